This design comes from an exercise in tuning for small area and a short achievable clock period on the open sky130 flow, not from production work. In this exercise RTL edits were held to simulation tests only and were not proved equivalent to the original. Runs are listed by start time; runs that overlapped did not see each other's results, and the first one shown may already differ from the original design. Not every run is shown, and edits may drop behaviour that the tests do not exercise. Power figures rest on the tool's default switching activity, not on a simulated workload.

**design.v**
```verilog
module processelement #(
parameter data_size = 8
)
(
  input  wire clk,
  input  wire reset,
  input  wire cal_ele_cho_in,
  input  wire mem_ele_cho,
  input  wire mem_change,
  input  wire [data_size - 1:0] MUL_A_in,
  input  wire [data_size - 1:0] MUL_B_in,
  output reg  [data_size - 1:0] MUL_A_out,
  output reg  [data_size - 1:0] MUL_B_out,  
  output reg  [data_size - 1:0] MEM_out,
  output reg  [data_size - 1:0] MUL_C_out,
  output reg cal_ele_cho_out,
  input  wire [data_size - 1:0] MEM_in
);
  wire [data_size - 1:0] RESULT;
  wire [data_size - 1:0] NEXT_RESULT;
  wire [data_size - 1:0] Meminput;
  assign RESULT 		= MUL_A_in * MUL_B_in;
  assign NEXT_RESULT = cal_ele_cho_in ? RESULT : RESULT + MUL_C_out;
  assign Meminput 	= mem_ele_cho ? MEM_in : NEXT_RESULT;
  always @( posedge clk ) begin
    if ( reset ) begin
      MUL_C_out <= 'b0;
		MEM_out <= 'b0;
		MUL_A_out <= 'b0;
		MUL_B_out <= 'b0;
		cal_ele_cho_out <= 0;
	 end
    else begin
      MUL_C_out <= NEXT_RESULT;
		MUL_A_out <= MUL_A_in;
		MUL_B_out <= MUL_B_in;
		cal_ele_cho_out <= cal_ele_cho_in;
		if (mem_change) begin
			MEM_out <= Meminput;
		end
	 end
   end
endmodule
module systolicDPcol
#(
	parameter data_size = 8, systolic_size = 2, memory_data_size = 16
)
(
 input wire  clk,reset,
 input wire  [systolic_size * data_size - 1:0] in_a,
 output wire [systolic_size * data_size - 1:0] out_a,
 input wire  [data_size - 1:0] memory_in_b,
 output wire [systolic_size * data_size - 1:0] result_out,
 input wire  [systolic_size * data_size - 1:0] result_in,
 input wire  					mem_ele_cho,
 input wire  					mem_change,
 input wire  [systolic_size - 1:0]		cal_ele_cho_array_in,
 output wire [systolic_size - 1:0]		cal_ele_cho_array_out
);
wire	 [(systolic_size + 1) * data_size - 1:0] in_b;
assign in_b[data_size - 1:0] = memory_in_b;
	genvar i;
	generate
	for(i = 0; i < systolic_size; i = i + 1) begin: generate_pe
		processelement #(
			.data_size(data_size)
		)pe(
			.clk(clk), 
			.reset(reset), 
			.cal_ele_cho_in(cal_ele_cho_array_in[i]), 
			.cal_ele_cho_out(cal_ele_cho_array_out[i]), 
			.mem_ele_cho(mem_ele_cho), 
			.mem_change(mem_change),
			.MEM_in(result_in[i * data_size +: data_size]), 
			.MEM_out(result_out[i * data_size +: data_size]), 
			.MUL_A_in(in_a[i * data_size +: data_size]),  
			.MUL_B_in(in_b[i * data_size +: data_size]),  
			.MUL_A_out(out_a[i * data_size +: data_size]), 
			.MUL_B_out(in_b[(i + 1) * data_size +: data_size]), 
			.MUL_C_out()
		);
	end
	endgenerate
endmodule
module systolicDP
#(
	parameter data_size = 8, systolic_size = 2, memory_data_size = 16
)
(
 input wire  clk,reset,
 input wire  [systolic_size * data_size - 1:0] memory_in_a,
 input wire  [systolic_size * data_size - 1:0] memory_in_b,
 output wire [systolic_size * data_size - 1:0] memory_out,
 input wire  [systolic_size - 1:0] cal_ele_cho_array,
 input wire  mem_ele_cho,
 input wire  mem_change
);
 localparam VW = systolic_size * data_size;
 wire [(systolic_size + 1) * VW - 1:0]            in_a;
 wire [(systolic_size + 1) * VW - 1:0]            result;
 wire [(systolic_size + 1) * systolic_size - 1:0] cal_ele_cho_array_block;
 assign in_a [VW - 1:0] = memory_in_a;
 assign cal_ele_cho_array_block [systolic_size - 1:0] = cal_ele_cho_array;
 assign memory_out = result [VW - 1:0];
 assign result [(systolic_size + 1) * VW - 1 : systolic_size * VW] = 'b0;
genvar i;
generate
for(i = 0; i < systolic_size; i = i + 1) begin: generate_DP_col
	systolicDPcol #(
		.data_size(data_size), .systolic_size(systolic_size), .memory_data_size(memory_data_size)
	)col(
		.clk(clk),
		.reset(reset),
		.in_a( in_a [i * VW +: VW]),
		.out_a( in_a [(i + 1) * VW +: VW]),
		.memory_in_b(memory_in_b [i * data_size +: data_size]),
		.result_out(result[i * VW +: VW]),
		.result_in(result[(i + 1) * VW +: VW]),
		.mem_ele_cho(mem_ele_cho),
		.mem_change(mem_change),
		.cal_ele_cho_array_in(cal_ele_cho_array_block[i * systolic_size +: systolic_size]),
		.cal_ele_cho_array_out(cal_ele_cho_array_block[(i + 1) * systolic_size +: systolic_size])
	);
end
endgenerate
endmodule
module systolicFIFO
#(
	parameter data_size = 8, systolic_size = 2, memory_data_size = 16, ADDR_W = 1
)
(
			output   reg 		[data_size   	:	0]						data_out,
			input		wire		[data_size  	:	0]	    				data_in,
			input		wire														RD_EN,
			input		wire														WR_EN,
			input		wire 														reset,
			input		wire														clk
);
			reg					[ADDR_W			: 0]						count;
			reg 				   [data_size     : 0] 						mem_array [0 : (2**(ADDR_W + 1) - 1)];
			reg					[ADDR_W  		: 0]		  				rd_ptr, wr_ptr;
			wire																	empty,full;
assign full = (count == (2**(ADDR_W + 1) - 1));
assign empty = (count == 0);
always @ (posedge clk)
begin
	if (reset) begin
		rd_ptr <= 0;
		wr_ptr <= 0;
		count <= 0;
	end
	else if (WR_EN == 1'b1 && (!full) && (RD_EN == 1'b0)) begin
		mem_array[wr_ptr]  <= data_in;
		wr_ptr <= wr_ptr + 1;
		count <= count + 1;
	end
	else if (WR_EN == 1'b0 && (!empty) && (RD_EN == 1'b1)) begin
		data_out  <= mem_array[rd_ptr];
		rd_ptr <= rd_ptr + 1;
		count <= count - 1;
	end
	else if (WR_EN == 1'b1 && (empty) && (RD_EN == 1'b1)) begin
		mem_array[wr_ptr]  <= data_in;
		wr_ptr <= wr_ptr + 1;
		count <= count + 1;
	end
	else if (WR_EN == 1'b1 && (full) && (RD_EN == 1'b1)) begin
		data_out  <= mem_array[rd_ptr];
		rd_ptr <= rd_ptr + 1;
		count <= count - 1;
	end
	else if ((WR_EN == 1'b1) && (!full) && (!empty) && (RD_EN == 1'b1)) begin
		mem_array[wr_ptr]  <= data_in;
		data_out  <= mem_array[rd_ptr];
		rd_ptr <= rd_ptr + 1;
		wr_ptr <= wr_ptr + 1;
	end
	else if (WR_EN == 1'b0 && (empty) && (RD_EN == 1'b1)) begin
		data_out  <= 0;
	end
end
endmodule
module systolicCU
#(
	parameter data_size = 8, systolic_size = 4, memory_data_size = 32, ADDR_W = 2, 
	baseaddr_A = 32'h00000000, baseaddr_B = 32'h40000000, baseaddr_C = 32'h80000000
)
(
 input  wire  clk,
 input  wire  reset,
 input  wire  [31:0] matrix_size,
 input  wire  go,
 output reg  done,
 output reg  mem_ele_cho,
 output reg  mem_change,
 output reg  [31:0] memory_address_A,
 output reg  [31:0] memory_address_B,
 output reg  [31:0] memory_address_OUT,
 output reg  in_out,
 output reg  out_in,
 output reg  [systolic_size - 1 :0] FIFO_rd,
 output reg  [systolic_size - 1 :0] FIFO_wr,
 output reg  [systolic_size - 1 :0] clear_cal_ele_cho
);
	reg [28 : 0] A_round;       
	reg [28 : 0] B_round;	    
	reg [28 : 0] in_round;		 
	reg [28 : 0] A_count;
	reg [28 : 0] B_count;
	reg [28 : 0] in_count;
	reg [28 : 0] flush_count;	 
	reg [28 : 0] load_count;	 
reg [systolic_size - 1 : 0] FIFO_rd_O;
reg [4:0] state_reg,state_next;
localparam IDLE  = 0;
localparam WAIT  = 1;
localparam LOAD  = 2;
localparam CALC  = 3;
localparam CHANGE= 4;
localparam FLUSH = 5;
localparam UPDATE= 6;
localparam DONE  = 7;
always @(posedge clk) begin
    if (reset) begin
        state_reg <= IDLE;
    end
    else begin
        state_reg <= state_next;
    end
end 
always @(*) begin 
    case (state_reg)
	   IDLE: begin
			if(go)
				state_next <= WAIT;
			else
				state_next <= IDLE;
		end
		WAIT:
			state_next <= LOAD;
		LOAD:
			state_next <= CALC;
		CALC:
			if(in_count == in_round - 1 + matrix_size)
				state_next <= CHANGE;
			else
				state_next <= CALC;
		CHANGE:
			state_next <= FLUSH;
		FLUSH:
			if(flush_count == systolic_size - 1)
				state_next <= UPDATE;
			else
				state_next <= FLUSH;
		UPDATE:
			if((A_count == A_round - 1)&& (B_count == B_round - 1))
				state_next <= DONE;
			else
				state_next <= WAIT;
		DONE:
			state_next <= DONE;
		default:
			state_next <= IDLE;
    endcase
end 
always @(posedge clk) begin
    case (state_reg)  
        IDLE: begin
				load_count <= 0;
				FIFO_rd_O  <= 0;
				memory_address_A <= baseaddr_A;
				memory_address_B <= baseaddr_B;
				memory_address_OUT <= baseaddr_C;
				A_round  <= matrix_size >> ADDR_W;
				B_round  <= matrix_size >> ADDR_W;
				in_round <= 2 * systolic_size - 1;
				A_count <= 0;
				B_count <= 0;
				in_count <= 0;
				flush_count <= 0;
				load_count <= 0;
				mem_ele_cho <= 0;
				mem_change <= 0;
				FIFO_wr <= 'b0;
				done <= 0;
				clear_cal_ele_cho <= 0;
				in_out <= 0;
				out_in <= 0;
				FIFO_rd <= 0;
        end
		  WAIT: begin
				memory_address_A <= baseaddr_A + A_count;
				memory_address_B <= baseaddr_B + B_count;
				out_in <= 1;
				in_count <= 0;
				mem_ele_cho <= 0;
				mem_change <= 0;
				flush_count <= 0;
				clear_cal_ele_cho <= 0;
				in_out <= 0;
				FIFO_rd <= FIFO_rd_O;
		  end
		  LOAD: begin
		      FIFO_wr <= ~0;
				load_count <= load_count + 1;				
				memory_address_OUT <= memory_address_A + baseaddr_C - baseaddr_A + B_count * matrix_size;
				memory_address_A <= memory_address_A + (matrix_size >> (ADDR_W));
				memory_address_B <= memory_address_B + (matrix_size >> (ADDR_W));
		  end
		  CALC: begin
		  		FIFO_rd <= (FIFO_rd << 1) + 1;
				in_count <= in_count + 1;
				if(in_count == 1)
					clear_cal_ele_cho <= 1;
				else
					clear_cal_ele_cho <= clear_cal_ele_cho << 1;
				if(load_count < matrix_size  ) begin    
					load_count <= load_count + 1;
					FIFO_wr <= ~0;
					memory_address_A <= memory_address_A + (matrix_size >> (ADDR_W));
					memory_address_B <= memory_address_B + (matrix_size >> (ADDR_W));
				end
				else if (load_count == matrix_size  ) begin
					FIFO_wr <= 0;
					out_in <= 0;
				end
		  end
		  CHANGE:begin
				mem_ele_cho <= 0;
				mem_change <= 1;
				load_count <= 0;
				in_out <= 1;
			end
		  FLUSH: begin
				mem_ele_cho <= 1;
				mem_change <= 1;
				if( flush_count == 0)
					memory_address_OUT <= memory_address_OUT;
				else
					memory_address_OUT <= memory_address_OUT + (matrix_size >> (ADDR_W));
				flush_count <= flush_count + 1;
		  end
		  UPDATE:begin
				if(A_count < A_round - 1) begin
					A_count <= A_count + 1;
				end
				else if(A_count == A_round - 1) begin
					A_count <= 0;
					B_count <= B_count + 1;
				end				
				in_out <= 0;
		  end
		  DONE:begin
		      done <= 1;
				load_count <= 0;
				FIFO_rd_O  <= 0;
				A_count <= 0;
				B_count <= 0;
				in_count <= 0;
				flush_count <= 0;
				load_count <= 0;
				mem_ele_cho <= 0;
				mem_change <= 0;
				FIFO_wr <= 'b0;
				clear_cal_ele_cho <= 0;
				in_out <= 0;
		  end
		  default: begin
		  end
    endcase
end
endmodule
module systolictop
#(
	parameter data_size = 8, systolic_size = 8, memory_data_size = 64, ADDR_W = 3, 
	baseaddr_A = 32'h00000000, baseaddr_B = 32'h40000000, baseaddr_C = 32'h80000000
)
(
 input  wire  clk,reset,
 input  wire  [memory_data_size - 1:0] memory_in_a,
 input  wire  [memory_data_size - 1:0] memory_in_b,
 output wire  [memory_data_size - 1:0] memory_out,
 output wire  [31:0] memory_address_A,
 output wire  [31:0] memory_address_B,
 output wire  in_out,
 output wire  [31:0] memory_address_OUT,
 output wire  out_in,
 input  wire  [31:0] matrix_size,
 input  wire  go,
 output wire  done 
);
 wire					    			mem_ele_cho;
 wire					    			mem_change;
 wire [ data_size - 1:0 ] 		memory_input_a [0 : systolic_size - 1];
 wire [ data_size - 1:0 ] 		memory_input_b [0 : systolic_size - 1];
 wire [ systolic_size * data_size - 1:0 ]	FIFO_input_a;
 wire [ systolic_size * data_size - 1:0 ] 	FIFO_input_b;
 wire [ systolic_size * data_size - 1:0 ]	memory_output;
 wire [ systolic_size - 1:0] 	FIFO_rd;
 wire [ systolic_size - 1:0] 	FIFO_wr;
 wire [ systolic_size - 1:0]    	clear_cal_ele_cho;
 wire [ systolic_size - 1:0]		cal_ele_cho_array;
 genvar i;
 generate
 for(i = 0; i < systolic_size; i = i + 1) begin: generate_seperate_wire
	assign memory_input_a[i] = memory_in_a[ data_size * i + data_size - 1: data_size * i ];
	assign memory_input_b[i] = memory_in_b[ data_size * i + data_size - 1: data_size * i ];
	assign memory_out[ data_size * i + data_size - 1 : data_size * i ] = memory_output [ data_size * i + data_size - 1 : data_size * i ];
	assign cal_ele_cho_array[i] = clear_cal_ele_cho[i];
 end
 endgenerate
 systolicDP #(
		.data_size(data_size),
		.systolic_size(systolic_size),
		.memory_data_size(memory_data_size)
	)DP(
		.clk(clk),
		.reset(reset),
		.memory_in_a(FIFO_input_a),
		.memory_in_b(FIFO_input_b),
		.memory_out(memory_output),
		.mem_ele_cho(mem_ele_cho),
		.mem_change(mem_change),
		.cal_ele_cho_array(cal_ele_cho_array)
	);
 genvar j;
 generate
 for(j = 0; j < systolic_size; j = j + 1) begin: generate_FIFO_a
 systolicFIFO #(
 		.data_size(data_size),
		.systolic_size(systolic_size),
		.memory_data_size(memory_data_size),
		.ADDR_W(ADDR_W)
	) FIFO_a(
		.data_out(FIFO_input_a[data_size * j +: data_size]),
		.data_in (memory_input_a[j]),
		.RD_EN	(FIFO_rd[j]),
		.WR_EN	(FIFO_wr[j]),
		.clk(clk),
		.reset(reset)
	);
 end
endgenerate
 genvar k;
 generate
 for(k = 0; k < systolic_size; k = k + 1) begin: generate_FIFO_b
 systolicFIFO #(
 		.data_size(data_size),
		.systolic_size(systolic_size),
		.memory_data_size(memory_data_size),
		.ADDR_W(ADDR_W)
	) FIFO_b(
		.data_out(FIFO_input_b[data_size * k +: data_size]),
		.data_in (memory_input_b[k]),
		.RD_EN	(FIFO_rd[k]),
		.WR_EN	(FIFO_wr[k]),
		.clk(clk),
		.reset(reset)
	);
 end
endgenerate
 systolicCU #(
		.data_size(data_size),
		.systolic_size(systolic_size),
		.memory_data_size(memory_data_size),
		.ADDR_W(ADDR_W),
		.baseaddr_A(baseaddr_A), 
		.baseaddr_B(baseaddr_B),  
		.baseaddr_C(baseaddr_C)
	) CTRL(
		.clk(clk), 
		.reset(reset),
		.go(go),
		.done(done),
		.mem_ele_cho(mem_ele_cho),
		.mem_change(mem_change),
		.memory_address_A(memory_address_A),
		.memory_address_B(memory_address_B),
		.memory_address_OUT(memory_address_OUT),
		.matrix_size(matrix_size),
		.in_out(in_out),
		.FIFO_rd(FIFO_rd),
		.FIFO_wr(FIFO_wr),
		.clear_cal_ele_cho(clear_cal_ele_cho),
		.out_in(out_in)
	);
endmodule
```
**run.sh**
```bash
#!/bin/bash
# synth_recipe.tcl (not shown) runs the flow's synth.tcl, then flattens the netlist and writes it again
# the make line also repeats each setting of config.mk as NAME=value (left out here)
make -C /OpenROAD-flow-scripts/flow DESIGN_CONFIG=/design/flow/config.mk WORK_HOME=/design/flow/orfs CLKGATE_MAP_FILE= SYNTH_SCRIPT=/design/flow/synth_recipe.tcl finish
```
**config.mk**
```make
export PLATFORM = sky130hd
export DESIGN_NAME = systolictop
export DESIGN_NICKNAME = systolictop
export VERILOG_FILES = /design/flow/design.v
export SDC_FILE = /design/flow/constraint.sdc
export NUM_CORES = 4
export LEC_CHECK = 0
export CAP_MARGIN = 20
export CORE_MARGIN = 2
export CORE_UTILIZATION = 45
export PLACE_DENSITY = 0.6
export SLEW_MARGIN = 20
```
**constraint.sdc**
```tcl
create_clock -name core_clock -period 10.0 [get_ports {clk}]
set_input_delay 2.0000 -clock core_clock [delete_from_list [all_inputs] [get_ports {clk}]]
set_output_delay 2.0000 -clock core_clock [all_outputs]
set_load 0.01 [all_outputs]
```
==> results of run 1 <==
## metal layers
layer	vias up	wire (um)	global-route usage, %
li1	80544	-	-
met1	84198	297000	30.0
met2	3577	320000	36.8
met3	960	33800	2.97
met4	30	19700	6.08
met5	-	187	0
## worst register-to-register path: cells and delay by family, from the launching register on
kind | cells | cell delay (ns)
AND/OR/NAND/NOR | 1 | 0.26
flip-flops | 1 | 0.76
buffers and inverters | 6 | 0.83
AO/OA/AOI/OAI | 8 | 1.71
XOR/XNOR | 1 | 0.14
adder cells (fa/ha/maj) | 9 | 4.16
## synth_stat cells, drive strengths merged (28+ instances only)
library cell  count  area (um^2)
o211ai           70          526
a22o             79          692
nand2          2025         7600
ha             1884        23600
nor3            116          586
nand4            76          488
and2           1843        11500
and3            103          644
buf             138          526
o21bai          140         1050
o21a             36          270
dfxtp          2235        44700
mux2i           534         5350
nand2b           55          344
a21o            321         2410
fa             1272        25500
inv            1863         6990
mux4            640        14400
xnor2          1236        10800
clkbuf          729         2740
nor2b          1080         6760
xor2            668         5850
a21oi           942         4710
o21ai           765         3830
nand3           121          606
nor4             28          190
edfxtp         2468        74100
o22ai            28          175
nor2           1887         7080
o31ai            65          493
a31oi            29          188
or3              59          369
## where the power goes
part           switching, mW  internal, mW  total (mW)  leakage (nW)
logic                   13.3          10.0        23.3          73.5
registers              0.817          21.1        21.9          41.0
clock network           8.32          11.6        19.9          8.74
total                   22.4          42.7        65.2           123
## worst paths after layout
kind         cells past startpoint  slack (ns)                          end
max                             27        1.13  CTRL.memory_address_OUT[31]
min                              2        0.46                    flip-flop
max reg2reg                     25        1.84  CTRL.memory_address_OUT[31]
min reg2reg                      2        0.46                    flip-flop
## cell families (layout without fill, tap and decap cells)
| logic type | after synthesis | count (layout) | share of synthesized area (%) |
|---|---|---|---|
| AOI/OAI and AO/OA | 2591 | 2591 | 5.76 |
| xor gates and xnor gates | 1904 | 1904 | 6.24 |
| adders and majority gates | 3156 | 3156 | 18.4 |
| buffers and inverters | 2730 | 3369 | 3.84 |
| DFF | 4703 | 4703 | 44.5 |
| muxes | 1184 | 1184 | 7.44 |
| other | 0 | 24 | 0 |
| and+or+nand+nor | 7485 | 7485 | 13.8 |
## area by class of cell
| class | count | area [um^2] |
|---|---|---|
| clock inverters | 238 | 2850 |
| flip-flops and latches | 4703 | 119000 |
| multi-input cells | 16320 | 138000 |
| repair buffers | 528 | 4950 |
| diodes | 24 | 60.1 |
| clock buffers | 740 | 15100 |
| inverters | 1863 | 6990 |
| well taps | 7810 | 9770 |
| fillers | 52519 | 294000 |
## stage by stage
| stage | hold slack, ns | instances | worst slack, ns |
|---|---|---|---|
| after global placement | 0.439 | 31222 | 0.183 |
| after floorplan | 0.425 | 23753 | 0.987 |
| after CTS | 0.464 | 32201 | 1.31 |
| final | 0.462 | 32226 | 1.13 |
| after detailed placement | 0.451 | 31223 | 0.119 |
| after global routing | 0.478 | 32210 | 0.784 |
==> results.tsv, run 1 <==
stage	metric	value	unit
outcome	status	finished clean	
critical_path	Top Family by Delay on Critical Path	adder cells	
critical_path	Max stage delay on crit path	0.70	ns
clock_tree	CTS sink cnt	4703	
detailed_routing	Via-to-Cell Ratio	5.25	
floorplanning	die width	774	um
synthesis	mapped cell area	267000	um^2
global_routing	Overflow after GRT	0	
detailed_routing	# DRC	0	
critical_path	Crit-path slowest cell	clkdlybuf4s50_1	
floorplanning	initial core utilization	45.2	%
critical_path	Critical Path Sink Type	flip-flop	
finish	Util after Layout	50.3	%
clock_tree	CTS root buf	clkbuf_16	
global_routing	first-pass GRT wire length	1040000	um
sta	crit share post-route	88.7	%
finish	Final nets	27273	
sta	min Tclk post-route	8.87	ns
clock_tree	total CTS buffers	538	
clock_tree	postcts setup bufs	0	
sta	RSZ-0062 raised after global routing	no	
floorplanning	die area	600000	um^2
sta	Max transition margin	15.2	%
critical_path	CP required	10.81	ns
floorplanning	height of the die	774	um
sta	Final Hold Vio Count	0	
synthesis	Post-synth ARST share	0	%
pwr	final total power	65.2	mW
floorplanning	Rows	282	
critical_path	CP dominant cell by count	fa_1	
placed_design	routability cong.	0.884	
critical_path	arrival time worst endpoint	9.68	ns
sta	Clock Skew	0.0661	ns
sta	count of final setup violators	0	
detailed_routing	first drt pass iteration count	6	
detailed_routing	via count	169309	
finish	top flop regs	generate_FIFO_a.FIFO_a.mem_array (1024), generate_FIFO_b.FIFO_b.mem_array (1024)	
pwr	leak pwr	123	nW
clock_tree	Worst-path clk slew	0.06	ns
critical_path	crit path kind	in2reg	
synthesis	synthesized area per cell	11.2	um^2
critical_path	crit start category	primary input	
synthesis	Mapped Cells	23753	
synthesis	sequential area share after synthesis	44.5	%
detailed_routing	drt total wl	670000	um
synthesis	Synth Warn #	4	
critical_path	Worst setup startpoint	matrix_size[10]	
detailed_routing	drt first-iter violations	11159	
global_routing	initial antenna violation count	58	
finish	fin area	297000	um^2
clock_tree	clock buffer depth	4	
floorplanning	core box area	590000	um^2
finish	layout cells sized above 1	7.19	%
global_routing	vias in the first global route	172531	
pwr	P per Cell Area	220	nW/um^2
placed_design	Detailed Place HPWL	499000	um
synthesis	#FFs+latches synth	4703	
floorplanning	Top Ports	326	
sta	maximum clock frequency	0.113	GHz
pwr	maximum VDD drop	1.17	mV
synthesis	Post-synth EDFFs	2468	
clock_tree	Post-CTS Hold Fix Bufs	0	
detailed_routing	Final ANT Viol Nets	0	
clock_tree	Worst-Skew Late Latency	1.08	ns
finish	most common cell after layout, fill and taps aside	edfxtp_1	
global_routing	all-layer global routing usage	22.0	%
critical_path	FF-to-FF Start	CTRL.B_count[2]	
placed_design	cell area after placement	279000	um^2
sta	Pins Over Slew Limit	0	
sta	Slew @ Worst Pin	1.26	ns
global_routing	largest net degree at the start of global routing	197	
finish	synth-to-layout area growth	11.1	%
detailed_routing	wire per inst	20.8	um
min_path	HP Class	reg2reg	
clock_tree	post-CTS sizing	0	
finish	most frequent cells in the layout	2468 x edfxtp_1, 2203 x dfxtp_1, 2024 x nand2_1	
critical_path	Buf/Inv on CP	8	
sta	total negative slack	0	ns
critical_path	CP max FO	23	
flow_run	Max Cap Viol	0	
synthesis	Yosys cell types	89	
clock_tree	H-tree depth	6	
synthesis	Synth Flop Type	edfxtp_1	
placed_design	Buffers on Ports	325	
clock_tree	CTS tree	done	
==> run 2: changes to the inputs <==
==> design.v (replaced) <==
module processelement (
  input  wire       clk,
  input  wire       clr,
  input  wire [7:0] a,
  input  wire [7:0] a3,
  input  wire [2:0] sel1,
  input  wire [2:0] sel2,
  input  wire [2:0] sel3,
  input  wire       b6,
  input  wire       b7,
  output wire [7:0] acc_n
);
  reg  [7:0] S_n;
  reg  [7:0] C_n;
  wire [7:0] sg_n = S_n | {8{clr}};
  wire [7:0] cg_n = {C_n[7:1], 1'b1};
  assign acc_n = S_n;
  wire p0_0_n = ~((sel1[0] | sel3[0]) & a[0]);
  wire p0_1_n = ~((sel1[0] & a[1]) | (sel2[0] & a[0]) | (sel3[0] & a3[1]));
  wire p0_2_n = ~((sel1[0] & a[2]) | (sel2[0] & a[1]) | (sel3[0] & a3[2]));
  wire p0_3_n = ~((sel1[0] & a[3]) | (sel2[0] & a[2]) | (sel3[0] & a3[3]));
  wire p0_4_n = ~((sel1[0] & a[4]) | (sel2[0] & a[3]) | (sel3[0] & a3[4]));
  wire p0_5_n = ~((sel1[0] & a[5]) | (sel2[0] & a[4]) | (sel3[0] & a3[5]));
  wire p0_6_n = ~((sel1[0] & a[6]) | (sel2[0] & a[5]) | (sel3[0] & a3[6]));
  wire p0_7_n = ~((sel1[0] & a[7]) | (sel2[0] & a[6]) | (sel3[0] & a3[7]));
  wire p1_0_n = ~((sel1[1] | sel3[1]) & a[0]);
  wire p1_1_n = ~((sel1[1] & a[1]) | (sel2[1] & a[0]) | (sel3[1] & a3[1]));
  wire p1_2_n = ~((sel1[1] & a[2]) | (sel2[1] & a[1]) | (sel3[1] & a3[2]));
  wire p1_3_n = ~((sel1[1] & a[3]) | (sel2[1] & a[2]) | (sel3[1] & a3[3]));
  wire p1_4_n = ~((sel1[1] & a[4]) | (sel2[1] & a[3]) | (sel3[1] & a3[4]));
  wire p1_5_n = ~((sel1[1] & a[5]) | (sel2[1] & a[4]) | (sel3[1] & a3[5]));
  wire p2_0_n = ~((sel1[2] | sel3[2]) & a[0]);
  wire p2_1_n = ~((sel1[2] & a[1]) | (sel2[2] & a[0]) | (sel3[2] & a3[1]));
  wire p2_2_n = ~((sel1[2] & a[2]) | (sel2[2] & a[1]) | (sel3[2] & a3[2]));
  wire p2_3_n = ~((sel1[2] & a[3]) | (sel2[2] & a[2]) | (sel3[2] & a3[3]));
  wire p3_0_n = ~(b6 & a[0]);
  wire p3_1_n = ~((b6 & a[1]) ^ (b7 & a[0]));
  wire t1_n, t2_n;
  pe_fa u_t1 (.a(sg_n[4]), .b(cg_n[4]), .c(1'b1), .s(t1_n), .co(t2_n));
  wire t3_n, t4_n;
  pe_fa u_t3 (.a(sg_n[5]), .b(cg_n[5]), .c(p0_5_n), .s(t3_n), .co(t4_n));
  wire t5_n, t6_n;
  pe_fa u_t5 (.a(sg_n[6]), .b(cg_n[6]), .c(p0_6_n), .s(t5_n), .co(t6_n));
  wire t7_n, t8_n;
  pe_fa u_t7 (.a(p1_4_n), .b(p2_2_n), .c(1'b1), .s(t7_n), .co(t8_n));
  wire t9_n = sg_n[7] ^ cg_n[7] ^ p0_7_n;
  wire t10_n = p1_5_n ^ p2_3_n ^ p3_1_n;
  wire t11_n, t12_n;
  pe_fa u_t11 (.a(sg_n[2]), .b(cg_n[2]), .c(1'b1), .s(t11_n), .co(t12_n));
  wire t13_n, t14_n;
  pe_fa u_t13 (.a(sg_n[3]), .b(cg_n[3]), .c(p0_3_n), .s(t13_n), .co(t14_n));
  wire t15_n, t16_n;
  pe_fa u_t15 (.a(t1_n), .b(p0_4_n), .c(p1_2_n), .s(t15_n), .co(t16_n));
  wire t17_n, t18_n;
  pe_fa u_t17 (.a(t3_n), .b(t2_n), .c(p1_3_n), .s(t17_n), .co(t18_n));
  wire t19_n, t20_n;
  pe_fa u_t19 (.a(t7_n), .b(t5_n), .c(t4_n), .s(t19_n), .co(t20_n));
  wire t21_n = t10_n ^ t9_n ^ t6_n;
  wire t22_n, t23_n;
  pe_fa u_t22 (.a(sg_n[0]), .b(p0_0_n), .c(1'b1), .s(t22_n), .co(t23_n));
  wire t24_n, t25_n;
  pe_fa u_t24 (.a(sg_n[1]), .b(cg_n[1]), .c(p0_1_n), .s(t24_n), .co(t25_n));
  wire t26_n, t27_n;
  pe_fa u_t26 (.a(t11_n), .b(p0_2_n), .c(p1_0_n), .s(t26_n), .co(t27_n));
  wire t28_n, t29_n;
  pe_fa u_t28 (.a(t13_n), .b(t12_n), .c(p1_1_n), .s(t28_n), .co(t29_n));
  wire t30_n, t31_n;
  pe_fa u_t30 (.a(t15_n), .b(t14_n), .c(p2_0_n), .s(t30_n), .co(t31_n));
  wire t32_n, t33_n;
  pe_fa u_t32 (.a(t17_n), .b(t16_n), .c(p2_1_n), .s(t32_n), .co(t33_n));
  wire t34_n, t35_n;
  pe_fa u_t34 (.a(t19_n), .b(t18_n), .c(p3_0_n), .s(t34_n), .co(t35_n));
  wire t36_n = t21_n ^ t20_n ^ t8_n;
  always @(posedge clk) begin
    S_n <= {t36_n, t34_n, t32_n, t30_n, t28_n, t26_n, t24_n, t22_n};
    C_n <= {t35_n, t33_n, t31_n, t29_n, t27_n, t25_n, t23_n, 1'b1};
  end
endmodule
module pe_fa (input wire a, input wire b, input wire c, output wire s, output wire co);
  assign s  = a ^ b ^ c;
  assign co = (a & b) | (a & c) | (b & c);
endmodule
module systolicDPcol (
  input  wire        clk,
  input  wire        clr_pre,   
  input  wire [7:0]  a,
  input  wire [7:0]  a3,
  input  wire [23:0] sel1,    
  input  wire [23:0] sel2,
  input  wire [23:0] sel3,
  input  wire [7:0]  b6,
  input  wire [7:0]  b7,
  input  wire [7:0]  rsel,
  output reg  [7:0]  dout
);
  wire [63:0] acc_n;
  reg clr;
  always @(posedge clk) clr <= clr_pre;
  genvar r;
  generate
    for (r = 0; r < 8; r = r + 1) begin : row
      processelement pe (
        .clk(clk), .clr(clr), .a(a), .a3(a3),
        .sel1(sel1[3*r +: 3]), .sel2(sel2[3*r +: 3]), .sel3(sel3[3*r +: 3]),
        .b6(b6[r]), .b7(b7[r]), .acc_n(acc_n[8*r +: 8]));
    end
  endgenerate
  integer i;
  reg [7:0] m;
  always @(*) begin
    m = 8'd0;
    for (i = 0; i < 8; i = i + 1)
      m = m | (~acc_n[8*i +: 8] & {8{rsel[i]}});
  end
  always @(posedge clk) dout <= m;
endmodule
module systolicDP (
  input  wire        clk,
  input  wire        clr_pre,
  input  wire        v,
  input  wire [63:0] memory_in_a,
  input  wire [63:0] memory_in_b,
  input  wire [7:0]  rsel,
  output wire [63:0] memory_out
);
  wire [63:0] a, a3;
  wire [23:0] sel1, sel2, sel3;
  wire [7:0]  b6, b7;
  genvar i;
  generate
    for (i = 0; i < 8; i = i + 1) begin : lane
      systolicFIFO fa (.clk(clk), .din(memory_in_a[8*i +: 8]), .a(a[8*i +: 8]), .a3(a3[8*i +: 8]));
      systolicFIFO_b fb (.clk(clk), .v(v), .din(memory_in_b[8*i +: 8]),
        .sel1(sel1[3*i +: 3]), .sel2(sel2[3*i +: 3]), .sel3(sel3[3*i +: 3]), .b6(b6[i]), .b7(b7[i]));
      systolicDPcol col (.clk(clk), .clr_pre(clr_pre), .a(a[8*i +: 8]), .a3(a3[8*i +: 8]),
        .sel1(sel1), .sel2(sel2), .sel3(sel3), .b6(b6), .b7(b7), .rsel(rsel),
        .dout(memory_out[8*i +: 8]));
    end
  endgenerate
endmodule
module systolicFIFO (
  input  wire       clk,
  input  wire [7:0] din,
  output reg  [7:0] a,
  output reg  [7:0] a3
);
  always @(posedge clk) begin
    a  <= din;
    a3 <= din + {din[6:0], 1'b0};
  end
endmodule
module systolicFIFO_b (
  input  wire       clk,
  input  wire       v,
  input  wire [7:0] din,
  output reg  [2:0] sel1,
  output reg  [2:0] sel2,
  output reg  [2:0] sel3,
  output reg        b6,
  output reg        b7
);
  integer i;
  always @(posedge clk) begin
    for (i = 0; i < 3; i = i + 1) begin
      sel1[i] <= v &  din[2*i] & ~din[2*i+1];
      sel2[i] <= v & ~din[2*i] &  din[2*i+1];
      sel3[i] <= v &  din[2*i] &  din[2*i+1];
    end
    b6 <= v & din[6];
    b7 <= v & din[7];
  end
endmodule
module systolicCU (
  input  wire        clk,
  input  wire        reset,
  input  wire [31:0] matrix_size,
  input  wire        go,
  output reg         done,
  output reg         out_in,
  output reg         in_out,
  output reg  [11:0] addr_a,
  output reg  [11:0] addr_b,
  output reg  [10:0] addr_o,
  output reg         v,        
  output reg         clr_pre,  
  output reg  [7:0]  rsel      
);
  localparam IDLE = 3'd0, WAIT = 3'd1, BODY = 3'd2, TAIL = 3'd3, FIN = 3'd4;
  reg [2:0] state;
  reg [4:0] nb;         
  reg [3:0] ac, bc;     
  reg [7:0] cnt;
  wire [4:0] ac1 = {1'b0, ac} + 5'd1;
  wire [4:0] bc1 = {1'b0, bc} + 5'd1;
  wire last_a   = (ac1 == nb);
  wire last_b   = (bc1 == nb);
  wire body_end = (cnt == {nb, 3'b000});
  wire tail_end = (cnt[4:0] == 5'd24);
  wire next_tile = (state == TAIL) && tail_end && !(last_a && last_b);
  wire start     = (state == IDLE) && go;
  always @(posedge clk) begin
    if (reset) begin
      state   <= IDLE;
      done    <= 1'b0;
      out_in  <= 1'b0;
      in_out  <= 1'b0;
      v       <= 1'b0;
      clr_pre <= 1'b0;
    end else begin
      v       <= (state == BODY) && !body_end;
      clr_pre <= (state == WAIT) || start || next_tile;
      in_out  <= (state == TAIL) && (cnt[4:0] >= 5'd15) && !tail_end;
      done    <= (state == FIN);
      case (state)
        IDLE: if (go) state <= WAIT;
        WAIT: begin
          state  <= BODY;
          out_in <= 1'b1;
        end
        BODY: if (body_end) begin
          state  <= TAIL;
          out_in <= 1'b0;
        end
        TAIL: if (tail_end) state <= (last_a && last_b) ? FIN : WAIT;
        default: ;
      endcase
    end
  end
  always @(posedge clk) begin
    cnt <= (state == BODY && !body_end) || (state == TAIL) ? cnt + 8'd1 : 8'd0;
    if (state == IDLE) begin
      nb <= matrix_size[7:3];
      ac <= 4'd0;
      bc <= 4'd0;
    end else if (next_tile) begin
      ac <= last_a ? 4'd0 : ac1[3:0];
      if (last_a) bc <= bc1[3:0];
    end
    addr_a <= (state == WAIT) ? {8'd0, ac} : addr_a + {7'd0, nb};
    addr_b <= (state == WAIT) ? {8'd0, bc} : addr_b + {7'd0, nb};
    if (state == BODY && cnt[2:0] == 3'd0 && cnt[7:3] == {1'b0, bc})
      addr_o <= addr_a[10:0];
    else if (state == TAIL && cnt[4:0] >= 5'd17)
      addr_o <= addr_o + {6'd0, nb};
    rsel <= {rsel[6:0], (state == TAIL) && (cnt[4:0] == 5'd15)};
  end
endmodule
module systolictop (
  input  wire        clk, reset,
  input  wire [63:0] memory_in_a,
  input  wire [63:0] memory_in_b,
  output wire [63:0] memory_out,
  output wire [31:0] memory_address_A,
  output wire [31:0] memory_address_B,
  output wire        in_out,
  output wire [31:0] memory_address_OUT,
  output wire        out_in,
  input  wire [31:0] matrix_size,
  input  wire        go,
  output wire        done
);
  wire [11:0] addr_a, addr_b;
  wire [10:0] addr_o;
  wire        v, clr_pre;
  wire [7:0]  rsel;
  assign memory_address_A   = {20'h00000, addr_a};
  assign memory_address_B   = {20'h40000, addr_b};
  assign memory_address_OUT = {21'h100000, addr_o};
  systolicCU CTRL (
    .clk(clk), .reset(reset), .matrix_size(matrix_size), .go(go), .done(done),
    .out_in(out_in), .in_out(in_out), .addr_a(addr_a), .addr_b(addr_b), .addr_o(addr_o),
    .v(v), .clr_pre(clr_pre), .rsel(rsel));
  systolicDP DP (
    .clk(clk), .clr_pre(clr_pre), .v(v), .memory_in_a(memory_in_a), .memory_in_b(memory_in_b),
    .rsel(rsel), .memory_out(memory_out));
endmodule
==> flow/run.sh (new file) <==
#!/bin/bash
# The standard layout, with the port buffers made of buf_4 cells instead
# of the slow delay buffers buffer_ports picks by default.
set -euo pipefail
export BUFFER_PORTS_ARGS="-buffer_cell sky130_fd_sc_hd__buf_4"
bash standard.sh > standard_flow.log 2>&1
==> standard.sh (new file) <==
#!/bin/bash
# synth_recipe.tcl (not shown) runs the flow's synth.tcl, then flattens the netlist and writes it again
# the make line also repeats each setting of config.mk as NAME=value (left out here)
make -C /OpenROAD-flow-scripts/flow DESIGN_CONFIG=/design/flow/config.mk WORK_HOME=/design/flow/orfs CLKGATE_MAP_FILE= SYNTH_SCRIPT=/design/flow/synth_recipe.tcl "${@:-finish}"
--- a/config.mk
+++ b/config.mk
@@ -10,3 +10,4 @@
 export CORE_UTILIZATION = 45
 export PLACE_DENSITY = 0.6
 export SLEW_MARGIN = 20
+export SYNTH_HIERARCHICAL = 1
removed: run.sh
==> run 2 against run 1 <==
Effect of this change:
- cell count is 72% lower
- clock power is 71% lower
- die area is 71% lower
- utilization up 1.5 points
- flip-flop and latch count down 3391
- worst setup slack improved by 5.3 ns
- wire length shrank 58%
- maximum frequency rose to 2.5 times the previous value
- clock skew fell by 0.027 ns
- area after synthesis down 72%
- critical endpoint is now DP.lane[2].col.row[3].pe.S_n[7]
==> results.tsv, run 2 <==
stage	metric	value	unit
sta	crit share post-route	35.5	%
synthesis	mapped cell area	75600	um^2
global_routing	vias in the first global route	64626	
clock_tree	Post-CTS Hold Fix Bufs	0	
critical_path	Critical Path Sink Type	flip-flop	
clock_tree	CTS root buf	clkbuf_16	
floorplanning	Top Ports	326	
pwr	leak pwr	29.3	nW
detailed_routing	Final ANT Viol Nets	0	
synthesis	Synth Warn #	11	
sta	Clock Skew	0.0390	ns
global_routing	largest net degree at the start of global routing	65	
floorplanning	die area	171000	um^2
global_routing	first-pass GRT wire length	420000	um
detailed_routing	drt total wl	279000	um
sta	fin worst setup slack	6.45	ns
detailed_routing	# DRC	0	
detailed_routing	first drt pass iteration count	13	
floorplanning	height of the die	414	um
critical_path	crit path kind	reg2reg	
finish	fin cells	8992	
finish	max FFs per register	512	
clock_tree	CTS tree	done	
clock_tree	post-CTS sizing	0	
pwr	P_sw	7.14	mW
finish	layout cells sized above 1	19.6	%
detailed_routing	Via-to-Cell Ratio	6.65	
sta	total negative slack	0	ns
floorplanning	Rows	150	
clock_tree	CTS sink cnt	1312	
flow_run	Max Cap Viol	0	
min_path	HP Class	reg2reg	
sta	Slew @ Worst Pin	1.27	ns
sta	RSZ-0062 raised after global routing	no	
pwr	switching share of power	34.3	%
clock_tree	H-tree depth	4	
pwr	final total power	20.8	mW
floorplanning	initial core utilization	45.3	%
floorplanning	core box area	167000	um^2
pwr	Cell Int Power	13.6	mW
global_routing	all-layer global routing usage	32.8	%
clock_tree	total CTS buffers	155	
sta	count of final setup violators	0	
placed_design	Buffers on Ports	237	
critical_path	crit start category	flip-flop	
placed_design	routability cong.	0.894	
clock_tree	Worst-path clk slew	0.06	ns
sta	maximum clock frequency	0.282	GHz
synthesis	synthesized area per cell	12.6	um^2
outcome	status	finished clean	
global_routing	Overflow after GRT	0	
global_routing	initial antenna violation count	13	
pwr	Clk pwr share	27.7	%
pwr	Seq pwr share	38.3	%
pwr	maximum VDD drop	0.208	mV
clock_tree	postcts setup bufs	0	
detailed_routing	drt first-iter violations	12576	
sta	Max transition margin	15.5	%
finish	Final nets	7918	
sta	Pins Over Slew Limit	0	
placed_design	Post-Place Cells	8698	
pwr	Comb pwr share	34.0	%
critical_path	CP max FO	33	
critical_path	arrival time worst endpoint	4.29	ns
critical_path	CP required	10.75	ns
detailed_routing	wire per inst	31.1	um
placed_design	Place WS	6.46	ns
finish	most frequent cells in the layout	1194 x dfxtp_1, 1035 x fa_1, 960 x a222oi_1	
finish	Biggest register	DP.lane.col.row.pe.S_n	
placed_design	Detailed Place HPWL	164000	um
floorplanning	die width	414	um
synthesis	Mapped Cells	5976	
clock_tree	Worst-Skew Late Latency	0.83	ns
sta	min Tclk post-route	3.55	ns
detailed_routing	via count	59815	
finish	synth-to-layout area growth	14.3	%
pwr	P per Cell Area	241	nW/um^2
finish	top flop regs	DP.lane.col.row.pe.S_n (512), DP.lane.col.row.pe.C_n (448)	
finish	most common cell after layout, fill and taps aside	dfxtp_1	
clock_tree	clock buffer depth	3	
sta	Final Hold Vio Count	0	
[run 2: final timing paths]
path                               from                         endpoint  slack [ns]  cells past startpoint
setup / recovery  DP.lane[3].fb.sel2[0]  DP.lane[2].col.row[3].pe.S_n[7]        6.45                      8
hold / removal             CTRL.rsel[6]                     CTRL.rsel[7]        0.46                      0
setup reg to reg  DP.lane[3].fb.sel2[0]  DP.lane[2].col.row[3].pe.S_n[7]        6.45                      8
hold reg to reg            CTRL.rsel[6]                     CTRL.rsel[7]        0.46                      0
[run 2: worst max-delay path, cell delays in order (launching register included)]
cell and delay (ns):
dfxtp_2 0.89, buf_4 0.62, a222oi_1 0.25, fa_1 0.53
fa_1 0.42, xor2_1 0.18, xnor2_1 0.21, xnor2_1 0.16
xnor2_1 0.14
[run 2: cell type report]
type,instances,area [um^2]
Tap cell,2204,2760
Inverter,115,452
Timing Repair Buffer,415,3120
Multi-Input combinational cell,4652,48300
Clock buffer,226,4500
Sequential cell,1312,26600
Antenna cell,10,25.0
Clock inverter,58,632
Fill cell,14696,80600
[run 2: power by group through the flow]
stage / registers [mW] / logic [mW] / clock network [mW]
after floorplan: 7.81 / 5.31 / 0
after global placement: 8.00 / 6.72 / 0
after detailed placement: 8.01 / 7.03 / 0
after CTS: 7.93 / 7.11 / 5.83
after global routing: 8.12 / 8.10 / 6.03
final: 7.96 / 7.06 / 5.77
[run 2: metal layers]
layer  wire [um]  vias up  GRT usage [%]
met1      101000    30126           42.4
met2      120000     4775           47.9
met3       41800      732           12.0
li1            -    24164              -
met4       15700       18           17.6
met5         168        -          0.791
[run 2: stage by stage]
stage,util [%],area (um^2),hold WS [ns]
3_5_place_dp,48.6,81200,0.427
2_1_floorplan,-,76500,0.391
4_1_cts,51.7,86400,0.448
6_report,51.7,86400,0.460
5_1_grt,51.7,86400,0.450
3_3_place_gp,48.6,81200,0.427
==> run 3: changes to the inputs <==
--- a/design.v
+++ b/design.v
@@ -178,9 +178,9 @@
   output reg         done,
   output reg         out_in,
   output reg         in_out,
-  output reg  [11:0] addr_a,
-  output reg  [11:0] addr_b,
-  output reg  [10:0] addr_o,
+  output wire [11:0] addr_a_q,
+  output wire [11:0] addr_b_q,
+  output wire [10:0] addr_o_q,
   output reg         v,        
   output reg         clr_pre,  
   output reg  [7:0]  rsel      
@@ -190,6 +190,8 @@
   reg [4:0] nb;         
   reg [3:0] ac, bc;     
   reg [7:0] cnt;
+  reg [11:0] addr_a, addr_b;
+  reg [10:0] addr_o;
   wire [4:0] ac1 = {1'b0, ac} + 5'd1;
   wire [4:0] bc1 = {1'b0, bc} + 5'd1;
   wire last_a   = (ac1 == nb);
@@ -226,6 +228,13 @@
       endcase
     end
   end
+  wire [11:0] addr_a_d = (state == WAIT) ? {8'd0, ac} : addr_a + {7'd0, nb};
+  wire [11:0] addr_b_d = (state == WAIT) ? {8'd0, bc} : addr_b + {7'd0, nb};
+  wire [10:0] addr_o_d =
+      (state == BODY && cnt[2:0] == 3'd0 && cnt[7:3] == {1'b0, bc}) ? addr_a[10:0] :
+      (state == TAIL && cnt[4:0] >= 5'd17) ? addr_o + {6'd0, nb} : addr_o;
+  systolicCU_outreg #(.W(35)) ports (.clk(clk), .d({addr_a_d, addr_b_d, addr_o_d}),
+                                     .q({addr_a_q, addr_b_q, addr_o_q}));
   always @(posedge clk) begin
     cnt <= (state == BODY && !body_end) || (state == TAIL) ? cnt + 8'd1 : 8'd0;
     if (state == IDLE) begin
@@ -236,14 +245,18 @@
       ac <= last_a ? 4'd0 : ac1[3:0];
       if (last_a) bc <= bc1[3:0];
     end
-    addr_a <= (state == WAIT) ? {8'd0, ac} : addr_a + {7'd0, nb};
-    addr_b <= (state == WAIT) ? {8'd0, bc} : addr_b + {7'd0, nb};
-    if (state == BODY && cnt[2:0] == 3'd0 && cnt[7:3] == {1'b0, bc})
-      addr_o <= addr_a[10:0];
-    else if (state == TAIL && cnt[4:0] >= 5'd17)
-      addr_o <= addr_o + {6'd0, nb};
+    addr_a <= addr_a_d;
+    addr_b <= addr_b_d;
+    addr_o <= addr_o_d;
     rsel <= {rsel[6:0], (state == TAIL) && (cnt[4:0] == 5'd15)};
   end
+endmodule
+module systolicCU_outreg #(parameter W = 1) (
+  input  wire         clk,
+  input  wire [W-1:0] d,
+  output reg  [W-1:0] q
+);
+  always @(posedge clk) q <= d;
 endmodule
 module systolictop (
   input  wire        clk, reset,
@@ -268,7 +281,7 @@
   assign memory_address_OUT = {21'h100000, addr_o};
   systolicCU CTRL (
     .clk(clk), .reset(reset), .matrix_size(matrix_size), .go(go), .done(done),
-    .out_in(out_in), .in_out(in_out), .addr_a(addr_a), .addr_b(addr_b), .addr_o(addr_o),
+    .out_in(out_in), .in_out(in_out), .addr_a_q(addr_a), .addr_b_q(addr_b), .addr_o_q(addr_o),
     .v(v), .clr_pre(clr_pre), .rsel(rsel));
   systolicDP DP (
     .clk(clk), .clr_pre(clr_pre), .v(v), .memory_in_a(memory_in_a), .memory_in_b(memory_in_b),
==> flow/run.sh (replaced) <==
#!/bin/bash
# The standard layout, with two changes to how it is optimised:
#  - the port buffers are buf_4 cells instead of the slow delay buffers that
#    buffer_ports picks by default;
#  - repair_timing aims for 6.7 ns of setup slack (a 3.3 ns period) instead
#    of 0, so it shortens the internal paths that the 10 ns clock would
#    otherwise leave alone.
set -euo pipefail
export BUFFER_PORTS_ARGS="-buffer_cell sky130_fd_sc_hd__buf_4"
export SETUP_SLACK_MARGIN=6.7
bash standard.sh > standard_flow.log 2>&1
==> run 3 against run 2 <==
Effect of this change:
- still clean
- hold slack worse by 0.022 ns
- clock power is 4.2% higher
- power up 1.2%
- worst setup slack improved by 0.27 ns
- sequential share of layout area grew 0.37 points
- wire length is essentially flat
- critical path depth fell by 7
- design area is 1.2% higher
==> results.tsv, run 3 <==
stage	metric	value	unit
synthesis	Synth Warn #	12	
global_routing	Overflow after GRT	0	
global_routing	first-pass GRT wire length	419000	um
placed_design	Post-Place Cells	8724	
sta	RSZ-0062 raised after global routing	yes	
detailed_routing	drt total wl	279000	um
floorplanning	core box area	168000	um^2
critical_path	Top Family by Delay on Critical Path	flip-flops	
clock_tree	clock buffer depth	3	
floorplanning	initial core utilization	45.4	%
clock_tree	Worst-path clk slew	0.06	ns
outcome	status	finished clean	
global_routing	vias in the first global route	63576	
placed_design	Buffers on Ports	237	
finish	most frequent cells in the layout	1200 x dfxtp_1, 1035 x fa_1, 960 x a222oi_1	
pwr	maximum VDD drop	0.215	mV
global_routing	all-layer global routing usage	32.3	%
pwr	P per Cell Area	241	nW/um^2
sta	Clock Skew	0.0344	ns
critical_path	arrival time worst endpoint	1.28	ns
floorplanning	die area	173000	um^2
detailed_routing	via count	59562	
sta	crit share post-route	32.8	%
synthesis	Mapped Cells	6011	
synthesis	synthesized area per cell	12.7	um^2
sta	fin worst setup slack	6.72	ns
critical_path	Crit-path slowest cell	dfxtp_2	
finish	most common cell after layout, fill and taps aside	dfxtp_1	
sta	Pins Over Slew Limit	0	
critical_path	Buf/Inv on CP	1	
sta	count of final setup violators	0	
detailed_routing	wire per inst	31.0	um
sta	total negative slack	0	ns
floorplanning	die width	415	um
finish	max FFs per register	512	
clock_tree	CTS sink cnt	1347	
pwr	leak pwr	29.8	nW
placed_design	Place WS	6.46	ns
sta	Final Hold Vio Count	0	
finish	fill count	14576	
detailed_routing	Via-to-Cell Ratio	6.61	
finish	Biggest register	DP.lane.col.row.pe.S_n	
floorplanning	Rows	150	
detailed_routing	first drt pass iteration count	14	
sta	Max transition margin	22.4	%
floorplanning	Top Ports	326	
critical_path	Critical Path Sink Type	primary output	
finish	Reg area	27200	um^2
clock_tree	total CTS buffers	156	
placed_design	Detailed Place HPWL	163000	um
sta	maximum clock frequency	0.305	GHz
clock_tree	Worst-Skew Late Latency	0.84	ns
global_routing	largest net degree at the start of global routing	89	
critical_path	CP cell instances	buf_6	
min_path	HP Class	reg2reg	
clock_tree	CTS tree	done	
clock_tree	Post-CTS Hold Fix Bufs	0	
finish	top flop regs	DP.lane.col.row.pe.S_n (512), DP.lane.col.row.pe.C_n (448)	
synthesis	mapped cell area	76200	um^2
finish	Final nets	7947	
finish	area of the multi-input gates	48300	um^2
finish	fin cells	9017	
global_routing	initial antenna violation count	11	
placed_design	routability cong.	0.858	
sta	Slew @ Worst Pin	1.16	ns
critical_path	CP required	8.00	ns
detailed_routing	# DRC	0	
detailed_routing	drt first-iter violations	11622	
clock_tree	H-tree depth	4	
critical_path	Max stage delay on crit path	0.35	ns
floorplanning	height of the die	415	um
clock_tree	CTS root buf	clkbuf_16	
flow_run	Max Cap Viol	0	
detailed_routing	Final ANT Viol Nets	0	
finish	synth-to-layout area growth	14.8	%
sta	min Tclk post-route	3.28	ns
critical_path	crit path kind	reg2out	
critical_path	CP max FO	3	
finish	layout cells sized above 1	20.1	%
critical_path	crit start category	flip-flop	
[run 3: path summary, 6_finish.rpt]
| kind | startpoint | endpoint | slack [ns] | depth (start not counted) |
|---|---|---|---|---|
| worst min-delay path | CTRL.rsel[4] | CTRL.rsel[5] | 0.44 | 0 |
| worst max-delay path | CTRL.out_in | out_in | 6.72 | 1 |
| worst min register to register | CTRL.rsel[4] | CTRL.rsel[5] | 0.44 | 0 |
| worst max register to register | DP.lane[1].fb.sel3[2] | DP.lane[3].col.row[1].pe.S_n[7] | 6.75 | 8 |
[run 3: metrics by stage]
stage	total power [mW]	utilization [%]	area, um^2	hold WS (ns)
after detailed placement	15.0	48.8	81700	0.424
final	21.0	52.2	87500	0.438
after floorplan	13.2	-	77100	0.391
after global placement	14.7	48.8	81700	0.439
after CTS	21.1	52.0	87200	0.432
after global routing	22.6	52.2	87400	0.460
[run 3: layout make-up]
class	instances	area share, %
clock buffer	224	5.20
sequential	1347	31.2
clock inverter	60	0.898
inverter	116	0.521
tap	2204	3.15
timing repair buffer	410	3.84
antenna	7	0.0200
multi-input combinational	4649	55.2
[run 3: what timing repair did]
item	in CTS	in global routing
setup endpoints to repair	64	69
gates resized for setup	53	60
hold endpoints to repair	0	0
setup buffers	0	2
[run 3: power by group]
| part | switching (mW) | internal, mW |
|---|---|---|
| Sequential | 1.07 | 7.06 |
| Combinational | 3.55 | 3.36 |
| Clock | 2.47 | 3.54 |
| Total | 7.09 | 14.0 |
[run 3: layer usage]
| layer | part of all wire, % | track usage [%] | wire length [um] |
|---|---|---|---|
| met1 | 36 | 41.8 | 101000 |
| met2 | 43 | 47.3 | 121000 |
| met3 | 14 | 10.2 | 38100 |
| met4 | 6.8 | 19.4 | 18900 |
| met5 | 0.025 | 0 | 71 |
==> run 4: changes to the inputs <==
--- a/design.v
+++ b/design.v
@@ -3,11 +3,9 @@
   input  wire       clr,
   input  wire [7:0] a,
   input  wire [7:0] a3,
-  input  wire [2:0] sel1,
-  input  wire [2:0] sel2,
-  input  wire [2:0] sel3,
-  input  wire       b6,
-  input  wire       b7,
+  input  wire [3:0] sel1,
+  input  wire [3:0] sel2,
+  input  wire [3:0] sel3,
   output wire [7:0] acc_n
 );
   reg  [7:0] S_n;
@@ -33,8 +31,8 @@
   wire p2_1_n = ~((sel1[2] & a[1]) | (sel2[2] & a[0]) | (sel3[2] & a3[1]));
   wire p2_2_n = ~((sel1[2] & a[2]) | (sel2[2] & a[1]) | (sel3[2] & a3[2]));
   wire p2_3_n = ~((sel1[2] & a[3]) | (sel2[2] & a[2]) | (sel3[2] & a3[3]));
-  wire p3_0_n = ~(b6 & a[0]);
-  wire p3_1_n = ~((b6 & a[1]) ^ (b7 & a[0]));
+  wire p3_0_n = ~((sel1[3] | sel3[3]) & a[0]);
+  wire p3_1_n = ~((sel1[3] & a[1]) | (sel2[3] & a[0]) | (sel3[3] & a3[1]));
   wire t1_n, t2_n;
   pe_fa u_t1 (.a(sg_n[4]), .b(cg_n[4]), .c(1'b1), .s(t1_n), .co(t2_n));
   wire t3_n, t4_n;
@@ -85,11 +83,9 @@
   input  wire        clr_pre,   
   input  wire [7:0]  a,
   input  wire [7:0]  a3,
-  input  wire [23:0] sel1,    
-  input  wire [23:0] sel2,
-  input  wire [23:0] sel3,
-  input  wire [7:0]  b6,
-  input  wire [7:0]  b7,
+  input  wire [31:0] sel1,    
+  input  wire [31:0] sel2,
+  input  wire [31:0] sel3,
   input  wire [7:0]  rsel,
   output reg  [7:0]  dout
 );
@@ -101,8 +97,8 @@
     for (r = 0; r < 8; r = r + 1) begin : row
       processelement pe (
         .clk(clk), .clr(clr), .a(a), .a3(a3),
-        .sel1(sel1[3*r +: 3]), .sel2(sel2[3*r +: 3]), .sel3(sel3[3*r +: 3]),
-        .b6(b6[r]), .b7(b7[r]), .acc_n(acc_n[8*r +: 8]));
+        .sel1(sel1[4*r +: 4]), .sel2(sel2[4*r +: 4]), .sel3(sel3[4*r +: 4]),
+        .acc_n(acc_n[8*r +: 8]));
     end
   endgenerate
   integer i;
@@ -124,16 +120,15 @@
   output wire [63:0] memory_out
 );
   wire [63:0] a, a3;
-  wire [23:0] sel1, sel2, sel3;
-  wire [7:0]  b6, b7;
+  wire [31:0] sel1, sel2, sel3;
   genvar i;
   generate
     for (i = 0; i < 8; i = i + 1) begin : lane
       systolicFIFO fa (.clk(clk), .din(memory_in_a[8*i +: 8]), .a(a[8*i +: 8]), .a3(a3[8*i +: 8]));
       systolicFIFO_b fb (.clk(clk), .v(v), .din(memory_in_b[8*i +: 8]),
-        .sel1(sel1[3*i +: 3]), .sel2(sel2[3*i +: 3]), .sel3(sel3[3*i +: 3]), .b6(b6[i]), .b7(b7[i]));
+        .sel1(sel1[4*i +: 4]), .sel2(sel2[4*i +: 4]), .sel3(sel3[4*i +: 4]));
       systolicDPcol col (.clk(clk), .clr_pre(clr_pre), .a(a[8*i +: 8]), .a3(a3[8*i +: 8]),
-        .sel1(sel1), .sel2(sel2), .sel3(sel3), .b6(b6), .b7(b7), .rsel(rsel),
+        .sel1(sel1), .sel2(sel2), .sel3(sel3), .rsel(rsel),
         .dout(memory_out[8*i +: 8]));
     end
   endgenerate
@@ -153,21 +148,17 @@
   input  wire       clk,
   input  wire       v,
   input  wire [7:0] din,
-  output reg  [2:0] sel1,
-  output reg  [2:0] sel2,
-  output reg  [2:0] sel3,
-  output reg        b6,
-  output reg        b7
+  output reg  [3:0] sel1,
+  output reg  [3:0] sel2,
+  output reg  [3:0] sel3
 );
   integer i;
   always @(posedge clk) begin
-    for (i = 0; i < 3; i = i + 1) begin
+    for (i = 0; i < 4; i = i + 1) begin
       sel1[i] <= v &  din[2*i] & ~din[2*i+1];
       sel2[i] <= v & ~din[2*i] &  din[2*i+1];
       sel3[i] <= v &  din[2*i] &  din[2*i+1];
     end
-    b6 <= v & din[6];
-    b7 <= v & din[7];
   end
 endmodule
 module systolicCU (
==> flow/run.sh (replaced) <==
#!/bin/bash
# The standard layout, with these changes to how it is optimised:
#  - the port buffers are buf_4 cells instead of the slow delay buffers that
#    buffer_ports picks by default;
#  - repair_timing aims for 7 ns of setup slack (a 3 ns period) instead of 0,
#    so it shortens the internal paths that the 10 ns clock leaves alone;
set -euo pipefail
export BUFFER_PORTS_ARGS="-buffer_cell sky130_fd_sc_hd__buf_4"
export SETUP_SLACK_MARGIN=7.0
export CTS_ARGS="-sink_clustering_enable -repair_clock_nets -dont_use_dummy_load -sink_clustering_size 20 -sink_clustering_max_diameter 80"
bash standard.sh > standard_flow.log 2>&1
==> run 4 against run 3 <==
Effect of this change:
- die area shrank 1.1%
- largest cell class unchanged
- sequential share of layout area increased by 0.68 points
- highest routed layer unchanged
- critical endpoint is now memory_out[36]
- area after synthesis fell by 1.1%
- critical path type unchanged
- first-iteration DRC count rose by 11%
- global-route usage increased by 1.2 points
==> results.tsv, run 4 <==
stage	metric	value	unit
outcome	status	finished clean	
clock_tree	total CTS buffers	103	
critical_path	Top Family by Delay on Critical Path	flip-flops	
global_routing	largest net degree at the start of global routing	82	
placed_design	Buffers on Ports	237	
floorplanning	Top Ports	326	
min_path	hold_sp	DP.lane[6].col.row[0].pe.C_n[1]	
detailed_routing	wire per inst	34.1	um
floorplanning	die width	413	um
pwr	P per Cell Area	219	nW/um^2
floorplanning	initial core utilization	45.2	%
critical_path	CP max FO	1	
synthesis	synthesized area per cell	12.6	um^2
pwr	maximum VDD drop	0.187	mV
flow_run	Max Cap Viol	0	
clock_tree	clock buffer depth	3	
finish	layout cells sized above 1	20.9	%
global_routing	all-layer global routing usage	33.4	%
critical_path	crit start category	flip-flop	
critical_path	arrival time worst endpoint	1.21	ns
critical_path	Critical Path Sink Type	primary output	
sta	Slew @ Worst Pin	1.30	ns
finish	top flop regs	DP.lane.col.row.pe.S_n (512), DP.lane.col.row.pe.C_n (448)	
global_routing	Overflow after GRT	0	
min_path	Hold Crit Depth	1	
synthesis	mapped cell area	75300	um^2
clock_tree	Worst-Skew Late Latency	0.78	ns
finish	fill count	14475	
finish	Final nets	7925	
clock_tree	Post-CTS Hold Fix Bufs	0	
critical_path	Worst R2R Path Depth	6	
critical_path	Worst setup startpoint	DP.lane[4].col.dout[4]	
detailed_routing	via count	61625	
sta	min Tclk post-route	3.21	ns
floorplanning	Rows	150	
critical_path	Max stage delay on crit path	0.33	ns
finish	max FFs per register	512	
synthesis	Synth Warn #	12	
detailed_routing	drt first-iter violations	12937	
sta	Clock Skew	0.0896	ns
sta	Pins Over Slew Limit	0	
synthesis	Mapped Cells	5963	
detailed_routing	met2 WL	128000	um
finish	most frequent cells in the layout	1138 x dfxtp_1, 1024 x a222oi_1, 1023 x fa_1	
detailed_routing	met3 wire length	49800	um
clock_tree	CTS root buf	clkbuf_16	
clock_tree	H-tree depth	3	
min_path	HP Class	reg2reg	
placed_design	Detailed Place HPWL	168000	um
sta	maximum clock frequency	0.311	GHz
pwr	leak pwr	29.0	nW
floorplanning	die area	171000	um^2
floorplanning	height of the die	413	um
detailed_routing	# DRC	0	
detailed_routing	drt total wl	303000	um
sta	Final Hold Vio Count	0	
clock_tree	CTS tree	done	
critical_path	CP cell instances	buf_6	
clock_tree	CTS sink cnt	1355	
sta	total negative slack	0	ns
finish	Util after Layout	51.9	%
global_routing	vias in the first global route	63655	
critical_path	Crit. path cell count	1	
floorplanning	core box area	167000	um^2
detailed_routing	Via-to-Cell Ratio	6.94	
sta	RSZ-0062 raised after global routing	yes	
detailed_routing	first drt pass iteration count	14	
global_routing	first-pass GRT wire length	426000	um
finish	most common cell after layout, fill and taps aside	dfxtp_1	
sta	Max transition margin	13.1	%
placed_design	routability cong.	0.877	
critical_path	Buf/Inv on CP	1	
finish	synth-to-layout area growth	14.9	%
clock_tree	Worst-path clk slew	0.10	ns
critical_path	FF-to-FF Start	DP.lane[3].fb.sel2[0]	
detailed_routing	Max Used Layer	met5	
finish	Biggest register	DP.lane.col.row.pe.S_n	
critical_path	Crit-path slowest cell	dfxtp_2	
sta	count of final setup violators	0	
sta	crit share post-route	32.1	%
detailed_routing	M1 WL	108000	um
critical_path	crit path kind	reg2out	
critical_path	CP required	8.00	ns
pwr	final total power	19.0	mW
detailed_routing	Final ANT Viol Nets	0	
global_routing	initial antenna violation count	16	
==> run 4: final cells by class <==
class / count / area, um^2 / area share [%]
Multi-Input combinational cell: 4593 / 47800 / 55.3
Sequential cell: 1355 / 27500 / 31.8
Timing Repair Buffer: 489 / 5320 / 6.15
Tap cell: 2204 / 2760 / 3.19
Clock buffer: 103 / 2580 / 2.98
Inverter: 116 / 455 / 0.526
Antenna cell: 15 / 37.5 / 0.0434
==> run 4: where the power goes <==
group / internal [mW] / total [mW] / leakage, nW / switching [mW]
Clock: 1.81 / 3.85 / 1.27 / 2.04
Combinational: 3.33 / 6.95 / 16.4 / 3.61
Sequential: 7.08 / 8.18 / 11.3 / 1.10
Total: 12.2 / 19.0 / 29.0 / 6.76
==> run 4: metal layers <==
| metal | vias up | global-route usage (%) |
|---|---|---|
| met1 | 31226 | 43.5 |
| met2 | 5143 | 49.3 |
| li1 | 24293 | - |
| met3 | 932 | 12.8 |
| met4 | 31 | 14.9 |
| met5 | - | 0.650 |
==> run 4: worst paths after layout <==
kind	endpoint	slack, ns
hold / removal	DP.lane[6].col.row[0].pe.C_n[2]	0.47
setup / recovery	memory_out[36]	6.79
setup reg to reg	DP.lane[0].col.row[3].pe.S_n[5]	7.02
hold reg to reg	DP.lane[6].col.row[0].pe.C_n[2]	0.47
==> run 4: stage by stage <==
stage | area [um^2] | std cells | setup slack (ns) | hold WS [ns]
2_1_floorplan | 76300 | 6214 | 6.82 | 0.391
6_report | 86500 | 8875 | 6.79 | 0.468
4_1_cts | 85000 | 8798 | 6.76 | 0.468
3_3_place_gp | 81500 | 8687 | 6.52 | 0.456
5_1_grt | 86500 | 8860 | 6.77 | 0.468
3_5_place_dp | 81500 | 8687 | 6.49 | 0.459
==> run 4: repair_timing <==
| action | 4_1_cts | 5_1_grt |
|---|---|---|
| cloned | 1 | 10 |
| gates resized for setup | 269 | 128 |
| pin swaps | 4 | 65 |
| setup endpoints to repair | 355 | 250 |
| buffers inserted | 7 | 52 |
==> run 5: changes to the inputs <==
==> flow/run.sh (replaced) <==
#!/bin/bash
# The standard layout, with these changes to how it is optimised:
#  - the port buffers are buf_4 cells instead of the slow delay buffers that
#    buffer_ports picks by default;
#  - repair_timing aims for 6.8 ns of setup slack (a 3.2 ns period) instead of 0,
#    so it shortens the internal paths that the 10 ns clock leaves alone;
set -euo pipefail
export BUFFER_PORTS_ARGS="-buffer_cell sky130_fd_sc_hd__buf_4"
export SETUP_SLACK_MARGIN=6.8
export CTS_ARGS="-sink_clustering_enable -repair_clock_nets -dont_use_dummy_load -sink_clustering_size 20 -sink_clustering_max_diameter 80"
bash standard.sh > standard_flow.log 2>&1
==> run 5 against run 4 <==
Effect of this change:
- still clean on timing, DRC and antenna
- clock skew is 0.0095 ns lower
- critical path depth unchanged
- sequential share of layout area increased by 0.71 points
- non-clock buffer count decreased by 66
- combinational power decreased by 1%
- wire length decreased by 6.1%
- hold slack improved by 0.010 ns
- area after synthesis stayed put
- highest routed layer unchanged
==> results.tsv, run 5 <==
stage	metric	value	unit
outcome	status	finished clean	
critical_path	crit path kind	reg2out	
finish	Biggest register	DP.lane.col.row.pe.S_n	
finish	Final nets	7852	
placed_design	routability cong.	0.888	
pwr	maximum VDD drop	0.178	mV
min_path	HP Class	reg2reg	
detailed_routing	via count	60125	
clock_tree	total CTS buffers	96	
placed_design	Detailed Place HPWL	170000	um
min_path	Hold Crit Depth	2	
floorplanning	Rows	150	
detailed_routing	drt first-iter violations	12956	
critical_path	Crit-path slowest cell	dfxtp_2	
flow_run	Max Cap Viol	0	
sta	Clock Skew	0.0801	ns
critical_path	CP cell instances	buf_6	
sta	fin worst setup slack	6.80	ns
synthesis	Mapped Cells	5963	
clock_tree	CTS sink cnt	1355	
detailed_routing	# DRC	0	
sta	RSZ-0062 raised after global routing	yes	
clock_tree	Worst-path clk slew	0.08	ns
sta	Slew @ Worst Pin	1.26	ns
finish	top flop regs	DP.lane.col.row.pe.S_n (512), DP.lane.col.row.pe.C_n (448)	
critical_path	reg2reg end	DP.lane[2].col.row[4].pe.S_n[7]	
sta	crit share post-route	32.0	%
clock_tree	CTS tree	done	
placed_design	Place WS	6.44	ns
clock_tree	Post-CTS Hold Fix Bufs	0	
critical_path	FF-to-FF Start	DP.lane[4].fb.sel2[0]	
sta	count of final setup violators	0	
global_routing	first-pass GRT wire length	421000	um
min_path	Hold EP	CTRL.ports.q[4]	
detailed_routing	Via-to-Cell Ratio	6.83	
finish	synth-to-layout area growth	12.4	%
critical_path	Critical Path Sink Type	primary output	
critical_path	Worst R2R Path Depth	8	
clock_tree	CTS root buf	clkbuf_16	
floorplanning	Top Ports	326	
placed_design	cell area after placement	81500	um^2
global_routing	largest net degree at the start of global routing	97	
finish	max FFs per register	512	
finish	most frequent cells in the layout	1146 x dfxtp_1, 1027 x fa_1, 1024 x a222oi_1	
floorplanning	initial core utilization	45.2	%
global_routing	Overflow after GRT	0	
synthesis	synthesized area per cell	12.6	um^2
critical_path	arrival time worst endpoint	1.20	ns
finish	layout cells sized above 1	19.7	%
synthesis	Synth Warn #	12	
clock_tree	clock buffer depth	3	
global_routing	all-layer global routing usage	33.0	%
detailed_routing	Final ANT Viol Nets	0	
min_path	hold_sp	CTRL.addr_a[4]	
critical_path	Max stage delay on crit path	0.35	ns
critical_path	Buf/Inv on CP	1	
pwr	P per Cell Area	221	nW/um^2
sta	min Tclk post-route	3.20	ns
floorplanning	core box area	167000	um^2
finish	Util after Layout	50.8	%
synthesis	mapped cell area	75300	um^2
placed_design	Buffers on Ports	237	
critical_path	CP max FO	2	
global_routing	vias in the first global route	64037	
detailed_routing	drt total wl	284000	um
sta	Final Hold Vio Count	0	
sta	maximum clock frequency	0.312	GHz
pwr	leak pwr	28.2	nW
floorplanning	die width	413	um
critical_path	CP required	8.00	ns
floorplanning	height of the die	413	um
floorplanning	die area	171000	um^2
critical_path	crit start category	flip-flop	
clock_tree	H-tree depth	3	
critical_path	Top Family by Delay on Critical Path	flip-flops	
finish	most common cell after layout, fill and taps aside	dfxtp_1	
detailed_routing	wire per inst	32.3	um
critical_path	flop2flop setup slack	6.83	ns
finish	fin area	84600	um^2
sta	Max transition margin	16.0	%
sta	total negative slack	0	ns
detailed_routing	first drt pass iteration count	15	
global_routing	initial antenna violation count	17	
clock_tree	Worst-Skew Late Latency	0.76	ns
sta	Min Hold Slack	0.479	ns
sta	Pins Over Slew Limit	0	
-- run 5: cell count changes in the layout (fill, tap and decap cells not counted), moves of 4 or more --
cell       change
buf_16        -14
buf_4         +39
xnor2_1        +9
buf_6         -32
diode_2        -4
buf_8         -11
fa_1           +4
buf_12        -36
clkbuf_16     -17
dfxtp_2        -8
fa_2           -4
xnor2_2        -9
dfxtp_1        +8
-- run 5: how the worst max path moves through the flow --
stage / from / to / depth (start not counted)
final: CTRL.out_in / out_in / 1
after detailed placement: memory_in_a[49] / DP.lane[6].fa.a3[7] / 8
after global routing: CTRL.ports.q[5] / memory_address_OUT[5] / 1
after floorplan: memory_in_a[0] / DP.lane[0].fa.a3[7] / 7
after global placement: memory_in_a[17] / DP.lane[2].fa.a3[7] / 8
after CTS: CTRL.ports.q[5] / memory_address_OUT[5] / 1
-- run 5: what timing repair did --
item,in CTS,in global routing
resized for setup,193,52
endpoints found under the setup margin,168,214
buffers inserted,1,3
pin swaps,0,0
-- run 5: cell type report --
class	count	area (um^2)
clock buffer	96	2400
timing repair buffer	423	3690
sequential	1355	27500
multi-input combinational	4593	47800
fill	14844	82000
antenna	11	27.5
tap	2204	2760
inverter	116	455
-- run 5: metrics by stage --
| step | std cells | power [mW] |
|---|---|---|
| 6_report | 8798 | 18.7 |
| 3_5_place_dp | 8687 | 15.0 |
| 5_1_grt | 8788 | 20.1 |
| 3_3_place_gp | 8687 | 14.7 |
| 4_1_cts | 8784 | 18.8 |
| 2_1_floorplan | 6214 | 13.1 |
-- run 5: report_power, final --
group / internal [mW] / leakage, nW / total, mW / switching [mW]
combinational: 3.29 / 15.7 / 6.85 / 3.56
sequential: 7.08 / 11.3 / 8.20 / 1.12
clock: 1.69 / 1.18 / 3.67 / 1.98
-- run 5: per-layer routing --
layer	GRT usage [%]	vias to the layer above	routed length [um]
met1	42.8	30523	104000
met2	48.3	4646	122000
met5	0.0848	-	205
met4	15.1	14	14500
li1	-	24143	-
met3	13.2	799	43900

-- separate check: timing with driven ports --
Ports are ideal in the flow. The routed layouts listed here were re-timed in OpenROAD. Step 1 (the two cells are an assumption about what drives the block):
set clk [get_ports {clk}]
set_driving_cell -lib_cell sky130_fd_sc_hd__clkbuf_16 $clk
set_driving_cell -lib_cell sky130_fd_sc_hd__buf_2 [delete_from_list [all_inputs] $clk]
Step 2 times the ports against the registers' clock, not the clock port: input delays grow and output delays shrink by t, the midpoint of the rising clock arrivals with the driver on. Three values: ideal ports, drivers, drivers and shift; two values: the first two.
run | t (ns) | slack for setup (ns) | worst setup path at the end | latest minus earliest clock arrival (ns) | cell pins on the clock port's net
run 1 | 1.175 | 1.134 / 1.234 / 0.059 | input to register | 0.125 / 0.125 | 1
run 2 | 0.896 | 6.454 / 6.454 / 6.422 | input to register | 0.044 / 0.044 | 1
run 3 | 0.912 | 6.720 / 6.631 / 6.423 | input to register | 0.038 / 0.038 | 1
run 4 | 0.819 | 6.787 / 6.700 / 6.467 | input to register | 0.093 / 0.093 | 1
run 5 | 0.809 | 6.797 / 6.708 / 6.447 | input to register | 0.083 / 0.082 | 1
After both steps setup and hold are still met in every run listed. The setup slack of run 1, which loses most, moves by +0.100 ns with the drivers and by -1.075 ns with both steps.
